Background: an optimization exercise with open tools, aiming at small area. Do not read the settings as production practice. Where RTL was checked, it was by simulation tests only, not by an equivalence proof against the original. Order is by start time. A run may have started before the one above it ended, and the first run may already hold edits. Some runs may be left out. An edit can pass the tests and still lose a function that they never use. Only the layout flow was run in run 7; the RTL was not checked for function there. The clock cells of runs 5 to 9 and 11 come from the design's own scripts or RTL, not from TritonCTS. The clock input has no modelled driver; a real chip could not lean on it and would need a root buffer or a full tree. No activity file was given, so power comes from the tool's default toggle rates.

<file path="design/flow/design.v">
module gGMUX_BKeys (
	input	[2:0]	LVDS_IG_A_DATA	,
	input	[2:0]	LVDS_IG_B_DATA	,
	input	LVDS_IG_A_CLK			,
	input	LVDS_IG_BKL_ON			,
	input	LVDS_IG_PANEL_PWR		,
	output	[2:0]	LVDS_A_DATA		,
	output	[2:0]	LVDS_B_DATA		,
	output	LVDS_A_CLK				,
	output	LVDS_B_CLK				,
	output	LCD_BKLT_EN				,
	output	LCD_PWR_EN				,
	output	LCD_BKLT_PWM			,
	output	P3V3GPU_EN				,
	output	P1V5FB1V8GPU_R_EN		,
	output	P1V0GPU_EN				,
	output	GPUVCORE_EN				,
	output	EG_RESET_L				,
	output	LVDS_DDC_SEL_IG			,
	output	LVDS_DDC_SEL_EG 		,
	output  DP_MUX_EN				,
	output  DP_MUX_SEL_EG			,
	output  GMUX_INT				,
	input  LPC_CLK33M_GMUX 			,
	input  PLT_RESET_L				,
	input  GMUX_RESET_L
);
	assign LVDS_A_DATA[2:0] = LVDS_IG_A_DATA[2:0];
	assign LVDS_B_DATA[2:0] = LVDS_IG_B_DATA[2:0];
	assign LVDS_A_CLK	= LVDS_IG_A_CLK;
	assign LVDS_B_CLK	= LVDS_IG_A_CLK;
	assign LCD_BKLT_EN	= LVDS_IG_BKL_ON;
	assign LCD_PWR_EN	= LVDS_IG_PANEL_PWR;
	assign P3V3GPU_EN			= 0;
	assign P1V5FB1V8GPU_R_EN	= 0;
	assign P1V0GPU_EN			= 0;
	assign GPUVCORE_EN			= 0;
	assign EG_RESET_L			= 0;
	assign LVDS_DDC_SEL_IG		= 1;
	assign LVDS_DDC_SEL_EG		= 0;
	assign DP_MUX_EN 			= 1;
	assign DP_MUX_SEL_EG		= 0;
	assign GMUX_INT				= 1;
	wire Rising_Edge_Event; 
	wire Falling_edge_event; 
	reg Edge_Event_dly; 
	always @(posedge LPC_CLK33M_GMUX) 
	begin
		Edge_Event_dly <= GMUX_RESET_L;
	end
	assign Rising_Edge_Event = (GMUX_RESET_L && !Edge_Event_dly); 
	assign Falling_edge_event = (!GMUX_RESET_L && Edge_Event_dly); 
	localparam Delay = 'h528;  
	localparam N = 5;
	reg[10:0] Delay_Counter;
	reg[13:0] Decoded_Frame; 
	reg[3:0] Bit_Number;
	reg[16:0] Frame_Counter;
	localparam Frame_Time = 'h10000;  
	localparam Brightness_Up = 'h1FFD;
	localparam Brightness_Down = 'h1FFE;
	reg[1:0] Last_Key_Press;
	reg[5:0] N_Frames_Counter;
	always @(posedge LPC_CLK33M_GMUX)
	begin
		if(!PLT_RESET_L) begin
			Delay_Counter <= Delay;
			Decoded_Frame = 'h000;
			Bit_Number = 0;
			Frame_Counter = 0;
			Last_Key_Press = 0;
			N_Frames_Counter = 0;
		end else begin
		if(Rising_Edge_Event == 1 || Falling_edge_event == 1) begin
			Delay_Counter <= 0;
		end else if(Delay_Counter <= Delay-1) begin
       			    if(Delay_Counter == Delay-1) begin
						Decoded_Frame[Bit_Number] = GMUX_RESET_L;
						if(Bit_Number < 13) begin
							Bit_Number= Bit_Number + 1;
						end
						else begin
							Bit_Number = 0;
						end
				end	
				Delay_Counter <= Delay_Counter +1;
		end
		if(GMUX_RESET_L == 1) begin
			Frame_Counter = 0;
		end
		else if(GMUX_RESET_L == 0) begin
			Frame_Counter = Frame_Counter + 1;
		end
		if(Frame_Counter >= Frame_Time) begin
			if(Decoded_Frame == Brightness_Up) begin
				Last_Key_Press[0] = 1;	
				N_Frames_Counter = 0;	
			end else if (Decoded_Frame == 	Brightness_Down) begin
				Last_Key_Press[1] = 1;
				N_Frames_Counter = 0;
			end	else begin	
				N_Frames_Counter = N_Frames_Counter + 1;
			end
			if(N_Frames_Counter >= N && Last_Key_Press > 0 ) begin
				Last_Key_Press = 0; 
				N_Frames_Counter = 0;		
			end
			Frame_Counter = 0;
			Bit_Number = 0;
			Decoded_Frame = 0;		
		end		
		end
	end
	reg Key_Clock;
	localparam  Prescale = 'h400000;
	reg[22:0] Prescale_Counter;  
	always @(posedge LPC_CLK33M_GMUX)
	begin
		if(!PLT_RESET_L) begin
			Prescale_Counter <= 'h0;
			Key_Clock <= 1'b0;
		end else begin
		Prescale_Counter <= Prescale_Counter + 1;
		 if(Prescale_Counter>=(Prescale)) begin
		   Prescale_Counter <= 'h0;
		  end
		  Key_Clock <= Prescale_Counter[22] ;  
		end
	end
	wire Brightness_Trigger ;
	reg  Brightness_Trigger_dly;
	wire Brightness_Trigger_Event ;
	assign Brightness_Trigger = (Key_Clock);
	always @(posedge LPC_CLK33M_GMUX)
	begin
		if(!PLT_RESET_L)
			Brightness_Trigger_dly <= 1'b0;
		else
			Brightness_Trigger_dly <= Brightness_Trigger ;
	end
	assign Brightness_Trigger_Event = (Brightness_Trigger && !Brightness_Trigger_dly)?1:0 ;
	reg [4:0] Brightness_Level;  
	reg [4:0] Brightness_Level_Next;
	always @(*)
	 begin	
			Brightness_Level_Next = Brightness_Level;
			if (Last_Key_Press[0] == 1  && Brightness_Level < 'd16 ) begin
				Brightness_Level_Next = Brightness_Level + 1;
			end else if(Last_Key_Press[1] == 1 && Brightness_Level > 'd0 ) begin
				Brightness_Level_Next = Brightness_Level - 1; 
			end else begin
			end
	 end 	
	always @(posedge LPC_CLK33M_GMUX)
	begin
		if(!PLT_RESET_L)
			Brightness_Level <= 'd11;
		else if(Brightness_Trigger_Event)
			Brightness_Level <= Brightness_Level_Next;
	end
	reg [31:0] Duty_Cycle;  
	wire [31:0] Periode ='d142711;  
	always @(posedge LPC_CLK33M_GMUX)
	begin
		if(!PLT_RESET_L) begin
			Duty_Cycle <= 'd49949;
		end else if (Brightness_Trigger_Event) begin
		case (Brightness_Level_Next)
			'd0 : Duty_Cycle <= 'd0 ;
			'd1 : Duty_Cycle <= 'd2854 ;
			'd2 : Duty_Cycle <= 'd4281 ;
			'd3 : Duty_Cycle <= 'd5708 ;
			'd4 : Duty_Cycle <= 'd8563 ;
			'd5 : Duty_Cycle <= 'd11417 ;
			'd6 : Duty_Cycle <= 'd15698 ;
			'd7 : Duty_Cycle <= 'd19980 ;
			'd8 : Duty_Cycle <= 'd25688 ;
			'd9 : Duty_Cycle <= 'd34251 ;
			'd10 : Duty_Cycle <= 'd41386 ;
			'd11 : Duty_Cycle <= 'd49949 ;
			'd12 : Duty_Cycle <= 'd59939 ;
			'd13 : Duty_Cycle <= 'd72783 ;
			'd14 : Duty_Cycle <= 'd87054 ;
			'd15 : Duty_Cycle <= 'd105606 ;
			'd16 : Duty_Cycle <= 'd127013 ;
			default : ;
		endcase
		end 
	end 
	reg[16:0] PWM_Counter;
	always @(posedge LPC_CLK33M_GMUX)
	 begin
	   if(!PLT_RESET_L)
		PWM_Counter <= 0;
	   else begin
	   PWM_Counter <= PWM_Counter + 1;
	   if(PWM_Counter>=Periode) 
		PWM_Counter <= 0;
	   end
	  end
	assign LCD_BKLT_PWM = (PWM_Counter<Duty_Cycle) ? 1:0 ;		
endmodule
</file>
<file path="design/flow/run.sh">
#!/bin/bash
# synth_recipe.tcl (not shown) runs the flow's synth.tcl, then flattens the netlist and writes it again
# the make line also repeats each setting of config.mk as NAME=value (left out here)
make -C /OpenROAD-flow-scripts/flow DESIGN_CONFIG=/design/flow/config.mk WORK_HOME=/design/flow/orfs CLKGATE_MAP_FILE= SYNTH_SCRIPT=/design/flow/synth_recipe.tcl finish
</file>
<file path="design/flow/config.mk">
export PLATFORM = sky130hd
export DESIGN_NAME = gGMUX_BKeys
export DESIGN_NICKNAME = gGMUX_BKeys
export VERILOG_FILES = /design/flow/design.v
export SDC_FILE = /design/flow/constraint.sdc
export NUM_CORES = 4
export LEC_CHECK = 0
export CAP_MARGIN = 20
export CORE_MARGIN = 2
export CORE_UTILIZATION = 40
export SLEW_MARGIN = 20
</file>
<file path="design/flow/constraint.sdc">
create_clock -name core_clock -period 10.0 [get_ports {LPC_CLK33M_GMUX}]
set_input_delay 2.0000 -clock core_clock [delete_from_list [all_inputs] [get_ports {LPC_CLK33M_GMUX}]]
set_output_delay 2.0000 -clock core_clock [all_outputs]
set_load 0.01 [all_outputs]
</file>
==> results by group, run 1 <==
Yosys
  • Fraction of synthesized cell area taken by the top area cell type: between 30% and 40%
  • Mean area per synthesized cell: 8.33 sq um
  • Cell types occupying the most area after synthesis: sky130_fd_sc_hd__dfxtp_1, sky130_fd_sc_hd__nor2_1, sky130_fd_sc_hd__xor2_1
  • Register bit count reported by yosys: 119
  • Number of different library cells in the post-synthesis netlist: 80
  • Post-synthesis sequential area ratio: 35.7%
  • Number of standard cells after synthesis: 802
  • Post-synthesis async set-or-reset flop share: 0%
  • Dominant register cell in the synthesized netlist: sky130_fd_sc_hd__dfxtp_1
  • Yosys warning count: 1
  • Cell Area, Synth: 6680 sq um
  • Area leader, netlist: sky130_fd_sc_hd__dfxtp_1
  • Count of flip-flops with a built-in enable after synthesis: 0

Clock tree
  • Buffers inserted during post-CTS setup optimization: 0
  • Clock transition at the register clock pins on the worst setup and hold paths after CTS: 0.06 ns
  • Maximum root-to-sink buffer count: 2
  • CTS sink cnt: around 120
  • Root buffer cell: sky130_fd_sc_hd__clkbuf_16
  • Number of buffers inserted by hold repair at cts: 0
  • Count of instances resized after the clock tree is built: 0
  • Clock latency on the worst-skew pair: approximately 0.41 ns
  • Number of buffers inserted during clock tree synthesis: 17
  • H-tree depth: 4
  • CTS tree: done

Cells and area
  • Net total in the final layout: 825
  • Area delta synth->final: 9.74%
  • Number of diodes: 0
  • Finished layout cell area: 7330 sq um
  • Proportion of layout cells with a drive suffix above 1: 8.77%

Setup path
  • Worst setup EP type: output pin
  • Cell count of the worst reg-to-reg path: 10
  • Slowest stage delay, CP: 0.55 ns
  • Chain of cells forming the critical path: inv_1, ha_1, a21o_1, a21o_1, a21o_1, a21o_1, a21oi_1, o21ai_0, a31oi_1, clkdlybuf4s50_1
  • Family with the most delay on the worst path: compound AO/OA/AOI/OAI gates
  • Worst path arrival time: 2.76 ns
  • Most Frequent Cell on Critical Path: sky130_fd_sc_hd__a21o_1
  • Worst path bufs/invs: 2
  • Crit path required time: around 8 ns
  • Type of the worst setup path: register to output pin
  • Startpoint types: register
  • CP Max Fanout: 2
  • Reg2Reg Launch Point: Bit_Number[0]
  • Reg-to-reg critical path endpoint: N_Frames_Counter[3]
  • Flop2flop setup slack: 6.41 ns
  • CP max-delay cell: sky130_fd_sc_hd__clkdlybuf4s50_1

Drt
  • Number of optimization iterations in the first detailed-route pass: 5
  • Routed length on met2: 5.83 mm
  • Post-route met1 wirelength: 6.84 mm
  • Initial drt markers: 397
  • Per-cell routed wire length: 13.2 microns
  • Detailed-route DRC error count: 0
  • Uppermost layer routed: met4
  • Length of routed met3 wiring: 606 microns
  • Routed Antenna Nets: 0
  • Routed via count: approximately 5400
  • Detailed Route WL: between 10 and 15 mm
  • Via density: 5.26

Power and ir drop
  • Switching power: 0.000258 W
  • Pleak: 2.69 nW
  • Cell area power density: 153 nW/um^2
  • Proportion of power drawn by flip-flops and latches: 43.4%
  • Worst ir drop on vdd: 0.116 mV
  • Combinational fraction of design power: under 10%
  • Fraction of power consumed by the clock network: a little over half
  • Fraction of power spent switching nets: between 20% and 30%
  • Internal power summed over all cells: around 0.00087 W

Die
  • Height of the die: approximately 130 microns
  • Core footprint: ~16000 sq um
  • FP Rows: 47
  • Horizontal extent of the die: 133 microns
  • Starting Density: 40.6%
  • Full die area: around 18000 sq um
  • Count of boundary I/O pins: 33

STA
  • Setup Viol. Count Final: 0
  • Period utilisation layout: 47.6%
  • Setup TNS: 0 ns
  • Final max-slew violation count: 0
  • Setup repair after global routing missed its margin: no
  • Max Clock Skew: 0.00707 ns
  • Time the worst path needs with I/O delays and setup: 4.76 ns
  • Transition at the pin with the smallest max-transition slack: 0.945 ns
  • Worst slew margin: approximately 37%
  • Maximum clock frequency: approximately 210 MHz
  • Hold Fails Final Rpt: 0

Placement
  • Total cell area at the placement stage: 6740 sq um
  • Number of input and output port buffers inserted: 3
  • Half-perimeter wire length after placement: between 9 and 10 mm
  • Gpl congestion: 0.895

GRT
  • Total global routing overflow: 0
  • Initial antenna violation count: 0
  • Via count of the first global-routing pass: 4949
  • GRT Total Usage: 15.9%
  • First-pass GRT wire length: about 24 mm
  • Largest net degree at the start of global routing: 33

Worst hold path
  • Worst min-delay path endpoint: Prescale_Counter[0]
  • Worst min-delay path category: register to register
  • Hold Startpoint: Prescale_Counter[0]
  • Number of instances on the worst hold path: 1

Flow run
  • Max Cap Violations: 0

Outcome
  • Status: complete, no violations
==> cell type report <==
type,count,area (sq um)
multi-input cells,611,3920
clock inverters,14,151
clock buffers,18,439
fillers,1630,9130
well taps,220,275
flip-flops and latches,119,2380
inverters,30,113
repair buffers,6,52.6
==> routing by layer <==
metal	global-route usage (%)	up-vias
li1	-	2771
met1	21.9	2458
met2	24.2	108
met3	4.30	17
met4	5.14	0
met5	0	-
==> worst max-delay path by stage <==
| stage | to | startpoint | depth (start not counted) | slack, ns |
|---|---|---|---|---|
| floorplan | LCD_BKLT_EN | LVDS_IG_BKL_ON | 1 | 5.88 |
| global placement | Last_Key_Press[1] | GMUX_RESET_L | 9 | 5.04 |
| detailed placement | Last_Key_Press[0] | GMUX_RESET_L | 9 | 5.02 |
| CTS | LCD_BKLT_PWM | Duty_Cycle[1] | 10 | 5.21 |
| global route | LCD_BKLT_PWM | Duty_Cycle[1] | 10 | 5.11 |
| finish | LCD_BKLT_PWM | Duty_Cycle[1] | 10 | 5.24 |
==> power groups by stage <==
| stage | Clock, W | Combinational, W | Sequential, W |
|---|---|---|---|
| after CTS | 0.000619 | 0.0000355 | 0.000487 |
| after floorplan | 0 | 0.0000365 | 0.000495 |
| final | 0.000601 | 0.0000354 | 0.000487 |
| after global routing | 0.000639 | 0.0000403 | 0.000488 |
| after detailed placement | 0 | 0.0000354 | 0.000498 |
| after global placement | 0 | 0.0000354 | 0.000498 |
==> flip-flops by register name, summed over array words and instances (netlist names) <==
name	cells
Bit_Number	4
Brightness_Level	5
Brightness_Trigger_dly	1
Decoded_Frame	14
Delay_Counter	11
Duty_Cycle	17
Edge_Event_dly	1
Frame_Counter	17
Key_Clock	1
Last_Key_Press	2
N_Frames_Counter	6
PWM_Counter	17
Prescale_Counter	23
==> synth_stat cells (3+ instances only) <==
| cell type | instances |
|---|---|
| sky130_fd_sc_hd__a21oi_1 | 44 |
| sky130_fd_sc_hd__buf_2 | 7 |
| sky130_fd_sc_hd__nand3b_1 | 5 |
| sky130_fd_sc_hd__and3_1 | 13 |
| sky130_fd_sc_hd__xor2_1 | 44 |
| sky130_fd_sc_hd__xnor2_1 | 25 |
| sky130_fd_sc_hd__o21ai_0 | 38 |
| sky130_fd_sc_hd__or3_1 | 6 |
| sky130_fd_sc_hd__ha_1 | 28 |
| sky130_fd_sc_hd__inv_1 | 30 |
| sky130_fd_sc_hd__nand2b_1 | 7 |
| sky130_fd_sc_hd__nand3_1 | 46 |
| sky130_fd_sc_hd__a22oi_1 | 4 |
| sky130_fd_sc_hd__buf_4 | 23 |
| sky130_fd_sc_hd__and4b_1 | 3 |
| sky130_fd_sc_hd__o211ai_1 | 8 |
| sky130_fd_sc_hd__and2_1 | 4 |
| sky130_fd_sc_hd__o31a_1 | 3 |
| sky130_fd_sc_hd__a21o_1 | 8 |
| sky130_fd_sc_hd__nor2b_1 | 6 |
| sky130_fd_sc_hd__and4_1 | 7 |
| sky130_fd_sc_hd__mux2i_1 | 3 |
| sky130_fd_sc_hd__nor2_1 | 107 |
| sky130_fd_sc_hd__a31oi_1 | 6 |
| sky130_fd_sc_hd__nor4_2 | 4 |
| sky130_fd_sc_hd__or2_2 | 5 |
| sky130_fd_sc_hd__clkbuf_1 | 18 |
| sky130_fd_sc_hd__o21ai_2 | 4 |
| sky130_fd_sc_hd__o21ai_1 | 3 |
| sky130_fd_sc_hd__a211oi_1 | 8 |
| sky130_fd_sc_hd__nor3_1 | 16 |
| sky130_fd_sc_hd__nand2_1 | 63 |
| sky130_fd_sc_hd__a21boi_0 | 3 |
| sky130_fd_sc_hd__nand4b_1 | 3 |
| sky130_fd_sc_hd__nand4_1 | 27 |
| sky130_fd_sc_hd__dfxtp_1 | 119 |
| sky130_fd_sc_hd__o31ai_1 | 3 |
==> logic make-up (layout without fill, tap and decap cells) <==
| kind of cell | after synthesis | in the layout | synth area share [%] |
|---|---|---|---|
| multiplexers | 4 | 4 | 0.787 |
| buffers and inverters | 81 | 68 | 6.20 |
| other | 2 | 11 | 0.112 |
| XOR/XNOR | 71 | 71 | 9.53 |
| AND/OR/NAND/NOR | 341 | 341 | 26.9 |
| AO/OA/AOI/OAI | 156 | 156 | 15.6 |
| flip-flops | 119 | 119 | 35.7 |
| adder cells (fa/ha/maj) | 28 | 28 | 5.24 |
==> placed cells by master, fill, tap and decap left out, types with 4 or more instances in the layout <==
cell                         instances
sky130_fd_sc_hd__a211oi_1            8
sky130_fd_sc_hd__a21o_1              8
sky130_fd_sc_hd__a21oi_1            44
sky130_fd_sc_hd__a22oi_1             4
sky130_fd_sc_hd__a31oi_1             6
sky130_fd_sc_hd__and2_1              4
sky130_fd_sc_hd__and3_1             13
sky130_fd_sc_hd__and4_1              7
sky130_fd_sc_hd__clkbuf_16          17
sky130_fd_sc_hd__clkinvlp_4          5
sky130_fd_sc_hd__conb_1             11
sky130_fd_sc_hd__dfxtp_1           119
sky130_fd_sc_hd__ha_1               28
sky130_fd_sc_hd__inv_1              29
sky130_fd_sc_hd__nand2_1            63
sky130_fd_sc_hd__nand2b_1            7
sky130_fd_sc_hd__nand3_1            46
sky130_fd_sc_hd__nand3b_1            5
sky130_fd_sc_hd__nand4_1            27
sky130_fd_sc_hd__nor2_1            107
sky130_fd_sc_hd__nor2b_1             6
sky130_fd_sc_hd__nor3_1             16
sky130_fd_sc_hd__nor4_2              4
sky130_fd_sc_hd__o211ai_1            8
sky130_fd_sc_hd__o21ai_0            38
sky130_fd_sc_hd__o21ai_2             4
sky130_fd_sc_hd__or2_2               5
sky130_fd_sc_hd__or3_1               6
sky130_fd_sc_hd__xnor2_1            25
sky130_fd_sc_hd__xor2_1             44
==> metrics by stage <==
| stage | power [W] | instances | setup WS, ns | util [%] | hold slack [ns] |
|---|---|---|---|---|---|
| 6_report | 0.00112 | 1018 | 5.24 | 44.5 | 0.438 |
| 3_3_place_gp | 0.000533 | 986 | 5.04 | 40.9 | 0.428 |
| 3_5_place_dp | 0.000533 | 986 | 5.02 | 40.9 | 0.433 |
| 2_1_floorplan | 0.000532 | 811 | 5.88 | - | 0.413 |
| 5_1_grt | 0.00117 | 1018 | 5.11 | 44.5 | 0.458 |
| 4_1_cts | 0.00114 | 1018 | 5.21 | 44.5 | 0.441 |
==> run 2: changes to the inputs <==
==> design/flow/design.v (replaced) <==
module gGMUX_BKeys (
	input	[2:0]	LVDS_IG_A_DATA	,
	input	[2:0]	LVDS_IG_B_DATA	,
	input	LVDS_IG_A_CLK			,
	input	LVDS_IG_BKL_ON			,
	input	LVDS_IG_PANEL_PWR		,
	output	[2:0]	LVDS_A_DATA		,
	output	[2:0]	LVDS_B_DATA		,
	output	LVDS_A_CLK				,
	output	LVDS_B_CLK				,
	output	LCD_BKLT_EN				,
	output	LCD_PWR_EN				,
	output	LCD_BKLT_PWM			,
	output	P3V3GPU_EN				,
	output	P1V5FB1V8GPU_R_EN		,
	output	P1V0GPU_EN				,
	output	GPUVCORE_EN				,
	output	EG_RESET_L				,
	output	LVDS_DDC_SEL_IG			,
	output	LVDS_DDC_SEL_EG 		,
	output  DP_MUX_EN				,
	output  DP_MUX_SEL_EG			,
	output  GMUX_INT				,
	input  LPC_CLK33M_GMUX 			,
	input  PLT_RESET_L				,
	input  GMUX_RESET_L
);
	assign LVDS_A_DATA[2:0] = LVDS_IG_A_DATA[2:0];
	assign LVDS_B_DATA[2:0] = LVDS_IG_B_DATA[2:0];
	assign LVDS_A_CLK	= LVDS_IG_A_CLK;
	assign LVDS_B_CLK	= LVDS_IG_A_CLK;
	assign LCD_BKLT_EN	= LVDS_IG_BKL_ON;
	assign LCD_PWR_EN	= LVDS_IG_PANEL_PWR;
	assign P3V3GPU_EN			= 0;
	assign P1V5FB1V8GPU_R_EN	= 0;
	assign P1V0GPU_EN			= 0;
	assign GPUVCORE_EN			= 0;
	assign EG_RESET_L			= 0;
	assign LVDS_DDC_SEL_IG		= 1;
	assign LVDS_DDC_SEL_EG		= 0;
	assign DP_MUX_EN 			= 1;
	assign DP_MUX_SEL_EG		= 0;
	assign GMUX_INT				= 1;
	wire clk = LPC_CLK33M_GMUX;
	wire rst = !PLT_RESET_L;
	wire line = GMUX_RESET_L;
	reg line_d;
	always @(posedge clk) line_d <= line;
	wire edge_ev = line ^ line_d;
	localparam [16:0] CNT_Z  = 17'h0aaaa;
	localparam [16:0] CNT_S  = 17'h1eeef;
	localparam [16:0] CNT_MS = 17'h026e4;
	localparam [16:0] CNT_C  = 17'h155ab;
	localparam [16:0] CNT_MC = 17'h19ffe;
	reg [16:0] cnt;
	reg        idle;
	wire close  = !line & !line_d & (((cnt ^ CNT_C) & CNT_MC) == 17'd0);
	wire sample = !edge_ev & !idle & (((cnt ^ CNT_S) & CNT_MS) == 17'd0);
	wire cnt_force = rst | edge_ev | close;
	always @(posedge clk) begin
		cnt[16:1] <= cnt_force ? CNT_Z[16:1] : ~cnt[15:0];
		cnt[0]    <= rst ? 1'b0 : edge_ev ? 1'b1 : close ? 1'b0 : cnt[16] ^ cnt[13];
		if (rst)
			idle <= 1'b1;
		else if (edge_ev)
			idle <= 1'b0;
		else if (sample)
			idle <= 1'b1;
	end
	reg [3:0] bitn;
	reg [3:0] run;
	reg       fb0, fb1;
	wire bit_ok = (bitn == 4'd0 || bitn == 4'd1) ? 1'b1 :
	              (bitn == 4'd13) ? !line_d : line_d;
	wire full = (run == 4'd14);
	wire key_up = full & fb0 & !fb1;
	wire key_dn = full & !fb0 & fb1;
	always @(posedge clk) begin
		if (rst || close) begin
			bitn <= 4'd0;
			run  <= 4'd1;
			fb0  <= 1'b0;
			fb1  <= 1'b0;
		end else if (sample) begin
			bitn <= (bitn == 4'd13) ? 4'd0 : bitn + 4'd1;
			run  <= !bit_ok ? 4'd0 : full ? run : run + 4'd1;
			if (bitn == 4'd0) fb0 <= line_d;
			if (bitn == 4'd1) fb1 <= line_d;
		end
	end
	reg [1:0] lkp;
	reg [2:0] nfc;
	always @(posedge clk) begin
		if (rst)
			lkp <= 2'b00;
		else if (close) begin
			if (key_up) lkp[0] <= 1'b1;
			else if (key_dn) lkp[1] <= 1'b1;
			else if (nfc[2]) lkp <= 2'b00;
		end
	end
	always @(posedge clk) begin
		if (close) begin
			if (key_up || key_dn || nfc[2]) nfc <= 3'd0;
			else nfc <= nfc + 3'd1;
		end
	end
	localparam [22:0] PRE_R = 23'h2aaaaa;
	localparam [22:0] PRE_E = 23'h554aa5;
	localparam [22:0] PRE_M = ~23'h058001;
	reg [22:0] pre;
	wire tick = ((pre ^ PRE_E) & PRE_M) == 23'd0;
	wire pre_force = rst | tick;
	always @(posedge clk) begin
		pre[22:1] <= pre_force ? PRE_R[22:1] : ~pre[21:0];
		pre[0]    <= rst ? 1'b0 : tick ? 1'b1 : pre[22] ^ pre[17];
	end
	reg [4:0] level;
	always @(posedge clk) begin
		if (rst) level <= 5'd11;
		else if (tick) begin
			if (lkp[0] && !level[4]) level <= level + 5'd1;
			else if (lkp[1] && level != 5'd0) level <= level - 5'd1;
		end
	end
	wire [16:0] duty =
		level[4]     ? 17'd127013 :
		(level[3:0] == 4'd0) ? 17'd0 :
		(level[3:0] == 4'd1) ? 17'd2854 :
		(level[3:0] == 4'd2) ? 17'd4281 :
		(level[3:0] == 4'd3) ? 17'd5708 :
		(level[3:0] == 4'd4) ? 17'd8563 :
		(level[3:0] == 4'd5) ? 17'd11417 :
		(level[3:0] == 4'd6) ? 17'd15698 :
		(level[3:0] == 4'd7) ? 17'd19980 :
		(level[3:0] == 4'd8) ? 17'd25688 :
		(level[3:0] == 4'd9) ? 17'd34251 :
		(level[3:0] == 4'd10) ? 17'd41386 :
		(level[3:0] == 4'd11) ? 17'd49949 :
		(level[3:0] == 4'd12) ? 17'd59939 :
		(level[3:0] == 4'd13) ? 17'd72783 :
		(level[3:0] == 4'd14) ? 17'd87054 :
		                17'd105606;
	reg [16:0] pwm_cnt;
	always @(posedge clk) begin
		if (rst) pwm_cnt <= 17'd0;
		else pwm_cnt <= pwm_cnt + 17'd1;
	end
	assign LCD_BKLT_PWM = (pwm_cnt < duty);
endmodule
--- a/design/flow/config.mk
+++ b/design/flow/config.mk
@@ -8,4 +8,6 @@
 export CAP_MARGIN = 20
 export CORE_MARGIN = 2
 export CORE_UTILIZATION = 40
+export CTS_CLUSTER_DIAMETER = 200
+export CTS_CLUSTER_SIZE = 50
 export SLEW_MARGIN = 20
==> results by group, run 2 <==
Clock tree
  • Number of buffers inserted by hold repair at cts: 0
  • H-tree depth: 3
  • Maximum root-to-sink buffer count: 2
  • Clock latency on the worst-skew pair: 0.35 ns
  • Buffers inserted during post-CTS setup optimization: 0
  • Number of buffers inserted during clock tree synthesis: 9
  • Count of instances resized after the clock tree is built: 0
  • CTS sink cnt: 79
  • Clock transition at the register clock pins on the worst setup and hold paths after CTS: about 0.090 ns
  • Root buffer cell: sky130_fd_sc_hd__clkbuf_8
  • CTS tree: done

Yosys
  • Number of standard cells after synthesis: 449
  • Post-synthesis async set-or-reset flop share: 0%
  • Dominant register cell in the synthesized netlist: sky130_fd_sc_hd__dfxtp_1
  • Most instantiated cells after synthesis: sky130_fd_sc_hd__dfxtp_1, sky130_fd_sc_hd__nand2_1, sky130_fd_sc_hd__nor2_1, sky130_fd_sc_hd__ha_1, sky130_fd_sc_hd__nand3_1
  • Number of different library cells in the post-synthesis netlist: 60
  • Post-synthesis sequential area ratio: 40.6%
  • Register bit count reported by yosys: 79
  • Area leader, netlist: sky130_fd_sc_hd__dfxtp_1
  • Fraction of synthesized cell area taken by the top area cell type: 38.4%
  • Count of flip-flops with a built-in enable after synthesis: 3
  • Mean area per synthesized cell: 8.83 sq um
  • Cell with the most instances after synthesis: sky130_fd_sc_hd__dfxtp_1
  • Yosys warning count: 1
  • Cell types occupying the most area after synthesis: sky130_fd_sc_hd__dfxtp_1, sky130_fd_sc_hd__ha_1, sky130_fd_sc_hd__nand2_1
  • Cell Area, Synth: 3970 sq um

Power and ir drop
  • Proportion of power drawn by flip-flops and latches: 55.8%
  • Fraction of power consumed by the clock network: 41.6%
  • Combinational fraction of design power: 2.7%
  • Worst ir drop on vdd: 0.0957 mV
  • Pleak: 1.60 nW
  • Switching power: 0.000142 W
  • Fraction of power spent switching nets: 24.6%
  • Internal power summed over all cells: 0.000436 W
  • Cell area power density: ~140 nW/um^2

Die
  • Full die area: 10700 sq um
  • Height of the die: 104 microns
  • FP Rows: 36
  • Core footprint: 9680 sq um
  • Horizontal extent of the die: between 100 and 150 microns
  • Count of boundary I/O pins: 33
  • Starting Density: 41.0%

Setup path
  • Reg2Reg Launch Point: level[4]
  • Worst path bufs/invs: 1
  • Most Frequent Cell on Critical Path: sky130_fd_sc_hd__a21o_1
  • Flop2flop setup slack: 7.50 ns
  • Slowest stage delay, CP: between 0.9 and 1 ns
  • Startpoint types: register
  • CP max-delay cell: sky130_fd_sc_hd__dfxtp_1
  • Worst setup EP type: output pin
  • Chain of cells forming the critical path: or2_2, a31oi_1, and2_1, ha_1, a21o_1, a211oi_1, o21ai_0, a21o_1, a21oi_1, clkdlybuf4s50_1
  • Worst path arrival time: 3.53 ns
  • Type of the worst setup path: register to output pin
  • Origin of the worst setup path: level[0]
  • CP Max Fanout: 27
  • Cell count of the worst reg-to-reg path: 6
  • Crit path required time: 8.00 ns
  • Reg-to-reg critical path endpoint: level[4]
  • Family with the most delay on the worst path: compound AO/OA/AOI/OAI gates

Drt
  • Routed via count: 2899
  • Detailed Route WL: 7.32 mm
  • Detailed-route DRC error count: 0
  • Number of optimization iterations in the first detailed-route pass: 4
  • Via density: 5.09
  • Per-cell routed wire length: roughly 13 microns
  • Routed Antenna Nets: 0
  • Initial drt markers: 116

Cells and area
  • Most used cells in the layout excluding fill and tap cells: sky130_fd_sc_hd__dfxtp_1, sky130_fd_sc_hd__nor2_1, sky130_fd_sc_hd__nand2_1
  • Register name with the most flops: pre
  • Commonest non-fill, non-tap cell in the layout: sky130_fd_sc_hd__dfxtp_1
  • Finished layout cell area: between 4000 and 5000 sq um
  • Number of diodes: 0
  • Proportion of layout cells with a drive suffix above 1: 6.65%
  • Largest regs: pre x23, cnt x17, pwm_cnt x17
  • Net total in the final layout: roughly 470
  • Area delta synth->final: 5.11%
  • Fill count: 951
  • Number of flip-flops under the largest register name: 23

Placement
  • Half-perimeter wire length after placement: between 5 and 6 mm
  • Gpl congestion: between 0.8 and 0.9
  • Worst slack after detailed placement: 4.87 ns
  • Total cell area at the placement stage: 3960 sq um
  • Number of input and output port buffers inserted: 3

STA
  • Transition at the pin with the smallest max-transition slack: 0.899 ns
  • Hold Fails Final Rpt: 0
  • Final max-slew violation count: 0
  • Period utilisation layout: between 50% and 60%
  • Time the worst path needs with I/O delays and setup: 5.53 ns
  • Maximum clock frequency: 181 MHz
  • Setup repair after global routing missed its margin: no
  • Setup slack of the critical path after layout: 4.47 ns
  • Max Clock Skew: 0.00979 ns
  • Setup TNS: 0 ns
  • Setup Viol. Count Final: 0
  • Final worst hold slack: 0.367 ns
  • Worst slew margin: 40.0%

Worst hold path
  • Worst min-delay path endpoint: pre[17]
  • Hold Startpoint: pre[16]
  • Number of instances on the worst hold path: 1
  • Worst min-delay path category: register to register

GRT
  • Initial antenna violation count: 0
  • GRT Total Usage: 14.4%
  • First-pass GRT wire length: 12.9 mm
  • Via count of the first global-routing pass: roughly 2800
  • Largest net degree at the start of global routing: 43
  • Total global routing overflow: 0

Flow run
  • Max Cap Violations: 0

Outcome
  • Status: complete, no violations
==> run 2: cell count changes after synthesis, sizes merged, moves of 22 or more <==
| cell | before | now |
|---|---|---|
| nor2 | 108 | 44 |
| nand3 | 46 | 23 |
| dfxtp | 119 | 76 |
| xor2 | 45 | 8 |
| a21oi | 44 | 19 |
| o21ai | 45 | 19 |
| inv | 30 | 6 |
| nand4 | 28 | 6 |
==> run 2: layer usage <==
layer	global-route usage [%]	vias to the layer above	wire length [microns]	share of wire, %
met5	0	-	0	0
met4	5.79	0	132	1.8
met3	2.45	13	229	3.1
met2	23.1	44	3360	46
met1	19.4	1342	3600	49
li1	-	1500	-	-
==> run 2: worst max path at each step <==
stage,endpoint,slack [ns],cells after the start
floorplan,LCD_BKLT_PWM,5.48,11
global placement,LCD_BKLT_PWM,4.93,10
detailed placement,LCD_BKLT_PWM,4.87,10
CTS,LCD_BKLT_PWM,4.46,10
global route,LCD_BKLT_PWM,4.26,10
finish,LCD_BKLT_PWM,4.47,10
==> run 2: cells by family (layout without fill, tap and decap cells) <==
family,after synthesis,after routing,share of synthesized area [%]
AO/OA/AOI/OAI,76,76,12.7
buffers and inverters,48,27,6.69
AND/OR/NAND/NOR,190,190,25.2
other,2,10,0.189
adder cells (fa/ha/maj),25,25,8.08
multiplexers,5,5,1.26
flip-flops,79,79,40.6
XOR/XNOR,24,24,5.30
==> run 2: stage by stage <==
stage / util [%] / total power [W] / cells
4_1_cts: 43.0 / 0.000587 / 569
6_report: 43.0 / 0.000578 / 569
5_1_grt: 43.0 / 0.000603 / 569
3_5_place_dp: 40.9 / 0.000345 / 553
3_3_place_gp: 40.9 / 0.000344 / 552
2_1_floorplan: - / 0.000347 / 457
==> run 2: area by class of cell <==
| cell class | count | area, sq um | share of cell area (%) |
|---|---|---|---|
| Clock buffer | 10 | 149 | 3.57 |
| Clock inverter | 6 | 57.6 | 1.38 |
| Inverter | 6 | 22.5 | 0.540 |
| Multi-Input combinational cell | 330 | 2120 | 50.8 |
| Sequential cell | 79 | 1610 | 38.7 |
| Tap cell | 133 | 166 | 3.99 |
| Timing Repair Buffer | 5 | 42.5 | 1.02 |
==> run 2: power by group through the flow <==
stage / sequential (W) / combinational, W / clock [W]
CTS: 0.000322 / 0.0000155 / 0.000249
floorplan: 0.000328 / 0.0000189 / 0
detailed placement: 0.000330 / 0.0000155 / 0
global placement: 0.000329 / 0.0000148 / 0
finish: 0.000322 / 0.0000154 / 0.000240
global route: 0.000323 / 0.0000173 / 0.000263
==> run 3: changes to the inputs <==
--- a/design/flow/config.mk
+++ b/design/flow/config.mk
@@ -7,7 +7,9 @@
 export LEC_CHECK = 0
 export CAP_MARGIN = 20
 export CORE_MARGIN = 2
-export CORE_UTILIZATION = 40
-export CTS_CLUSTER_DIAMETER = 200
-export CTS_CLUSTER_SIZE = 50
+export CORE_UTILIZATION = 70
+export CTS_BUF_LIST = sky130_fd_sc_hd__clkbuf_8
+export CTS_CLUSTER_DIAMETER = 300
+export CTS_CLUSTER_SIZE = 100
+export PLACE_DENSITY = 0.8
 export SLEW_MARGIN = 20
==> results by group, run 3 <==
Drt
  • Routed via count: about 2900
  • Initial drt markers: 110
  • Number of optimization iterations in the first detailed-route pass: 4
  • Detailed Route WL: 7.09 mm
  • Detailed-route DRC error count: 0
  • Per-cell routed wire length: 14.0 microns
  • Routed Antenna Nets: 0
  • Via density: between 5 and 6

Setup path
  • Worst path arrival time: about 3.5 ns
  • Slowest stage delay, CP: 0.88 ns
  • Startpoint types: register
  • Type of the worst setup path: register to output pin
  • Worst setup EP type: output pin
  • Chain of cells forming the critical path: or2_2, a31oi_1, and2_1, ha_1, a21o_1, a211oi_1, o21ai_0, a21o_1, a21oi_1, clkdlybuf4s50_1
  • CP Max Fanout: 27
  • Reg2Reg Launch Point: level[4]
  • CP max-delay cell: sky130_fd_sc_hd__dfxtp_1
  • Family with the most delay on the worst path: compound AO/OA/AOI/OAI gates
  • Most Frequent Cell on Critical Path: sky130_fd_sc_hd__a21o_1
  • Crit path required time: ~8 ns
  • Worst path bufs/invs: 1
  • Origin of the worst setup path: level[0]

Power and ir drop
  • Switching power: 0.000129 W
  • Pleak: 1.60 nW
  • Internal power summed over all cells: ~0.00047 W
  • Cell area power density: approximately 150 nW/um^2
  • Combinational fraction of design power: 2.5%
  • Fraction of power spent switching nets: 21.5%
  • Proportion of power drawn by flip-flops and latches: 53.4%
  • Fraction of power consumed by the clock network: between 40% and 50%
  • Worst ir drop on vdd: around 0.12 mV
  • Overall power of the completed layout: 0.000602 W

GRT
  • First-pass GRT wire length: between 10 and 15 mm
  • Initial antenna violation count: 0
  • Total global routing overflow: 0
  • GRT Total Usage: between 20% and 30%
  • Via count of the first global-routing pass: approximately 2700
  • Largest net degree at the start of global routing: 43

Cells and area
  • Register name with the most flops: pre
  • Area delta synth->final: 3.75%
  • Largest regs: pre x23, cnt x17, pwm_cnt x17
  • Number of flip-flops under the largest register name: 23
  • Number of diodes: 0
  • Commonest non-fill, non-tap cell in the layout: sky130_fd_sc_hd__dfxtp_1
  • Net total in the final layout: 467
  • Most used cells in the layout excluding fill and tap cells: sky130_fd_sc_hd__dfxtp_1, sky130_fd_sc_hd__nor2_1, sky130_fd_sc_hd__nand2_1
  • Proportion of layout cells with a drive suffix above 1: about 6.7%
  • Cell Count, Final, Fillers Out: ~510

Placement
  • Total instance count after detailed placement: 491
  • Gpl congestion: 0.847
  • Number of input and output port buffers inserted: 3
  • Half-perimeter wire length after placement: between 4 and 5 mm

STA
  • Max Clock Skew: 0.00604 ns
  • Hold Fails Final Rpt: 0
  • Final max-slew violation count: 0
  • Worst slew margin: between 40% and 50%
  • Setup TNS: 0 ns
  • Setup Viol. Count Final: 0
  • Maximum clock frequency: 183 MHz
  • Time the worst path needs with I/O delays and setup: 5.47 ns
  • Transition at the pin with the smallest max-transition slack: 0.897 ns
  • Setup repair after global routing missed its margin: no
  • Period utilisation layout: about 55%

Yosys
  • Yosys warning count: 1
  • Most instantiated cells after synthesis: sky130_fd_sc_hd__dfxtp_1, sky130_fd_sc_hd__nand2_1, sky130_fd_sc_hd__nor2_1, sky130_fd_sc_hd__ha_1, sky130_fd_sc_hd__nand3_1
  • Simple-gate share of the synthesized area: 25.2%
  • Adder-Cell Fraction of Synth Area: ~8%
  • XOR/XNOR share of the synthesized area: 5.30%
  • Portion of netlist area occupied by mux cells: roughly 1.3%
  • Register bit count reported by yosys: 79
  • Post-synthesis sequential area ratio: about two fifths
  • Cell Area, Synth: about 4000 sq um
  • Number of different library cells in the post-synthesis netlist: 60
  • Cell types occupying the most area after synthesis: sky130_fd_sc_hd__dfxtp_1, sky130_fd_sc_hd__ha_1, sky130_fd_sc_hd__nand2_1
  • Complex-gate fraction of the synthesized area: 12.7%
  • Largest family of logic cells by synthesized area: simple AND/OR/NAND/NOR gates
  • Number of standard cells after synthesis: 449
  • Dominant register cell in the synthesized netlist: sky130_fd_sc_hd__dfxtp_1
  • Count of flip-flops with a built-in enable after synthesis: 3
  • Post-synthesis async set-or-reset flop share: 0%
  • Mean area per synthesized cell: 8.83 sq um
  • Area leader, netlist: sky130_fd_sc_hd__dfxtp_1
  • Cell with the most instances after synthesis: sky130_fd_sc_hd__dfxtp_1
  • Fraction of synthesized cell area taken by the top area cell type: a little under two fifths

Clock tree
  • Number of buffers inserted by hold repair at cts: 0
  • Buffers inserted during post-CTS setup optimization: 0
  • Clock transition at the register clock pins on the worst setup and hold paths after CTS: approximately 0.080 ns
  • Count of instances resized after the clock tree is built: 0
  • Maximum root-to-sink buffer count: 2
  • Root buffer cell: sky130_fd_sc_hd__clkbuf_8
  • CTS sink cnt: 79
  • Clock latency on the worst-skew pair: 0.35 ns
  • Number of buffers inserted during clock tree synthesis: 9
  • H-tree depth: 3
  • CTS tree: done

Flow run
  • Max Cap Violations: 0

Worst hold path
  • Worst min-delay path category: register to register
  • Hold Startpoint: cnt[0]

Die
  • Height of the die: 79.3 microns
  • Horizontal extent of the die: 79.3 microns
  • FP Rows: 27
  • Starting Density: 72.5%
  • Full die area: approximately 6300 sq um
  • Core footprint: around 5500 sq um
  • Count of boundary I/O pins: 33

Outcome
  • Status: complete, no violations
[run 3: cell counts after synthesis]
No cell type changed its count.
[run 3: worst reg2reg max path: stages, from the launching register on]
cell	delay, ns
sky130_fd_sc_hd__dfxtp_1	0.77
sky130_fd_sc_hd__nand2b_1	0.32
sky130_fd_sc_hd__ha_1	0.31
sky130_fd_sc_hd__a21o_1	0.21
sky130_fd_sc_hd__a221o_1	0.32
sky130_fd_sc_hd__a22o_1	0.23
sky130_fd_sc_hd__a31o_2	0.23
[run 3: worst paths after layout]
kind / slack [ns] / to / depth (start not counted)
worst min register to register: 0.37 / cnt[1] / 1
worst max-delay path: 4.53 / LCD_BKLT_PWM / 10
worst max register to register: 7.52 / level[4] / 6
worst min-delay path: 0.37 / cnt[1] / 1
[run 3: cells by family after synthesis]
logic type                 count (synthesis)
other                                      2
muxes                                      5
buffers and inverters                     48
AOI/OAI and AO/OA                         76
xor gates and xnor gates                  24
DFF                                       79
adders and majority gates                 25
and+or+nand+nor                          190
[run 3: power by group through the flow]
stage	logic (W)	clock network [W]	registers (W)
after detailed placement	0.0000147	0	0.000329
final	0.0000149	0.000266	0.000322
after global routing	0.0000172	0.000283	0.000322
after floorplan	0.0000189	0	0.000328
after CTS	0.0000152	0.000271	0.000322
after global placement	0.0000146	0	0.000329
[run 3: area by class of cell]
class / count / area, sq um
multi-input cells: 330 / 2120
flip-flops and latches: 79 / 1610
fillers: 400 / 1360
clock buffers: 10 / 138
clock inverters: 6 / 91.3
well taps: 72 / 90.1
repair buffers: 4 / 37.5
inverters: 6 / 22.5
[run 3: layer usage]
metal	share of wire, %	GRT usage (%)
met1	46	30.3
met2	48	40.3
met3	3.8	6.25
met4	2.3	8.79
met5	0	0
[run 3: per-stage QoR]
step / setup slack (ns) / util (%) / cell area [sq um] / hold WS (ns)
2_1_floorplan: 5.48 / - / 4000 / 0.343
5_1_grt: 4.25 / 75.2 / 4120 / 0.379
6_report: 4.53 / 75.2 / 4120 / 0.368
3_5_place_dp: 4.93 / 71.0 / 3890 / 0.350
3_3_place_gp: 4.99 / 70.9 / 3880 / 0.345
4_1_cts: 4.54 / 75.2 / 4120 / 0.371
==> run 4: changes to the inputs <==
==> design/flow/config.mk (replaced) <==
export PLATFORM = sky130hd
export DESIGN_NAME = gGMUX_BKeys
export DESIGN_NICKNAME = gGMUX_BKeys
export VERILOG_FILES = /design/flow/design.v
export SDC_FILE = /design/flow/constraint.sdc
export NUM_CORES = 4
export LEC_CHECK = 0
export CAP_MARGIN = 20
export CORE_MARGIN = 2
export CORE_UTILIZATION = 40
export SLEW_MARGIN = 20
==> results by group, run 4 <==
Outcome
  • Status: complete, no violations

Yosys
  • Number of different library cells in the post-synthesis netlist: 60
  • Dominant register cell in the synthesized netlist: sky130_fd_sc_hd__dfxtp_1
  • Cell Area, Synth: 3970 sq um
  • Cell with the most instances after synthesis: sky130_fd_sc_hd__dfxtp_1
  • Most instantiated cells after synthesis: sky130_fd_sc_hd__dfxtp_1, sky130_fd_sc_hd__nand2_1, sky130_fd_sc_hd__nor2_1, sky130_fd_sc_hd__ha_1, sky130_fd_sc_hd__nand3_1
  • Mean area per synthesized cell: 8.83 sq um
  • Count of flip-flops with a built-in enable after synthesis: 3
  • Yosys warning count: 1
  • Fraction of synthesized cell area taken by the top area cell type: 38.4%
  • Cell types occupying the most area after synthesis: sky130_fd_sc_hd__dfxtp_1, sky130_fd_sc_hd__ha_1, sky130_fd_sc_hd__nand2_1
  • Post-synthesis sequential area ratio: 40.6%
  • Post-synthesis async set-or-reset flop share: 0%
  • Register bit count reported by yosys: 79
  • Area leader, netlist: sky130_fd_sc_hd__dfxtp_1
  • Number of standard cells after synthesis: 449

Setup path
  • CP Max Fanout: 27
  • Type of the worst setup path: register to output pin
  • Worst setup EP type: output pin
  • Worst path arrival time: 3.53 ns
  • Most Frequent Cell on Critical Path: sky130_fd_sc_hd__a21o_1
  • Slowest stage delay, CP: 0.91 ns
  • Crit path required time: 8.00 ns
  • Startpoint types: register
  • Chain of cells forming the critical path: or2_2, a31oi_1, and2_1, ha_1, a21o_1, a211oi_1, o21ai_0, a21o_1, a21oi_1, clkdlybuf4s50_1
  • CP max-delay cell: sky130_fd_sc_hd__dfxtp_1

STA
  • Hold Fails Final Rpt: 0
  • Setup TNS: 0 ns
  • Final max-slew violation count: 0
  • Final worst hold slack: 0.367 ns
  • Worst slew margin: 40.0%
  • Period utilisation layout: a little under three fifths
  • Setup Viol. Count Final: 0
  • Max Clock Skew: 0.00979 ns
  • Setup repair after global routing missed its margin: no
  • Transition at the pin with the smallest max-transition slack: 0.899 ns
  • Time the worst path needs with I/O delays and setup: 5.53 ns
  • Maximum clock frequency: about 180 MHz

Clock tree
  • Clock transition at the register clock pins on the worst setup and hold paths after CTS: 0.09 ns
  • Root buffer cell: sky130_fd_sc_hd__clkbuf_8
  • Buffers inserted during post-CTS setup optimization: 0
  • H-tree depth: 3
  • Clock latency on the worst-skew pair: 0.35 ns
  • Number of buffers inserted by hold repair at cts: 0
  • Count of instances resized after the clock tree is built: 0
  • Maximum root-to-sink buffer count: 2
  • CTS tree: done
  • Number of buffers inserted during clock tree synthesis: 9
  • CTS sink cnt: 79

Die
  • Height of the die: 104 microns
  • Starting Density: around 41%
  • Full die area: 10700 sq um
  • Core footprint: slightly below 10000 sq um
  • FP Rows: 36
  • Horizontal extent of the die: 104 microns
  • Count of boundary I/O pins: 33

Drt
  • Initial drt markers: roughly 120
  • Routed via count: 2899
  • Via density: 5.09
  • Detailed-route DRC error count: 0
  • Detailed Route WL: 7.32 mm
  • Routed Antenna Nets: 0
  • Per-cell routed wire length: roughly 13 microns
  • Number of optimization iterations in the first detailed-route pass: 4

GRT
  • First-pass GRT wire length: 12.9 mm
  • GRT Total Usage: about 14%
  • Initial antenna violation count: 0
  • Total global routing overflow: 0
  • Largest net degree at the start of global routing: 43
  • Via count of the first global-routing pass: between 2000 and 3000

Cells and area
  • Number of diodes: 0
  • Register name with the most flops: pre
  • Core occupancy in the finished layout: 43.0%
  • Most used cells in the layout excluding fill and tap cells: sky130_fd_sc_hd__dfxtp_1, sky130_fd_sc_hd__nor2_1, sky130_fd_sc_hd__nand2_1
  • Number of flip-flops under the largest register name: 23
  • Area delta synth->final: 5.11%
  • Cell Count, Final, Fillers Out: 569
  • Net total in the final layout: 468
  • Proportion of layout cells with a drive suffix above 1: 6.65%
  • Commonest non-fill, non-tap cell in the layout: sky130_fd_sc_hd__dfxtp_1
  • Largest regs: pre x23, cnt x17, pwm_cnt x17

Power and ir drop
  • Cell area power density: 139 nW/um^2
  • Overall power of the completed layout: 0.000578 W
  • Pleak: ~1.6 nW
  • Worst ir drop on vdd: 0.0957 mV

Placement
  • Total instance count after detailed placement: 553
  • Gpl congestion: about 0.82
  • Number of input and output port buffers inserted: 3
  • Half-perimeter wire length after placement: between 5 and 6 mm

Worst hold path
  • Worst min-delay path category: register to register

Flow run
  • Max Cap Violations: 0
run 4: cell counts after synthesis:
No cell type changed its count.
run 4: metal layers:
layer | GRT usage [%] | up-vias | routed length [microns]
met5 | 0 | - | 0
met4 | 5.79 | 0 | 132
met3 | 2.45 | 13 | 229
met2 | 23.1 | 44 | 3360
met1 | 19.4 | 1342 | 3600
li1 | - | 1500 | -
run 4: report_power, final:
| group | switching [W] | internal (W) | leakage [nW] | total (W) |
|---|---|---|---|---|
| combinational | 0.0000101 | 0.00000535 | 0.838 | 0.0000154 |
| clock | 0.000129 | 0.000111 | 0.106 | 0.000240 |
| sequential | 0.00000313 | 0.000319 | 0.651 | 0.000322 |
| total | 0.000142 | 0.000436 | 1.60 | 0.000578 |
run 4: critical path: cells and delay by family (launching register included):
| family | cells | cell delay, ns |
|---|---|---|
| AO/OA/AOI/OAI | 6 | 0.94 |
| flip-flops | 1 | 0.91 |
| buffers and inverters | 1 | 0.55 |
| AND/OR/NAND/NOR | 2 | 0.49 |
| adder cells (fa/ha/maj) | 1 | 0.28 |
run 4: cell families after synthesis:
group                    Yosys count  synth area share [%]
AO/OA/AOI/OAI                     76                  12.7
XOR/XNOR                          24                  5.30
adder cells (fa/ha/maj)           25                  8.08
buffers and inverters             48                  6.69
flip-flops                        79                  40.6
multiplexers                       5                  1.26
other                              2                 0.189
AND/OR/NAND/NOR                  190                  25.2
run 4: stage by stage:
step           instance area (sq um)  setup WS (ns)
6_report                        4170           4.47
5_1_grt                         4170           4.26
4_1_cts                         4170           4.46
3_5_place_dp                    3960           4.87
3_3_place_gp                    3960           4.93
2_1_floorplan                   4000           5.48
run 4: cell type report:
cell class | instances | area, sq um
Fill cell | 951 | 5520
Multi-Input combinational cell | 330 | 2120
Clock buffer | 10 | 149
Clock inverter | 6 | 57.6
Inverter | 6 | 22.5
Tap cell | 133 | 166
Sequential cell | 79 | 1610
Timing Repair Buffer | 5 | 42.5
run 4: path summary, 6_finish.rpt:
kind,from,endpoint,slack [ns],cells after the start
setup / recovery,level[0],LCD_BKLT_PWM,4.47,10
hold / removal,pre[16],pre[17],0.37,1
setup reg to reg,level[4],level[4],7.50,6
hold reg to reg,pre[16],pre[17],0.37,1
==> run 5: changes to the inputs <==
--- a/design/flow/design.v
+++ b/design/flow/design.v
@@ -44,6 +44,17 @@
 	wire clk = LPC_CLK33M_GMUX;
 	wire rst = !PLT_RESET_L;
 	wire line = GMUX_RESET_L;
+	function [16:0] inc17(input [16:0] x);
+		integer i;
+		reg c;
+		begin
+			c = 1'b1;
+			for (i = 0; i < 17; i = i + 1) begin
+				inc17[i] = x[i] ^ c;
+				c = c & x[i];
+			end
+		end
+	endfunction
 	reg line_d;
 	always @(posedge clk) line_d <= line;
 	wire edge_ev = line ^ line_d;
@@ -82,8 +93,8 @@
 			fb0  <= 1'b0;
 			fb1  <= 1'b0;
 		end else if (sample) begin
-			bitn <= (bitn == 4'd13) ? 4'd0 : bitn + 4'd1;
-			run  <= !bit_ok ? 4'd0 : full ? run : run + 4'd1;
+			bitn <= (bitn == 4'd13) ? 4'd0 : inc17({13'd0, bitn});
+			run  <= !bit_ok ? 4'd0 : full ? run : inc17({13'd0, run});
 			if (bitn == 4'd0) fb0 <= line_d;
 			if (bitn == 4'd1) fb1 <= line_d;
 		end
@@ -102,7 +113,7 @@
 	always @(posedge clk) begin
 		if (close) begin
 			if (key_up || key_dn || nfc[2]) nfc <= 3'd0;
-			else nfc <= nfc + 3'd1;
+			else nfc <= inc17({14'd0, nfc});
 		end
 	end
 	localparam [22:0] PRE_R = 23'h2aaaaa;
@@ -119,8 +130,8 @@
 	always @(posedge clk) begin
 		if (rst) level <= 5'd11;
 		else if (tick) begin
-			if (lkp[0] && !level[4]) level <= level + 5'd1;
-			else if (lkp[1] && level != 5'd0) level <= level - 5'd1;
+			if (lkp[0] && !level[4]) level <= inc17({12'd0, level});
+			else if (lkp[1] && level != 5'd0) level <= ~inc17({12'd0, ~level});
 		end
 	end
 	wire [16:0] duty =
@@ -144,7 +155,15 @@
 	reg [16:0] pwm_cnt;
 	always @(posedge clk) begin
 		if (rst) pwm_cnt <= 17'd0;
-		else pwm_cnt <= pwm_cnt + 17'd1;
+		else pwm_cnt <= inc17(pwm_cnt);
 	end
-	assign LCD_BKLT_PWM = (pwm_cnt < duty);
+	wire [16:0] ge;
+	assign ge[0] = pwm_cnt[0] | ~duty[0];
+	genvar gi;
+	generate
+		for (gi = 1; gi < 17; gi = gi + 1) begin : g_cmp
+			assign ge[gi] = (pwm_cnt[gi] & ~duty[gi]) | (pwm_cnt[gi] & ge[gi-1]) | (~duty[gi] & ge[gi-1]);
+		end
+	endgenerate
+	assign LCD_BKLT_PWM = ~ge[16];
 endmodule
==> design/flow/flow/run.sh (new file) <==
#!/bin/bash
# Own layout flow: the standard flow (standard.sh) with three changes,
# all through ORFS's own variables:
#  - synthesis maps the logic with an area-oriented ABC script
#    (flow/abc_area.script in place of abc_speed.script) and leaves adders
#    to ABC too (ADDER_MAP_FILE empty); registers are mapped as before;
#  - clock tree: one clock buffer drives all register clock pins
#    (flow/manual_cts.tcl in place of clock_tree_synthesis in cts.tcl);
#  - everything else is ORFS's scripts unchanged.
set -euo pipefail
W=$(pwd)
S="$W/scripts"
rm -rf "$S"
mkdir -p "$S"
for f in "$FLOW_HOME"/scripts/*; do ln -s "$f" "$S"/; done
rm -f "$S/abc_speed.script" "$S/cts.tcl"
cp "$W/flow/abc_area.script" "$S/abc_speed.script"
cp "$W/flow/manual_cts.tcl" "$S/manual_cts.tcl"
sed 's|^log_cmd clock_tree_synthesis {\*}\$cts_args$|source $::env(SCRIPTS_DIR)/manual_cts.tcl\nmanual_cts|' \
  "$FLOW_HOME/scripts/cts.tcl" > "$S/cts.tcl"
grep -q '^manual_cts$' "$S/cts.tcl"
export MANUAL_CTS_BUF=sky130_fd_sc_hd__clkbuf_8
export MANUAL_CTS_GROUPS=4
bash "$W/standard.sh" SCRIPTS_DIR="$S" ADDER_MAP_FILE= finish > "$W/flow_make.log" 2>&1
==> design/flow/flow/abc_area.script (new file) <==
&get -n
&st
&dch -f
&nf -a
&put
strash
dch -f
amap
topo
==> design/flow/flow/manual_cts.tcl (new file) <==
# Clock distribution for a small design: the register clock pins are split
# into MANUAL_CTS_GROUPS groups of nearly equal size by location
# (balanced k-means); one clock buffer
# (MANUAL_CTS_BUF) at the centre of each group drives its clock pins, and
# the clock port drives only these buffers.  Used by cts.tcl in place of
# clock_tree_synthesis (see run.sh).
proc manual_cts {} {
  set block [ord::get_db_block]
  set db [ord::get_db]
  set master [$db findMaster $::env(MANUAL_CTS_BUF)]
  set k $::env(MANUAL_CTS_GROUPS)
  set src [lindex [get_property [lindex [all_clocks] 0] sources] 0]
  set bterm [$block findBTerm [get_full_name $src]]
  set clk [$bterm getNet]
  set sinks [$clk getITerms]
  set pts {}
  foreach it $sinks {
    set loc [[$it getInst] getLocation]
    lappend pts [list [lindex $loc 0] [lindex $loc 1]]
  }
  set n [llength $pts]
  if {$k > $n} { set k $n }
  # k-means, seeded with sinks spread along the sorted x order
  set order [lsort -integer -index 0 $pts]
  set cs {}
  for {set j 0} {$j < $k} {incr j} {
    lappend cs [lindex $order [expr {int(($j + 0.5) * $n / $k)}]]
  }
  # balanced k-means: each group takes at most cap pins; pins that lose
  # most by not getting their nearest centre choose first
  set cap [expr {($n + $k - 1) / $k}]
  set assign {}
  for {set iter 0} {$iter < 30} {incr iter} {
    set rows {}
    set i 0
    foreach p $pts {
      set ds {}
      for {set j 0} {$j < $k} {incr j} {
        set c [lindex $cs $j]
        lappend ds [list $j [expr {abs([lindex $p 0] - [lindex $c 0]) + abs([lindex $p 1] - [lindex $c 1])}]]
      }
      set ds [lsort -integer -index 1 $ds]
      set regret [expr {[lindex $ds end 1] - [lindex $ds 0 1]}]
      lappend rows [list $i $regret $ds]
      incr i
    }
    set rows [lsort -integer -decreasing -index 1 $rows]
    set used {}
    for {set j 0} {$j < $k} {incr j} { lappend used 0 }
    set assign [lrepeat $n 0]
    foreach r $rows {
      foreach d [lindex $r 2] {
        set j [lindex $d 0]
        if {[lindex $used $j] < $cap} {
          lset used $j [expr {[lindex $used $j] + 1}]
          lset assign [lindex $r 0] $j
          break
        }
      }
    }
    set ncs {}
    for {set j 0} {$j < $k} {incr j} {
      set sx 0; set sy 0; set m 0
      foreach p $pts a $assign {
        if {$a == $j} { incr sx [lindex $p 0]; incr sy [lindex $p 1]; incr m }
      }
      if {$m == 0} { lappend ncs [lindex $cs $j] } else { lappend ncs [list [expr {$sx / $m}] [expr {$sy / $m}]] }
    }
    if {$ncs eq $cs} { break }
    set cs $ncs
  }
  set bufs {}
  for {set j 0} {$j < $k} {incr j} {
    set nn [odb::dbNet_create $block "clknet_${j}_[$clk getName]"]
    $nn setSigType CLOCK
    set inst [odb::dbInst_create $block $master "clkbuf_${j}_[$clk getName]"]
    lappend bufs [list $inst $nn]
  }
  foreach it $sinks a $assign {
    $it disconnect
    $it connect [lindex [lindex $bufs $a] 1]
  }
  for {set j 0} {$j < $k} {incr j} {
    set inst [lindex [lindex $bufs $j] 0]
    [$inst findITerm A] connect $clk
    [$inst findITerm X] connect [lindex [lindex $bufs $j] 1]
    set c [lindex $cs $j]
    $inst setLocation [lindex $c 0] [lindex $c 1]
    $inst setPlacementStatus PLACED
    puts "manual_cts: [$inst getName] drives [llength [[lindex [lindex $bufs $j] 1] getITerms]] pins"
  }
  set_propagated_clock [all_clocks]
}
==> design/flow/standard.sh (new file) <==
#!/bin/bash
# synth_recipe.tcl (not shown) runs the flow's synth.tcl, then flattens the netlist and writes it again
# the make line also repeats each setting of config.mk as NAME=value (left out here)
make -C /OpenROAD-flow-scripts/flow DESIGN_CONFIG=/design/flow/config.mk WORK_HOME=/design/flow/orfs CLKGATE_MAP_FILE= SYNTH_SCRIPT=/design/flow/synth_recipe.tcl "${@:-finish}"
removed: design/flow/run.sh
==> results by group, run 5 <==
Clock tree
  • Buffers inserted during post-CTS setup optimization: 0
  • Count of instances resized after the clock tree is built: 0
  • Number of buffers inserted by hold repair at cts: 0
  • Clock latency on the worst-skew pair: 0.17 ns
  • Clock transition at the register clock pins on the worst setup and hold paths after CTS: 0.12 ns

Setup path
  • CP Max Fanout: 13
  • CP max-delay cell: sky130_fd_sc_hd__dfxtp_1
  • Reg2Reg Launch Point: cnt[9]
  • Type of the worst setup path: register to output pin
  • Slowest stage delay, CP: 0.60 ns
  • Worst path arrival time: 4.19 ns
  • Startpoint types: register
  • Flop2flop setup slack: 7.12 ns
  • Chain of cells forming the critical path: clkinv_1, nor2_1, nor2_1, a31oi_1, nand2_1, a221o_1, o221ai_1, a222oi_1, o21ai_0, a222oi_1, nor2_1, a21o_1, o21ai_0, o211ai_1, nand2_1, o221ai_1, nand2_1, o221a_1, a221o_1, o21ai_0, clkdlybuf4s50_1
  • Crit path required time: 8.00 ns
  • Origin of the worst setup path: level[2]
  • Worst setup EP type: output pin

Cells and area
  • Net total in the final layout: between 400 and 500
  • Area delta synth->final: 3.52%
  • Largest regs: pre x23, cnt x17, pwm_cnt x17
  • Number of diodes: 0
  • Commonest non-fill, non-tap cell in the layout: sky130_fd_sc_hd__nor2_1
  • Register name with the most flops: pre
  • Number of flip-flops under the largest register name: 23
  • Core occupancy in the finished layout: 43.4%
  • Proportion of layout cells with a drive suffix above 1: 1.75%
  • Cell Count, Final, Fillers Out: 501
  • Most used cells in the layout excluding fill and tap cells: sky130_fd_sc_hd__nor2_1, sky130_fd_sc_hd__dfxtp_1, sky130_fd_sc_hd__clkinv_1

Die
  • Full die area: between 8000 and 9000 sq um
  • Starting Density: 41.9%
  • Height of the die: 94.4 microns
  • Horizontal extent of the die: 94.4 microns
  • FP Rows: 32
  • Count of boundary I/O pins: 33
  • Core footprint: between 7000 and 8000 sq um

Yosys
  • Number of different library cells in the post-synthesis netlist: 39
  • Post-synthesis async set-or-reset flop share: 0%
  • Yosys warning count: 1
  • Mean area per synthesized cell: 8.16 sq um
  • Cell with the most instances after synthesis: sky130_fd_sc_hd__nor2_1
  • Count of flip-flops with a built-in enable after synthesis: 3
  • Most instantiated cells after synthesis: sky130_fd_sc_hd__nor2_1, sky130_fd_sc_hd__dfxtp_1, sky130_fd_sc_hd__clkinv_1, sky130_fd_sc_hd__nand2_1, sky130_fd_sc_hd__nand3_1
  • Dominant register cell in the synthesized netlist: sky130_fd_sc_hd__dfxtp_1
  • Number of standard cells after synthesis: 401
  • Cell Area, Synth: 3270 sq um
  • Fraction of synthesized cell area taken by the top area cell type: 46.5%
  • Cell types occupying the most area after synthesis: sky130_fd_sc_hd__dfxtp_1, sky130_fd_sc_hd__nor2_1, sky130_fd_sc_hd__buf_4
  • Register bit count reported by yosys: 79
  • Area leader, netlist: sky130_fd_sc_hd__dfxtp_1
  • Post-synthesis sequential area ratio: 49.3%

GRT
  • Largest net degree at the start of global routing: 22
  • Total global routing overflow: 0
  • Initial antenna violation count: 0
  • First-pass GRT wire length: 11.0 mm
  • GRT Total Usage: 14.5%
  • Via count of the first global-routing pass: 2475

Drt
  • Per-cell routed wire length: 12.5 microns
  • Routed via count: 2683
  • Initial drt markers: 198
  • Number of optimization iterations in the first detailed-route pass: 5
  • Via density: 5.36
  • Detailed Route WL: 6.27 mm
  • Routed Antenna Nets: 0
  • Detailed-route DRC error count: 0

STA
  • Final max-slew violation count: 0
  • Setup TNS: 0 ns
  • Worst slew margin: 38.1%
  • Setup slack of the critical path after layout: 3.81 ns
  • Transition at the pin with the smallest max-transition slack: 0.921 ns
  • Final worst hold slack: 0.389 ns
  • Setup Viol. Count Final: 0
  • Period utilisation layout: 61.9%
  • Setup repair after global routing missed its margin: no
  • Time the worst path needs with I/O delays and setup: 6.19 ns
  • Hold Fails Final Rpt: 0
  • Maximum clock frequency: 162 MHz
  • Max Clock Skew: 0.00973 ns

Placement
  • Total instance count after detailed placement: 497
  • Number of input and output port buffers inserted: 3
  • Half-perimeter wire length after placement: 4.45 mm
  • Worst slack after detailed placement: 4.12 ns
  • Gpl congestion: about 0.88

Worst hold path
  • Hold Startpoint: pre[15]
  • Worst min-delay path category: register to register

Flow run
  • Max Cap Violations: 0

Power and ir drop
  • Worst ir drop on vdd: between 0.1 and 0.15 mV
  • Pleak: approximately 1.2 nW
  • Cell area power density: 133 nW/um^2

Outcome
  • Status: complete, no violations
## run 5: cell types whose count changed after synthesis, sizes merged, moves of 16 or more
cell	delta
and2	-16
clkbuf	-17
clkinv	+30
ha	-24
nand2	-18
nor2	+46
xnor2	-16
## run 5: path summary, 6_finish.rpt
| check | to | cells after the start |
|---|---|---|
| setup / recovery | LCD_BKLT_PWM | 21 |
| hold / removal | pre[16] | 1 |
| setup reg to reg | bitn[1] | 7 |
| hold reg to reg | pre[16] | 1 |
## run 5: power by group
group | internal (W) | total, W | switching (W) | leakage [nW]
sequential | 0.000319 | 0.000321 | 0.00000186 | 0.651
combinational | 0.00000403 | 0.0000142 | 0.0000102 | 0.513
clock | 0.0000376 | 0.000117 | 0.0000790 | 0.0288
## run 5: routing by layer
layer,vias up,global-route usage [%],share of wire [%]
met5,-,0,0
met4,0,4.95,3.4
met3,17,0.878,3.8
met2,66,24.1,43
met1,1217,20.0,50
li1,1383,-,-
## run 5: cell families (layout without fill, tap and decap cells)
group                  count (synthesis)  in the layout  synth area share [%]
AOI/OAI and AO/OA                     92             92                  18.4
other                                  2             10                 0.230
buffers and inverters                 50             40                  8.03
DFF                                   79             79                  49.3
and+or+nand+nor                      178            178                  24.1
## run 5: area by class of cell
cell class | instances | area (sq um)
timing repair buffer | 6 | 52.6
tap | 102 | 128
buffer | 4 | 55.1
sequential | 79 | 1610
multi-input combinational | 280 | 1430
inverter | 30 | 113
fill | 815 | 4420
## run 5: worst max-delay path: cells and delay by family, from the launching register on
kind,cells,cell delay (ns)
AOI/OAI and AO/OA,13,1.82
buffers and inverters,2,0.91
and+or+nand+nor,6,0.71
DFF,1,0.60
## run 5: stage by stage
stage | total power, W | instance area [sq um]
after floorplan | 0.000344 | 3300
after global placement | 0.000342 | 3330
final | 0.000452 | 3390
after detailed placement | 0.000342 | 3330
after CTS | 0.000457 | 3390
after global routing | 0.000471 | 3390
==> run 6: changes to the inputs <==
--- a/design/flow/flow/run.sh
+++ b/design/flow/flow/run.sh
@@ -6,6 +6,8 @@
 #    to ABC too (ADDER_MAP_FILE empty); registers are mapped as before;
 #  - clock tree: one clock buffer drives all register clock pins
 #    (flow/manual_cts.tcl in place of clock_tree_synthesis in cts.tcl);
+#  - constant outputs share one tie cell per value (SKIP_REPAIR_TIE_FANOUT)
+#    and ports are buffered with buf_1 (BUFFER_PORTS_ARGS);
 #  - everything else is ORFS's scripts unchanged.
 set -euo pipefail
 W=$(pwd)
@@ -19,6 +21,7 @@
 sed 's|^log_cmd clock_tree_synthesis {\*}\$cts_args$|source $::env(SCRIPTS_DIR)/manual_cts.tcl\nmanual_cts|' \
   "$FLOW_HOME/scripts/cts.tcl" > "$S/cts.tcl"
 grep -q '^manual_cts$' "$S/cts.tcl"
-export MANUAL_CTS_BUF=sky130_fd_sc_hd__clkbuf_8
+export MANUAL_CTS_BUF=sky130_fd_sc_hd__buf_8
 export MANUAL_CTS_GROUPS=4
-bash "$W/standard.sh" SCRIPTS_DIR="$S" ADDER_MAP_FILE= finish > "$W/flow_make.log" 2>&1
+bash "$W/standard.sh" SCRIPTS_DIR="$S" ADDER_MAP_FILE= SKIP_REPAIR_TIE_FANOUT=1 \
+  BUFFER_PORTS_ARGS="-buffer_cell sky130_fd_sc_hd__buf_1" finish > "$W/flow_make.log" 2>&1
==> design/flow/flow/abc_area.script (replaced) <==
&get -n
&st
&dch -f
&nf -a
&put
strash
dch -f
amap
strash
dch -f
amap
topo
==> results by group, run 6 <==
Cells and area
  • Most used cells in the layout excluding fill and tap cells: sky130_fd_sc_hd__nor2_1, sky130_fd_sc_hd__dfxtp_1, sky130_fd_sc_hd__clkinv_1
  • Multi-input logic area: 1370 sq um
  • Fill count: 805
  • Area delta synth->final: 1.96%
  • Net total in the final layout: 407
  • Largest regs: pre x23, cnt x17, pwm_cnt x17
  • Proportion of layout cells with a drive suffix above 1: 1.53%
  • Register name with the most flops: pre
  • Finished layout cell area: ~3300 sq um
  • Number of flip-flops under the largest register name: 23
  • Number of diodes: 0
  • Commonest non-fill, non-tap cell in the layout: sky130_fd_sc_hd__nor2_1
  • Sequential cell area: 1610 sq um

Die
  • Count of boundary I/O pins: 33
  • FP Rows: 32
  • Starting Density: 41.7%
  • Horizontal extent of the die: ~94 microns
  • Core footprint: about 8000 sq um
  • Full die area: 8880 sq um
  • Height of the die: around 94 microns

Setup path
  • Slowest stage delay, CP: around 0.45 ns
  • Cell count of the worst reg-to-reg path: 13
  • Startpoint types: register
  • Worst path arrival time: approximately 3.6 ns
  • Crit path required time: ~8.0 ns
  • Flop2flop setup slack: 7.16 ns
  • Reg2Reg Launch Point: pwm_cnt[2]
  • Reg-to-reg critical path endpoint: pwm_cnt[16]
  • Most Frequent Cell on Critical Path: sky130_fd_sc_hd__nor2_1
  • CP Max Fanout: 7
  • Worst path bufs/invs: 3
  • CP max-delay cell: sky130_fd_sc_hd__dfxtp_1
  • Family with the most delay on the worst path: compound AO/OA/AOI/OAI gates
  • Type of the worst setup path: register to output pin
  • Worst setup EP type: output pin

Yosys
  • Simple-gate share of the synthesized area: 24.5%
  • Post-synthesis sequential area ratio: 49.5%
  • Yosys warning count: 1
  • Fraction of synthesized cell area taken by the top area cell type: 46.7%
  • Register bit count reported by yosys: 79
  • Largest family of logic cells by synthesized area: simple AND/OR/NAND/NOR gates
  • Portion of netlist area occupied by mux cells: 0%
  • Number of different library cells in the post-synthesis netlist: 34
  • Area leader, netlist: sky130_fd_sc_hd__dfxtp_1
  • Count of flip-flops with a built-in enable after synthesis: 3
  • Post-synthesis async set-or-reset flop share: 0%
  • Most instantiated cells after synthesis: sky130_fd_sc_hd__nor2_1, sky130_fd_sc_hd__dfxtp_1, sky130_fd_sc_hd__clkinv_1, sky130_fd_sc_hd__nand2_1, sky130_fd_sc_hd__nand3_1
  • Number of standard cells after synthesis: 404
  • Cell types occupying the most area after synthesis: sky130_fd_sc_hd__dfxtp_1, sky130_fd_sc_hd__nor2_1, sky130_fd_sc_hd__buf_4
  • Dominant register cell in the synthesized netlist: sky130_fd_sc_hd__dfxtp_1
  • Complex-gate fraction of the synthesized area: 17.4%
  • Cell Area, Synth: 3260 sq um
  • Cell with the most instances after synthesis: sky130_fd_sc_hd__nor2_1
  • Adder-Cell Fraction of Synth Area: 0%
  • XOR/XNOR share of the synthesized area: 0%
  • Mean area per synthesized cell: 8.06 sq um

GRT
  • First-pass GRT wire length: roughly 11 mm
  • Largest net degree at the start of global routing: 24
  • Via count of the first global-routing pass: ~2400
  • Total global routing overflow: 0
  • Initial antenna violation count: 0
  • GRT Total Usage: 14.0%

Flow run
  • Max Cap Violations: 0

STA
  • Worst slew margin: between 30% and 40%
  • Setup repair after global routing missed its margin: no
  • Setup TNS: 0 ns
  • Final max-slew violation count: 0
  • Period utilisation layout: about 56%
  • Max Clock Skew: 0.00911 ns
  • Transition at the pin with the smallest max-transition slack: 0.986 ns
  • Setup Viol. Count Final: 0
  • Hold Fails Final Rpt: 0
  • Time the worst path needs with I/O delays and setup: about 5.6 ns
  • Maximum clock frequency: 177 MHz

Power and ir drop
  • Pleak: 1.14 nW
  • Cell area power density: approximately 140 nW/um^2
  • Worst ir drop on vdd: 0.119 mV
  • Overall power of the completed layout: approximately 0.00046 W

Placement
  • Half-perimeter wire length after placement: 4.22 mm
  • Gpl congestion: a little over 0.9
  • Total cell area at the placement stage: 3260 sq um
  • Number of input and output port buffers inserted: 3

Drt
  • Routed via count: 2562
  • Number of optimization iterations in the first detailed-route pass: 4
  • Detailed-route DRC error count: 0
  • Via density: 5.18
  • Per-cell routed wire length: 12.1 microns
  • Initial drt markers: ~120
  • Detailed Route WL: ~6 mm
  • Routed Antenna Nets: 0

Clock tree
  • Number of buffers inserted by hold repair at cts: 0
  • Clock latency on the worst-skew pair: approximately 0.14 ns
  • Clock transition at the register clock pins on the worst setup and hold paths after CTS: 0.10 ns
  • Buffers inserted during post-CTS setup optimization: 0
  • Count of instances resized after the clock tree is built: 0

Worst hold path
  • Worst min-delay path category: register to register
  • Worst min-delay path endpoint: pre[16]
  • Hold Startpoint: pre[15]
  • Number of instances on the worst hold path: 1

Outcome
  • Status: complete, no violations
[run 6: cell count changes after synthesis, sizes merged, moves of 2 or more]
cell	previous run	this run
nor2	90	95
nand2	26	29
nor3	15	19
a21oi	22	16
a22oi	3	7
o21ai	23	21
a221o	2	0
clkinv	30	33
and2	4	2
[run 6: area by class of cell]
type | count | share of cell area (%)
flip-flops and latches | 79 | 48.5
multi-input cells | 272 | 41.3
well taps | 102 | 3.84
inverters | 33 | 3.73
plain buffers | 4 | 1.81
repair buffers | 5 | 0.792
[run 6: how the worst max path moves through the flow]
stage,startpoint,endpoint,slack [ns],depth (start not counted)
2_1_floorplan,level[0],LCD_BKLT_PWM,5.04,25
3_3_place_gp,level[0],LCD_BKLT_PWM,4.63,26
3_5_place_dp,level[0],LCD_BKLT_PWM,4.55,26
4_1_cts,level[0],LCD_BKLT_PWM,4.36,26
5_1_grt,level[0],LCD_BKLT_PWM,3.89,26
6_report,level[0],LCD_BKLT_PWM,4.36,26
[run 6: power by group]
| group | internal, W | switching (W) | total (W) |
|---|---|---|---|
| Combinational | 0.00000328 | 0.0000101 | 0.0000134 |
| Sequential | 0.000319 | 0.00000202 | 0.000321 |
| Clock | 0.0000459 | 0.0000768 | 0.000123 |
| Total | 0.000368 | 0.0000890 | 0.000457 |
[run 6: routing by layer]
metal	up-vias	routed length (microns)	global-route usage [%]
li1	1374	-	-
met1	1164	3120	20.0
met2	18	2650	23.6
met3	6	110	0.803
met4	0	88	2.29
met5	-	0	0
[run 6: stage by stage]
step,instances,hold slack [ns],util [%],setup WS [ns]
floorplan,404,0.367,-,5.04
global placement,491,0.370,41.7,4.63
detailed placement,491,0.374,41.7,4.55
CTS,495,0.381,42.5,4.36
global route,495,0.403,42.5,3.89
finish,495,0.393,42.5,4.36
[run 6: kinds of logic (layout without fill, tap and decap cells)]
group | Yosys count | in the layout
AND/OR/NAND/NOR | 184 | 184
AO/OA/AOI/OAI | 86 | 86
flip-flops | 79 | 79
other | 2 | 2
buffers and inverters | 53 | 42
==> run 7: changes to the inputs <==
--- a/design/flow/design.v
+++ b/design/flow/design.v
@@ -80,23 +80,31 @@
 	end
 	reg [3:0] bitn;
 	reg [3:0] run;
-	reg       fb0, fb1;
-	wire bit_ok = (bitn == 4'd0 || bitn == 4'd1) ? 1'b1 :
-	              (bitn == 4'd13) ? !line_d : line_d;
+	reg       fb0;
+	wire pos0  = (bitn == 4'd0);
+	wire pos1  = (bitn == 4'd1);
+	wire pos13 = (bitn == 4'd13);
+	wire flip  = pos0 & (line_d ^ fb0);
+	wire bit_ok = pos0 | (pos1 ? (line_d ^ fb0) : pos13 ? !line_d : line_d);
 	wire full = (run == 4'd14);
-	wire key_up = full & fb0 & !fb1;
-	wire key_dn = full & !fb0 & fb1;
+	wire key_up = full & fb0;
+	wire key_dn = full & !fb0;
 	always @(posedge clk) begin
 		if (rst || close) begin
 			bitn <= 4'd0;
 			run  <= 4'd1;
 			fb0  <= 1'b0;
-			fb1  <= 1'b0;
 		end else if (sample) begin
-			bitn <= (bitn == 4'd13) ? 4'd0 : inc17({13'd0, bitn});
-			run  <= !bit_ok ? 4'd0 : full ? run : inc17({13'd0, run});
-			if (bitn == 4'd0) fb0 <= line_d;
-			if (bitn == 4'd1) fb1 <= line_d;
+			bitn <= pos13 ? 4'd0 : inc17({13'd0, bitn});
+			if (!bit_ok)
+				run <= 4'd0;
+			else if (flip && full)
+				run <= 4'd13;
+			else if (flip && run == 4'd12)
+				run <= 4'd14;
+			else if (!full)
+				run <= inc17({13'd0, run});
+			if (pos0) fb0 <= line_d;
 		end
 	end
 	reg [1:0] lkp;
==> results by group, run 7 <==
Setup path
  • Type of the worst setup path: register to output pin
  • Worst path bufs/invs: 4
  • Crit path required time: 8.00 ns
  • Startpoint types: register
  • Slowest stage delay, CP: roughly 0.56 ns
  • Family with the most delay on the worst path: compound AO/OA/AOI/OAI gates
  • Worst setup EP type: output pin
  • Most Frequent Cell on Critical Path: sky130_fd_sc_hd__nor2_1
  • CP Max Fanout: 11
  • Worst path arrival time: 3.76 ns
  • CP max-delay cell: sky130_fd_sc_hd__dfxtp_1
  • Chain of cells forming the critical path: clkinv_1, nor2_1, clkinv_1, nor2_1, o21ai_0, nor2_1, a21oi_1, a222oi_1, clkinv_1, o221ai_1, a221oi_1, o32ai_1, o21ai_0, nand2_1, a21o_1, o221ai_1, o211ai_1, nand2_1, o221a_1, a221oi_1, nor2_1, a21oi_1, buf_1

Yosys
  • Count of flip-flops with a built-in enable after synthesis: 3
  • Number of standard cells after synthesis: roughly 430
  • Mean area per synthesized cell: 7.82 sq um
  • Post-synthesis async set-or-reset flop share: 0%
  • Area leader, netlist: sky130_fd_sc_hd__dfxtp_1
  • Fraction of synthesized cell area taken by the top area cell type: about 45%
  • Cell Area, Synth: 3340 sq um
  • Cell with the most instances after synthesis: sky130_fd_sc_hd__nor2_1
  • Most instantiated cells after synthesis: sky130_fd_sc_hd__nor2_1, sky130_fd_sc_hd__dfxtp_1, sky130_fd_sc_hd__clkinv_1, sky130_fd_sc_hd__nand3_1
  • Cell types occupying the most area after synthesis: sky130_fd_sc_hd__dfxtp_1, sky130_fd_sc_hd__nor2_1, sky130_fd_sc_hd__buf_4
  • Post-synthesis sequential area ratio: 47.7%
  • Yosys warning count: 1
  • Register bit count reported by yosys: 78
  • Number of different library cells in the post-synthesis netlist: 36
  • Dominant register cell in the synthesized netlist: sky130_fd_sc_hd__dfxtp_1

Cells and area
  • Fill count: 796
  • Largest regs: pre x23, cnt x17, pwm_cnt x17
  • Net total in the final layout: 430
  • Finished layout cell area: 3410 sq um
  • Proportion of layout cells with a drive suffix above 1: 1.44%
  • Multi-input logic area: 1470 sq um
  • Sequential cell area: 1590 sq um
  • Number of flip-flops under the largest register name: 23
  • Area delta synth->final: 2.02%
  • Number of diodes: 0
  • Most used cells in the layout excluding fill and tap cells: sky130_fd_sc_hd__nor2_1, sky130_fd_sc_hd__dfxtp_1, sky130_fd_sc_hd__clkinv_1
  • Commonest non-fill, non-tap cell in the layout: sky130_fd_sc_hd__nor2_1
  • Register name with the most flops: pre

Placement
  • Gpl congestion: between 0.9 and 1
  • Number of input and output port buffers inserted: 3
  • Total cell area at the placement stage: approximately 3300 sq um
  • Half-perimeter wire length after placement: approximately 4.7 mm

GRT
  • Largest net degree at the start of global routing: 24
  • First-pass GRT wire length: ~11 mm
  • Via count of the first global-routing pass: 2498
  • Total global routing overflow: 0
  • GRT Total Usage: between 10 and 15%
  • Initial antenna violation count: 0

Drt
  • Per-cell routed wire length: approximately 12 microns
  • Detailed-route DRC error count: 0
  • Detailed Route WL: roughly 6.4 mm
  • Routed Antenna Nets: 0
  • Routed via count: around 2800
  • Initial drt markers: 117
  • Number of optimization iterations in the first detailed-route pass: 5
  • Via density: between 5 and 6

STA
  • Transition at the pin with the smallest max-transition slack: ~0.91 ns
  • Time the worst path needs with I/O delays and setup: 5.76 ns
  • Period utilisation layout: 57.6%
  • Setup Viol. Count Final: 0
  • Max Clock Skew: between 0.008 and 0.009 ns
  • Final max-slew violation count: 0
  • Maximum clock frequency: 174 MHz
  • Setup TNS: 0 ns
  • Hold Fails Final Rpt: 0
  • Worst slew margin: 39.1%
  • Setup repair after global routing missed its margin: no

Power and ir drop
  • Worst ir drop on vdd: 0.101 mV
  • Pleak: between 1 and 1.5 nW
  • Cell area power density: 133 nW/um^2

Flow run
  • Max Cap Violations: 0

Clock tree
  • Clock latency on the worst-skew pair: 0.13 ns
  • Count of instances resized after the clock tree is built: 0
  • Buffers inserted during post-CTS setup optimization: 0
  • Clock transition at the register clock pins on the worst setup and hold paths after CTS: 0.11 ns
  • Number of buffers inserted by hold repair at cts: 0

Die
  • Height of the die: 95.4 microns
  • FP Rows: 33
  • Count of boundary I/O pins: 33
  • Horizontal extent of the die: ~95 microns
  • Starting Density: slightly above 40%
  • Full die area: 9090 sq um
  • Core footprint: 8130 sq um

Worst hold path
  • Worst min-delay path category: register to register

Outcome
  • Status: complete, no violations
[run 7: changes by cell type in the layout (fill, tap and decap cells not counted), sizes merged, moves of 3 or more]
cell | before | now
or2 | 0 | 4
nand4b | 3 | 0
nor3 | 19 | 26
a22oi | 7 | 3
a21oi | 16 | 26
nor2 | 95 | 105
nand2 | 29 | 20
[run 7: layout make-up]
| cell class | instances | area share [%] |
|---|---|---|
| Inverter | 35 | 3.86 |
| Multi-Input combinational cell | 294 | 43.0 |
| Sequential cell | 78 | 46.7 |
| Timing Repair Buffer | 5 | 0.771 |
| Tap cell | 105 | 3.86 |
| Buffer | 4 | 1.76 |
[run 7: kinds of logic after synthesis]
logic type,after synthesis,synth area share (%)
simple gates,204,27.0
compound gates,88,16.6
flops,78,47.7
buf+inv,55,8.43
other cells,2,0.225
[run 7: report_power, final]
group          total (W)  internal [W]  switching, W
Combinational  0.0000148    0.00000360     0.0000112
Clock           0.000120     0.0000459     0.0000741
Sequential      0.000317      0.000315    0.00000170
[run 7: metal layers]
layer	part of all wire, %	global-route usage (%)
met5	0	0
met4	1.3	2.05
met3	4.4	1.26
met2	46	24.9
met1	48	19.7
[run 7: path summary, 6_finish.rpt]
check | startpoint | end | slack, ns | cells after the start
setup / recovery | level[2] | LCD_BKLT_PWM | 4.24 | 23
hold / removal | pre[18] | pre[19] | 0.40 | 1
setup reg to reg | line_d | bitn[3] | 7.05 | 10
hold reg to reg | pre[18] | pre[19] | 0.40 | 1
[run 7: metrics by stage]
step	hold WS, ns	total power, W	util (%)	std cells	worst slack (ns)
CTS	0.397	0.000458	41.9	521	4.27
global route	0.406	0.000470	41.9	521	3.73
finish	0.395	0.000452	41.9	521	4.24
detailed placement	0.374	0.000339	41.1	517	4.46
floorplan	0.367	0.000341	-	427	4.95
global placement	0.373	0.000339	41.1	517	4.54
==> run 8: changes to the inputs <==
--- a/design/flow/design.v
+++ b/design/flow/design.v
@@ -80,31 +80,23 @@
 	end
 	reg [3:0] bitn;
 	reg [3:0] run;
-	reg       fb0;
-	wire pos0  = (bitn == 4'd0);
-	wire pos1  = (bitn == 4'd1);
-	wire pos13 = (bitn == 4'd13);
-	wire flip  = pos0 & (line_d ^ fb0);
-	wire bit_ok = pos0 | (pos1 ? (line_d ^ fb0) : pos13 ? !line_d : line_d);
+	reg       fb0, fb1;
+	wire bit_ok = (bitn == 4'd0 || bitn == 4'd1) ? 1'b1 :
+	              (bitn == 4'd13) ? !line_d : line_d;
 	wire full = (run == 4'd14);
-	wire key_up = full & fb0;
-	wire key_dn = full & !fb0;
+	wire key_up = full & fb0 & !fb1;
+	wire key_dn = full & !fb0 & fb1;
 	always @(posedge clk) begin
 		if (rst || close) begin
 			bitn <= 4'd0;
 			run  <= 4'd1;
 			fb0  <= 1'b0;
+			fb1  <= 1'b0;
 		end else if (sample) begin
-			bitn <= pos13 ? 4'd0 : inc17({13'd0, bitn});
-			if (!bit_ok)
-				run <= 4'd0;
-			else if (flip && full)
-				run <= 4'd13;
-			else if (flip && run == 4'd12)
-				run <= 4'd14;
-			else if (!full)
-				run <= inc17({13'd0, run});
-			if (pos0) fb0 <= line_d;
+			bitn <= (bitn == 4'd13) ? 4'd0 : inc17({13'd0, bitn});
+			run  <= !bit_ok ? 4'd0 : full ? run : inc17({13'd0, run});
+			if (bitn == 4'd0) fb0 <= line_d;
+			if (bitn == 4'd1) fb1 <= line_d;
 		end
 	end
 	reg [1:0] lkp;
--- a/design/flow/config.mk
+++ b/design/flow/config.mk
@@ -7,5 +7,6 @@
 export LEC_CHECK = 0
 export CAP_MARGIN = 20
 export CORE_MARGIN = 2
-export CORE_UTILIZATION = 40
+export CORE_UTILIZATION = 70
+export PLACE_DENSITY = 0.85
 export SLEW_MARGIN = 20
==> results by group, run 8 <==
Drt
  • Per-cell routed wire length: roughly 14 microns
  • Number of optimization iterations in the first detailed-route pass: 4
  • Routed Antenna Nets: 0
  • Detailed-route DRC error count: 0
  • Via density: roughly 6.0
  • Routed via count: 2660
  • Detailed Route WL: about 6.0 mm
  • Initial drt markers: 276

Cells and area
  • Number of diodes: 0
  • Commonest non-fill, non-tap cell in the layout: sky130_fd_sc_hd__nor2_1
  • Cell Count, Final, Fillers Out: 444
  • Largest regs: pre x23, cnt x17, pwm_cnt x17
  • Fill count: around 340
  • Net total in the final layout: 406
  • Number of flip-flops under the largest register name: 23
  • Finished layout cell area: roughly 3200 sq um
  • Proportion of layout cells with a drive suffix above 1: 1.28%
  • Register name with the most flops: pre
  • Most used cells in the layout excluding fill and tap cells: sky130_fd_sc_hd__nor2_1, sky130_fd_sc_hd__dfxtp_1, sky130_fd_sc_hd__clkinv_1
  • Area delta synth->final: -0.192%

STA
  • Final max-slew violation count: 0
  • Time the worst path needs with I/O delays and setup: around 5.6 ns
  • Transition at the pin with the smallest max-transition slack: between 0.9 and 1 ns
  • Worst slew margin: about 36%
  • Setup repair after global routing missed its margin: no
  • Setup TNS: 0 ns
  • Maximum clock frequency: 177 MHz
  • Setup Viol. Count Final: 0
  • Max Clock Skew: 0.00460 ns
  • Period utilisation layout: 56.4%
  • Hold Fails Final Rpt: 0

Die
  • Count of boundary I/O pins: 33
  • Height of the die: 72.2 microns
  • Full die area: 5210 sq um
  • Horizontal extent of the die: 72.2 microns
  • Core footprint: approximately 4400 sq um
  • Starting Density: around three quarters
  • FP Rows: 24

GRT
  • Largest net degree at the start of global routing: 24
  • Total global routing overflow: 0
  • GRT Total Usage: 23.4%
  • First-pass GRT wire length: 10.3 mm
  • Initial antenna violation count: 0
  • Via count of the first global-routing pass: 2410

Placement
  • Total cell area at the placement stage: 3190 sq um
  • Gpl congestion: a little under 1
  • Total instance count after detailed placement: 440
  • Half-perimeter wire length after placement: around 4.3 mm
  • Number of input and output port buffers inserted: 3

Clock tree
  • Clock latency on the worst-skew pair: 0.13 ns
  • Count of instances resized after the clock tree is built: 0
  • Number of buffers inserted by hold repair at cts: 0
  • Buffers inserted during post-CTS setup optimization: 0
  • Clock transition at the register clock pins on the worst setup and hold paths after CTS: 0.10 ns

Setup path
  • Crit path required time: 8.00 ns
  • Worst path arrival time: roughly 3.6 ns
  • Type of the worst setup path: register to output pin
  • CP Max Fanout: 7
  • Worst setup EP type: output pin
  • Startpoint types: register

Yosys
  • Number of standard cells after synthesis: about 400
  • Dominant register cell in the synthesized netlist: sky130_fd_sc_hd__dfxtp_1
  • Number of different library cells in the post-synthesis netlist: 34
  • Register bit count reported by yosys: 79
  • Most instantiated cells after synthesis: sky130_fd_sc_hd__nor2_1, sky130_fd_sc_hd__dfxtp_1, sky130_fd_sc_hd__clkinv_1, sky130_fd_sc_hd__nand2_1, sky130_fd_sc_hd__nand3_1
  • Yosys warning count: 1
  • Post-synthesis async set-or-reset flop share: 0%
  • Cell Area, Synth: 3260 sq um
  • Post-synthesis sequential area ratio: ~50%
  • Area leader, netlist: sky130_fd_sc_hd__dfxtp_1
  • Cell types occupying the most area after synthesis: sky130_fd_sc_hd__dfxtp_1, sky130_fd_sc_hd__nor2_1, sky130_fd_sc_hd__buf_4
  • Cell with the most instances after synthesis: sky130_fd_sc_hd__nor2_1
  • Fraction of synthesized cell area taken by the top area cell type: a little under half
  • Mean area per synthesized cell: slightly above 8 sq um
  • Count of flip-flops with a built-in enable after synthesis: 3

Outcome
  • Status: complete, no violations

Power and ir drop
  • Fraction of power consumed by the clock network: between 20% and 30%
  • Combinational fraction of design power: 2.8%
  • Cell area power density: 139 nW/um^2
  • Proportion of power drawn by flip-flops and latches: 71.0%
  • Pleak: 1.14 nW
  • Worst ir drop on vdd: 0.162 mV
  • Internal power summed over all cells: 0.000368 W
  • Switching power: between 0.00008 and 0.00009 W
  • Fraction of power spent switching nets: 18.6%

Worst hold path
  • Worst min-delay path category: register to register

Flow run
  • Max Cap Violations: 0
run 8: cell types whose count changed after synthesis, sizes merged, moves of 3 or more:
cell	previous run	this run
a21oi	26	16
nor2	105	95
nand2	20	29
nor3	26	19
a22oi	3	7
or2	4	0
nand4b	0	3
run 8: kinds of logic (layout without fill, tap and decap cells):
family	after synthesis	after routing	synth area share [%]
buffers and inverters	53	41	8.42
flip-flops	79	79	49.5
AO/OA/AOI/OAI	86	86	17.4
AND/OR/NAND/NOR	184	184	24.5
other	2	2	0.231
run 8: metrics by stage:
step                      utilization, %  setup slack [ns]  total power, W  hold WS [ns]
after global placement              72.3              4.65        0.000341         0.372
after global routing                73.6              3.91        0.000469         0.413
after CTS                           73.6              4.42        0.000456         0.398
final                               73.6              4.36        0.000452         0.397
after floorplan                        -              5.04        0.000344         0.367
after detailed placement            72.3              4.61        0.000341         0.376
run 8: power by group through the flow:
stage / clock network, W / registers (W) / logic [W]
3_5_place_dp: 0 / 0.000328 / 0.0000128
3_3_place_gp: 0 / 0.000328 / 0.0000125
5_1_grt: 0.000133 / 0.000321 / 0.0000147
2_1_floorplan: 0 / 0.000328 / 0.0000159
6_report: 0.000118 / 0.000321 / 0.0000129
4_1_cts: 0.000122 / 0.000321 / 0.0000128
run 8: final timing paths:
| check | start | cells after the start | slack (ns) | endpoint |
|---|---|---|---|---|
| setup / recovery | level[0] | 26 | 4.36 | LCD_BKLT_PWM |
| hold reg to reg | pre[15] | 1 | 0.40 | pre[16] |
| setup reg to reg | pwm_cnt[2] | 13 | 7.19 | pwm_cnt[16] |
| hold / removal | pre[15] | 1 | 0.40 | pre[16] |
run 8: final cells by class:
type | count | area (sq um) | share of cell area, %
well taps | 52 | 65.1 | 2.00
repair buffers | 4 | 18.8 | 0.578
flip-flops and latches | 79 | 1610 | 49.6
multi-input cells | 272 | 1370 | 42.2
inverters | 33 | 124 | 3.81
plain buffers | 4 | 60.1 | 1.85
run 8: critical path, cell delays in order, from the launching register on:
cell and delay [ns]:
sky130_fd_sc_hd__dfxtp_1 0.45, sky130_fd_sc_hd__clkinv_1 0.21, sky130_fd_sc_hd__nor2_1 0.31, sky130_fd_sc_hd__nor2_1 0.14, sky130_fd_sc_hd__clkinv_1 0.10, sky130_fd_sc_hd__nor2_1 0.04, sky130_fd_sc_hd__nor2_1 0.09, sky130_fd_sc_hd__nor3_1 0.07
sky130_fd_sc_hd__nand2_1 0.10, sky130_fd_sc_hd__a22oi_1 0.08, sky130_fd_sc_hd__o21ai_0 0.07, sky130_fd_sc_hd__o221ai_1 0.12, sky130_fd_sc_hd__a222oi_1 0.24, sky130_fd_sc_hd__o22ai_1 0.11, sky130_fd_sc_hd__a222oi_1 0.23, sky130_fd_sc_hd__nor2_1 0.09
sky130_fd_sc_hd__a21o_1 0.16, sky130_fd_sc_hd__o21ai_0 0.07, sky130_fd_sc_hd__nand2_1 0.07, sky130_fd_sc_hd__a21o_1 0.15, sky130_fd_sc_hd__o221ai_1 0.06, sky130_fd_sc_hd__o211ai_1 0.11, sky130_fd_sc_hd__nand2_1 0.07, sky130_fd_sc_hd__o221ai_1 0.10
sky130_fd_sc_hd__nand2_1 0.07, sky130_fd_sc_hd__o21ai_0 0.07, sky130_fd_sc_hd__buf_1 0.13
run 8: layer usage:
metal / track usage [%] / vias up / share of wire (%)
met1: 30.3 / 1238 / 46
met2: 43.8 / 45 / 50
met5: 0 / - / 0
li1: - / 1370 / -
met3: 1.81 / 7 / 3.2
met4: 2.94 / 0 / 0.80
==> run 9: changes to the inputs <==
--- a/design/flow/flow/run.sh
+++ b/design/flow/flow/run.sh
@@ -21,7 +21,7 @@
 sed 's|^log_cmd clock_tree_synthesis {\*}\$cts_args$|source $::env(SCRIPTS_DIR)/manual_cts.tcl\nmanual_cts|' \
   "$FLOW_HOME/scripts/cts.tcl" > "$S/cts.tcl"
 grep -q '^manual_cts$' "$S/cts.tcl"
-export MANUAL_CTS_BUF=sky130_fd_sc_hd__buf_8
+export MANUAL_CTS_BUF=sky130_fd_sc_hd__buf_6
 export MANUAL_CTS_GROUPS=4
 bash "$W/standard.sh" SCRIPTS_DIR="$S" ADDER_MAP_FILE= SKIP_REPAIR_TIE_FANOUT=1 \
   BUFFER_PORTS_ARGS="-buffer_cell sky130_fd_sc_hd__buf_1" finish > "$W/flow_make.log" 2>&1
==> results by group, run 9 <==
GRT
  • Via count of the first global-routing pass: 2389
  • First-pass GRT wire length: around 10 mm
  • Total global routing overflow: 0
  • Initial antenna violation count: 0
  • Largest net degree at the start of global routing: 24
  • GRT Total Usage: 23.1%

Drt
  • Routed via count: 2655
  • Per-cell routed wire length: 13.3 microns
  • Initial drt markers: 281
  • Via density: between 5 and 6
  • Detailed-route DRC error count: 0
  • Number of optimization iterations in the first detailed-route pass: 5
  • Routed Antenna Nets: 0
  • Detailed Route WL: 5.89 mm

Cells and area
  • Largest regs: pre x23, cnt x17, pwm_cnt x17
  • Number of flip-flops under the largest register name: 23
  • Proportion of layout cells with a drive suffix above 1: under 10%
  • Net total in the final layout: 406
  • Area delta synth->final: -0.653%
  • Core occupancy in the finished layout: 73.3%
  • Most used cells in the layout excluding fill and tap cells: sky130_fd_sc_hd__nor2_1, sky130_fd_sc_hd__dfxtp_1, sky130_fd_sc_hd__clkinv_1
  • Number of diodes: 0
  • Register name with the most flops: pre
  • Commonest non-fill, non-tap cell in the layout: sky130_fd_sc_hd__nor2_1

STA
  • Time the worst path needs with I/O delays and setup: 5.68 ns
  • Final max-slew violation count: 0
  • Hold Fails Final Rpt: 0
  • Setup TNS: 0 ns
  • Setup slack of the critical path after layout: between 4 and 5 ns
  • Maximum clock frequency: 176 MHz
  • Setup Viol. Count Final: 0
  • Period utilisation layout: a little under three fifths
  • Final worst hold slack: 0.401 ns
  • Max Clock Skew: 0.00466 ns
  • Setup repair after global routing missed its margin: no
  • Worst slew margin: 36.4%
  • Transition at the pin with the smallest max-transition slack: ~0.95 ns

Yosys
  • Area leader, netlist: sky130_fd_sc_hd__dfxtp_1
  • Count of flip-flops with a built-in enable after synthesis: 3
  • Dominant register cell in the synthesized netlist: sky130_fd_sc_hd__dfxtp_1
  • Most instantiated cells after synthesis: sky130_fd_sc_hd__nor2_1, sky130_fd_sc_hd__dfxtp_1, sky130_fd_sc_hd__clkinv_1, sky130_fd_sc_hd__nand2_1, sky130_fd_sc_hd__nand3_1
  • Mean area per synthesized cell: 8.06 sq um
  • Cell Area, Synth: roughly 3300 sq um
  • Register bit count reported by yosys: just under 80
  • Yosys warning count: 1
  • Cell with the most instances after synthesis: sky130_fd_sc_hd__nor2_1
  • Number of standard cells after synthesis: 404
  • Fraction of synthesized cell area taken by the top area cell type: 46.7%
  • Number of different library cells in the post-synthesis netlist: 34
  • Post-synthesis async set-or-reset flop share: 0%
  • Post-synthesis sequential area ratio: 49.5%
  • Cell types occupying the most area after synthesis: sky130_fd_sc_hd__dfxtp_1, sky130_fd_sc_hd__nor2_1, sky130_fd_sc_hd__buf_4

Setup path
  • Type of the worst setup path: register to output pin
  • Worst path arrival time: 3.68 ns
  • Crit path required time: around 8.0 ns
  • Worst setup EP type: output pin
  • Flop2flop setup slack: between 7 and 8 ns
  • Startpoint types: register
  • CP Max Fanout: 7

Worst hold path
  • Worst min-delay path category: register to register

Power and ir drop
  • Worst ir drop on vdd: about 0.15 mV
  • Combinational fraction of design power: 2.9%
  • Cell area power density: around 140 nW/um^2
  • Fraction of power spent switching nets: 19.2%
  • Pleak: 1.13 nW
  • Internal power summed over all cells: 0.000355 W
  • Switching power: about 0.000084 W
  • Proportion of power drawn by flip-flops and latches: 73.2%
  • Fraction of power consumed by the clock network: 23.9%

Flow run
  • Max Cap Violations: 0

Placement
  • Worst slack after detailed placement: 4.61 ns
  • Number of input and output port buffers inserted: 3
  • Half-perimeter wire length after placement: approximately 4.3 mm
  • Gpl congestion: approximately 0.97

Clock tree
  • Clock latency on the worst-skew pair: around 0.14 ns
  • Number of buffers inserted by hold repair at cts: 0
  • Count of instances resized after the clock tree is built: 0
  • Clock transition at the register clock pins on the worst setup and hold paths after CTS: 0.12 ns
  • Buffers inserted during post-CTS setup optimization: 0

Die
  • Height of the die: 72.2 microns
  • Core footprint: 4410 sq um
  • Full die area: 5210 sq um
  • Starting Density: 73.8%
  • Horizontal extent of the die: slightly above 70 microns
  • FP Rows: 24
  • Count of boundary I/O pins: 33

Outcome
  • Status: complete, no violations
==> run 9: per-stage QoR <==
stage	power (W)	area, sq um	std cells
global placement	0.000341	3190	440
detailed placement	0.000341	3190	440
global route	0.000457	3230	444
finish	0.000439	3230	444
floorplan	0.000344	3260	404
CTS	0.000443	3230	444
==> run 9: worst paths after layout <==
| path | from | to | cells after the start |
|---|---|---|---|
| max | level[0] | LCD_BKLT_PWM | 26 |
| min | pre[15] | pre[16] | 1 |
| max reg2reg | pwm_cnt[2] | pwm_cnt[16] | 13 |
| min reg2reg | pre[15] | pre[16] | 1 |
==> run 9: final cells by class <==
| type | count | area [sq um] |
|---|---|---|
| Sequential cell | 79 | 1610 |
| Tap cell | 52 | 65.1 |
| Inverter | 33 | 124 |
| Multi-Input combinational cell | 272 | 1370 |
| Fill cell | 344 | 1180 |
| Buffer | 4 | 45.0 |
| Timing Repair Buffer | 4 | 18.8 |
==> run 9: power by group through the flow <==
stage	logic [W]	clock network, W	registers [W]
6_report	0.0000128	0.000105	0.000321
5_1_grt	0.0000147	0.000121	0.000322
4_1_cts	0.0000128	0.000109	0.000321
3_5_place_dp	0.0000128	0	0.000328
3_3_place_gp	0.0000125	0	0.000328
2_1_floorplan	0.0000159	0	0.000328
==> run 9: kinds of logic (layout without fill, tap and decap cells) <==
logic type / after synthesis / in the layout / share of synthesized area (%)
other cells: 2 / 2 / 0.231
buf+inv: 53 / 41 / 8.42
flops: 79 / 79 / 49.5
simple gates: 184 / 184 / 24.5
compound gates: 86 / 86 / 17.4
==> run 9: worst max-delay path: stages, from the launching register on <==
cell,delay (ns)
sky130_fd_sc_hd__dfxtp_1,0.46
sky130_fd_sc_hd__clkinv_1,0.21
sky130_fd_sc_hd__nor2_1,0.32
sky130_fd_sc_hd__nor2_1,0.14
sky130_fd_sc_hd__clkinv_1,0.10
sky130_fd_sc_hd__nor2_1,0.04
sky130_fd_sc_hd__nor2_1,0.09
sky130_fd_sc_hd__nor3_1,0.07
sky130_fd_sc_hd__nand2_1,0.10
sky130_fd_sc_hd__a22oi_1,0.08
sky130_fd_sc_hd__o21ai_0,0.07
sky130_fd_sc_hd__o221ai_1,0.12
sky130_fd_sc_hd__a222oi_1,0.24
sky130_fd_sc_hd__o22ai_1,0.11
sky130_fd_sc_hd__a222oi_1,0.24
sky130_fd_sc_hd__nor2_1,0.09
sky130_fd_sc_hd__a21o_1,0.16
sky130_fd_sc_hd__o21ai_0,0.07
sky130_fd_sc_hd__nand2_1,0.07
sky130_fd_sc_hd__a21o_1,0.15
sky130_fd_sc_hd__o221ai_1,0.06
sky130_fd_sc_hd__o211ai_1,0.11
sky130_fd_sc_hd__nand2_1,0.07
sky130_fd_sc_hd__o221ai_1,0.10
sky130_fd_sc_hd__nand2_1,0.07
sky130_fd_sc_hd__o21ai_0,0.07
sky130_fd_sc_hd__buf_1,0.13
==> run 9: metal layers <==
| metal | up-vias | GRT usage [%] | wire (microns) |
|---|---|---|---|
| met5 | - | 0 | 0 |
| met4 | 0 | 2.52 | 48 |
| met3 | 7 | 1.81 | 264 |
| met2 | 68 | 43.0 | 2940 |
| met1 | 1208 | 30.3 | 2640 |
| li1 | 1372 | - | - |
==> run 10: changes to the inputs <==
--- a/design/flow/config.mk
+++ b/design/flow/config.mk
@@ -7,6 +7,6 @@
 export LEC_CHECK = 0
 export CAP_MARGIN = 20
 export CORE_MARGIN = 2
-export CORE_UTILIZATION = 70
-export PLACE_DENSITY = 0.85
+export CORE_UTILIZATION = 85
+export PLACE_DENSITY = 0.92
 export SLEW_MARGIN = 20
==> results by group, run 10 <==
Outcome
  • Status: aborted with a tool error
  • Stage reached: global placement without I/O (3_1_place_gp_skip_io)
  • Run-stopping error: [ERROR GPL-0301] Utilization 102.273 % exceeds 100%.

Die
  • Starting Density: 88.9%
  • FP Rows: 22
  • Height of the die: 65.9 microns
  • Horizontal extent of the die: 65.9 microns

Yosys
  • Cell Area, Synth: 3260 sq um
  • Most instantiated cells after synthesis: sky130_fd_sc_hd__nor2_1, sky130_fd_sc_hd__dfxtp_1, sky130_fd_sc_hd__clkinv_1, sky130_fd_sc_hd__nand2_1, sky130_fd_sc_hd__nand3_1
  • Count of flip-flops with a built-in enable after synthesis: 3
  • Number of standard cells after synthesis: around 400
  • Register bit count reported by yosys: roughly 80
  • Area leader, netlist: sky130_fd_sc_hd__dfxtp_1
  • Mean area per synthesized cell: 8.06 sq um
  • Dominant register cell in the synthesized netlist: sky130_fd_sc_hd__dfxtp_1
  • Cell types occupying the most area after synthesis: sky130_fd_sc_hd__dfxtp_1, sky130_fd_sc_hd__nor2_1, sky130_fd_sc_hd__buf_4
  • Post-synthesis async set-or-reset flop share: 0%
  • Yosys warning count: 1
  • Cell with the most instances after synthesis: sky130_fd_sc_hd__nor2_1
  • Post-synthesis sequential area ratio: 49.5%
  • Number of different library cells in the post-synthesis netlist: 34
  • Fraction of synthesized cell area taken by the top area cell type: approximately 47%
## run 10: cell families after synthesis
group           count (synthesis)  synth area share [%]
simple gates                  184                  24.5
other cells                     2                 0.231
compound gates                 86                  17.4
flops                          79                  49.5
buf+inv                        53                  8.42
==> run 11: changes to the inputs <==
--- a/design/flow/flow/run.sh
+++ b/design/flow/flow/run.sh
@@ -1,14 +1,18 @@
 #!/bin/bash
-# Own layout flow: the standard flow (standard.sh) with three changes,
-# all through ORFS's own variables:
+# Own layout flow: the standard flow (standard.sh, ORFS) with these
+# changes, made through ORFS's own variables and a copy of its scripts
+# folder in which two files are replaced:
 #  - synthesis maps the logic with an area-oriented ABC script
 #    (flow/abc_area.script in place of abc_speed.script) and leaves adders
-#    to ABC too (ADDER_MAP_FILE empty); registers are mapped as before;
-#  - clock tree: one clock buffer drives all register clock pins
-#    (flow/manual_cts.tcl in place of clock_tree_synthesis in cts.tcl);
+#    to ABC too (ADDER_MAP_FILE empty); the rest of the synthesis, including
+#    how registers are mapped and named, is the standard one;
+#  - clock tree: cts.tcl calls manual_cts (flow/manual_cts.tcl) in place of
+#    clock_tree_synthesis: the register clock pins are split by location
+#    into MANUAL_CTS_GROUPS groups of nearly equal size, each driven by one
+#    MANUAL_CTS_BUF buffer that the clock port drives; the rest of cts.tcl
+#    (placement legalisation, timing repair) is unchanged;
 #  - constant outputs share one tie cell per value (SKIP_REPAIR_TIE_FANOUT)
 #    and ports are buffered with buf_1 (BUFFER_PORTS_ARGS);
-#  - everything else is ORFS's scripts unchanged.
 set -euo pipefail
 W=$(pwd)
 S="$W/scripts"
--- a/design/flow/config.mk
+++ b/design/flow/config.mk
@@ -7,6 +7,6 @@
 export LEC_CHECK = 0
 export CAP_MARGIN = 20
 export CORE_MARGIN = 2
-export CORE_UTILIZATION = 85
-export PLACE_DENSITY = 0.92
+export CORE_UTILIZATION = 70
+export PLACE_DENSITY = 0.85
 export SLEW_MARGIN = 20
==> results by group, run 11 <==
Setup path
  • Worst path arrival time: 3.68 ns
  • Reg-to-reg critical path endpoint: pwm_cnt[16]
  • Cell count of the worst reg-to-reg path: 13
  • CP Max Fanout: 7
  • End point of the critical path: LCD_BKLT_PWM
  • Origin of the worst setup path: level[0]
  • Reg2Reg Launch Point: pwm_cnt[2]
  • Crit path required time: 8.00 ns
  • Flop2flop setup slack: 7.19 ns
  • Worst setup EP type: output pin
  • Type of the worst setup path: register to output pin
  • Startpoint types: register

STA
  • Setup TNS: 0 ns
  • Hold Fails Final Rpt: 0
  • Transition at the pin with the smallest max-transition slack: approximately 0.95 ns
  • Final max-slew violation count: 0
  • Maximum clock frequency: 176 MHz
  • Final worst hold slack: 0.401 ns
  • Max Clock Skew: 0.00466 ns
  • Setup slack of the critical path after layout: 4.32 ns
  • Setup Viol. Count Final: 0
  • Time the worst path needs with I/O delays and setup: 5.68 ns
  • Setup repair after global routing missed its margin: no
  • Period utilisation layout: a little under three fifths
  • Worst slew margin: 36.4%

Power and ir drop
  • Worst ir drop on vdd: about 0.15 mV
  • Fraction of power spent switching nets: 19.2%
  • Internal power summed over all cells: around 0.00035 W
  • Fraction of power consumed by the clock network: 23.9%
  • Combinational fraction of design power: a little under 3%
  • Switching power: 0.0000840 W
  • Proportion of power drawn by flip-flops and latches: between 70% and 80%
  • Pleak: 1.13 nW
  • Cell area power density: approximately 140 nW/um^2

Die
  • Core footprint: 4410 sq um
  • Height of the die: ~72 microns
  • Count of boundary I/O pins: 33
  • FP Rows: 24
  • Full die area: 5210 sq um
  • Starting Density: 73.8%
  • Horizontal extent of the die: 72.2 microns

Cells and area
  • Number of flip-flops under the largest register name: 23
  • Register name with the most flops: pre
  • Core occupancy in the finished layout: 73.3%
  • Commonest non-fill, non-tap cell in the layout: sky130_fd_sc_hd__nor2_1
  • Most used cells in the layout excluding fill and tap cells: sky130_fd_sc_hd__nor2_1, sky130_fd_sc_hd__dfxtp_1, sky130_fd_sc_hd__clkinv_1
  • Net total in the final layout: ~410
  • Multi-input logic area: 1370 sq um
  • Proportion of layout cells with a drive suffix above 1: approximately 1.3%
  • Cell Count, Final, Fillers Out: 444
  • Largest regs: pre x23, cnt x17, pwm_cnt x17
  • Area delta synth->final: -0.653%
  • Fill count: 344
  • Sequential cell area: 1610 sq um
  • Number of diodes: 0

Outcome
  • Status: complete, no violations

Drt
  • Initial drt markers: 281
  • Number of optimization iterations in the first detailed-route pass: 5
  • Via density: 5.98
  • Detailed Route WL: 5.89 mm
  • Routed via count: 2655
  • Per-cell routed wire length: about 13 microns
  • Detailed-route DRC error count: 0
  • Routed Antenna Nets: 0

GRT
  • Initial antenna violation count: 0
  • Total global routing overflow: 0
  • Via count of the first global-routing pass: 2389
  • Largest net degree at the start of global routing: 24
  • GRT Total Usage: 23.1%
  • First-pass GRT wire length: 10.2 mm

Clock tree
  • Number of buffers inserted by hold repair at cts: 0
  • Buffers inserted during post-CTS setup optimization: 0
  • Clock latency on the worst-skew pair: 0.14 ns
  • Clock transition at the register clock pins on the worst setup and hold paths after CTS: 0.12 ns
  • Count of instances resized after the clock tree is built: 0

Yosys
  • Count of flip-flops with a built-in enable after synthesis: 3
  • Area leader, netlist: sky130_fd_sc_hd__dfxtp_1
  • Post-synthesis async set-or-reset flop share: 0%
  • Fraction of synthesized cell area taken by the top area cell type: a little under half
  • Register bit count reported by yosys: ~80
  • Mean area per synthesized cell: 8.06 sq um
  • Number of standard cells after synthesis: between 400 and 500
  • Cell with the most instances after synthesis: sky130_fd_sc_hd__nor2_1
  • Dominant register cell in the synthesized netlist: sky130_fd_sc_hd__dfxtp_1
  • Cell Area, Synth: 3260 sq um
  • Cell types occupying the most area after synthesis: sky130_fd_sc_hd__dfxtp_1, sky130_fd_sc_hd__nor2_1, sky130_fd_sc_hd__buf_4
  • Number of different library cells in the post-synthesis netlist: 34
  • Yosys warning count: 1
  • Most instantiated cells after synthesis: sky130_fd_sc_hd__nor2_1, sky130_fd_sc_hd__dfxtp_1, sky130_fd_sc_hd__clkinv_1, sky130_fd_sc_hd__nand2_1, sky130_fd_sc_hd__nand3_1
  • Post-synthesis sequential area ratio: 49.5%

Flow run
  • Max Cap Violations: 0

Worst hold path
  • Hold Startpoint: pre[15]
  • Worst min-delay path category: register to register

Placement
  • Half-perimeter wire length after placement: approximately 4.3 mm
  • Worst slack after detailed placement: 4.61 ns
  • Total instance count after detailed placement: 440
  • Number of input and output port buffers inserted: 3
  • Gpl congestion: 0.972
[run 11: cell counts after synthesis]
No cell type changed its count.
[run 11: kinds of logic after synthesis]
| family | Yosys count | synth area share (%) |
|---|---|---|
| other | 2 | 0.231 |
| flip-flops | 79 | 49.5 |
| buffers and inverters | 53 | 8.42 |
| AO/OA/AOI/OAI | 86 | 17.4 |
| AND/OR/NAND/NOR | 184 | 24.5 |
[run 11: power by group through the flow]
stage                     sequential [W]  combinational [W]  clock, W
after floorplan                 0.000328          0.0000159         0
after global placement          0.000328          0.0000125         0
after detailed placement        0.000328          0.0000128         0
after CTS                       0.000321          0.0000128  0.000109
after global routing            0.000322          0.0000147  0.000121
final                           0.000321          0.0000128  0.000105
[run 11: area by class of cell]
cell class,count,share of cell area [%]
tap,52,2.01
timing repair buffer,4,0.580
inverter,33,3.83
buffer,4,1.39
sequential,79,49.8
multi-input combinational,272,42.4
[run 11: worst min-delay path by stage]
stage	end	cells past startpoint	slack [ns]
after floorplan	pre[17]	1	0.37
after global placement	pre[16]	1	0.37
after detailed placement	cnt[1]	1	0.38
after CTS	pre[16]	1	0.40
after global routing	cnt[1]	1	0.42
final	pre[16]	1	0.40
[run 11: metrics by stage]
| stage | cell area, sq um | total power (W) |
|---|---|---|
| final | 3230 | 0.000439 |
| after detailed placement | 3190 | 0.000341 |
| after global placement | 3190 | 0.000341 |
| after CTS | 3230 | 0.000443 |
| after global routing | 3230 | 0.000457 |
| after floorplan | 3260 | 0.000344 |
[run 11: per-layer routing]
layer,global-route usage (%),vias up,wire length [microns]
li1,-,1372,-
met1,30.3,1208,2640
met2,43.0,68,2940
met3,1.81,7,264
met4,2.52,0,48
met5,0,-,0
[run 11: worst max-delay path, stage by stage, from the launching register on]
cell                       delay (ns)
sky130_fd_sc_hd__dfxtp_1         0.46
sky130_fd_sc_hd__clkinv_1        0.21
sky130_fd_sc_hd__nor2_1          0.32
sky130_fd_sc_hd__nor2_1          0.14
sky130_fd_sc_hd__clkinv_1        0.10
sky130_fd_sc_hd__nor2_1          0.04
sky130_fd_sc_hd__nor2_1          0.09
sky130_fd_sc_hd__nor3_1          0.07
sky130_fd_sc_hd__nand2_1         0.10
sky130_fd_sc_hd__a22oi_1         0.08
sky130_fd_sc_hd__o21ai_0         0.07
sky130_fd_sc_hd__o221ai_1        0.12
sky130_fd_sc_hd__a222oi_1        0.24
sky130_fd_sc_hd__o22ai_1         0.11
sky130_fd_sc_hd__a222oi_1        0.24
sky130_fd_sc_hd__nor2_1          0.09
sky130_fd_sc_hd__a21o_1          0.16
sky130_fd_sc_hd__o21ai_0         0.07
sky130_fd_sc_hd__nand2_1         0.07
sky130_fd_sc_hd__a21o_1          0.15
sky130_fd_sc_hd__o221ai_1        0.06
sky130_fd_sc_hd__o211ai_1        0.11
sky130_fd_sc_hd__nand2_1         0.07
sky130_fd_sc_hd__o221ai_1        0.10
sky130_fd_sc_hd__nand2_1         0.07
sky130_fd_sc_hd__o21ai_0         0.07
sky130_fd_sc_hd__buf_1           0.13

port drivers added, routing unchanged:
Ports are ideal in the flow. The routed layouts listed here were re-timed in OpenROAD.
Step 1 assumes that a clkbuf_16 drives the clock port and a buf_2 every other input.
Step 2 also shifts input and output timing later by t, the mid clock arrival at the registers, as if the neighbouring blocks saw the same clock.
Slacks: no drivers / after step 1 / after step 2; pairs: no drivers / after step 1.
run | t (ns) | slack for setup (ns) | worst register clock-pin slew, ns
run 1 | 0.450 | 5.244 / 5.205 / 4.926 | 0.06 / 0.06
run 2 | 0.377 | 4.466 / 4.436 / 4.813 | 0.09 / 0.09
run 3 | 0.373 | 4.534 / 4.505 / 4.878 | 0.08 / 0.08
run 4 | 0.377 | 4.466 / 4.436 / 4.813 | 0.09 / 0.09
run 5 | 0.226 | 3.815 / 3.756 / 3.981 | 0.12 / 0.12
run 6 | 0.205 | 4.360 / 4.286 / 4.490 | 0.11 / 0.11
run 7 | 0.202 | 4.237 / 4.163 / 4.365 | 0.11 / 0.10
run 8 | 0.194 | 4.360 / 4.293 / 4.487 | 0.10 / 0.10
run 9 | 0.199 | 4.315 / 4.257 / 4.455 | 0.12 / 0.12
run 11 | 0.199 | 4.315 / 4.257 / 4.455 | 0.12 / 0.12
After both steps setup and hold are still met in every run listed. For run 1, which loses most, drivers alone change the setup slack by -0.039 ns; drivers and shift together by -0.318 ns.
